This design comes from an exercise in tuning for small area on the open sky130 flow, not from production work. Function was checked by simulation only, so behaviour that the tests miss may differ from the original. Runs are listed by start time; runs that overlapped did not see each other's results, and the first one shown may already differ from the original design. The series may have gaps, and a smaller design here may also do less where the tests do not look. No activity file was given, so power comes from the tool's default toggle rates.

--- flow/design.v ---
`timescale 1ns / 1ps
module register_component(
   input [15:0] in,
   input clock,
   input write,
   output wire [15:0] out,
	input reset
    );
	reg [15:0] internal;
	always @(posedge clock)
	begin
		if (reset)
		begin
			internal <= 16'b0000000000000000;
		end
		else if (write)
		begin
			internal <= in;
		end
	end
	assign out = internal;
endmodule
`timescale 1ns / 1ps
module left_shift_2(
    input [15:0] in,
    output reg [15:0] out
    );
	always@* begin
		out <= {in[13:0], 2'b00};
	end
endmodule
`timescale 1ns / 1ps
module sign_extender(
    input [7:0] in,
    output reg [15:0] out
    );
	always@* begin
		if (in[7] == 0) 
			out <= {8'b00000000, in}; 
		else
			out <= {8'b11111111, in};
	end 
endmodule
`timescale 1ns / 1ps
module zeroextender(
    input [7:0] in,
    output reg [15:0] out
    );
	always@* begin
		out <= {8'b00000000, in}; 
	end 
endmodule
`timescale 1ns / 1ps
module alu(
	input [15:0] mary,
	input [15:0] sp,
	input [15:0] shelley,
	input [15:0] zext_imm,
	input [15:0] sext_imm,
	input [15:0] sext_ls_imm,
	input [0:0] SrcA,
	input [1:0] SrcB,
	input [3:0] AluOp,
	input clock,
	output [15:0] out,
	output Overflow,
	input reset
	);
	reg [15:0] A;  
	reg [15:0] B;  
	reg [15:0] AluOut;  
	register_component AluOutReg(
	.in(AluOut),
	.clock(clock),
	.write(1'b1),
	.out(out),
	.reset(reset)
	);
	always @ *
	begin
		case(SrcA)
			1'b0: A = mary;
			1'b1: A = sp;
		endcase
		case(SrcB)
			2'b00: B = shelley;
			2'b01: B = zext_imm;
			2'b10: B = sext_imm;
			2'b11: B = sext_ls_imm;
		endcase
	end
	wire [16:0] add;  
	assign add = A + B;
	assign CarryOut = add[16];
	wire [15:0] sub;  
	assign sub = A - B;
	wire slt;  
	assign slt = (sub[15] == 1'b1) ? 1 : 0;
	wire seq;  
	assign seq = (sub == 0) ? 1 : 0;
	wire sgt;  
	assign sgt = (~slt & ~seq);
	always @*
	begin
		case(AluOp)
		4'b0000:  
			AluOut = A & B;
		4'b0001:  
			AluOut = A | B;
		4'b0010:  
			AluOut = add[15:0];
		4'b0011:  
			AluOut = sub;
		4'b0100:  
			AluOut = slt;
		4'b0101:  
			AluOut = sgt;
		4'b0110:  
			AluOut = seq;
		4'b0111:  
			AluOut = B;
		4'b1000:  
			AluOut = A << B;
		4'b1001:  
			AluOut = A >> B;
		default:
			AluOut = 16'b0000000000000000;
		endcase
	end
endmodule
`timescale 1ns / 1ps
module RegBlock(
	input [15:0] memval,
	input [15:0] aluout,
	input [15:0] immediate,
	input [15:0] pc,
	input mary_write,
	input shelley_write,
	input comp_write,
	input ra_write,
	input [2:0] mary_src,
	input [1:0] shelley_src,
	input ra_src,  
	input clock,
	output [15:0] mary_out,
	output [15:0] shelley_out,
	output [15:0] comp_out,
	output [15:0] ra_out,
	input reset,
	input [15:0] comary,
	input [15:0] coshelley,
	input [15:0] cocomp,
	input [15:0] cora
	);
	reg [15:0] mary_in;
	reg [15:0] shelley_in;
	reg [15:0] ra_in;
	always @*
	begin
		case(mary_src)
			3'b000: mary_in = memval;
			3'b001: mary_in = aluout;
			3'b010: mary_in = shelley_out;
			3'b011: mary_in = immediate;
			3'b100: mary_in = comary;  
			default: mary_in = memval;
		endcase
		case(shelley_src)
			2'b00: shelley_in = memval;
			2'b01: shelley_in = immediate;
			2'b10: shelley_in = mary_out;
			default: shelley_in = memval;
		endcase
		case(ra_src)
			1'b0: ra_in = memval;
			1'b1: ra_in = pc;
		endcase
	end
register_component mary(
	.in(mary_in),
	.clock(clock),
	.write(mary_write),
	.out(mary_out),
	.reset(reset)
	);
register_component shelley(
	.in(shelley_in),
	.clock(clock),
	.write(shelley_write),
	.out(shelley_out),
	.reset(reset)
	);
register_component comp(
	.in(aluout),
	.clock(clock),
	.write(comp_write),
	.out(comp_out),
	.reset(reset)
	);
register_component ra(
	.in(ra_in),
	.clock(clock),
	.write(ra_write),
	.out(ra_out),
	.reset(reset)
	);
endmodule
`timescale 1ns / 1ps
module RegBlock_backup(
	input [15:0] mary,
	input [15:0] shelley,
	input [15:0] comp,
	input [15:0] ra,
	input clock, 
	input in_kernel,
	output [15:0] comary_out,
	output [15:0] coshelley_out,
	output [15:0] cocomp_out,
	output [15:0] cora_out,
	input reset
	);
register_component comary(
	.in(mary),
	.clock(clock),
	.write(~in_kernel),
	.out(comary_out),
	.reset(reset)
	);
register_component coshelley(
	.in(shelley),
	.clock(clock),
	.write(~in_kernel),
	.out(coshelley_out),
	.reset(reset)
	);
endmodule
`timescale 1ns / 1ps
module RegBlockAndAlu(
	input [15:0] memval,
	input [7:0] immediate,
	input [15:0] sp,
	input [15:0] pc,
	input mary_write,
	input shelley_write,
	input comp_write,
	input ra_write,
	input [2:0] mary_src,
	input [1:0] shelley_src,
	input ra_src,  
	input clock,
	input [0:0] SrcA,
	input [1:0] SrcB,
	input [3:0] AluOp,
	output overflow,
	output [15:0] mary_output,
	output [15:0] shelley_output,
	output [15:0] comp_output,
	output [15:0] ra_output,
	output [15:0] zext_imm_output,
	output [15:0] sext_imm_output,
	output [15:0] sext_ls_imm_output,
	input reset,
	input in_kernel
	);
	wire [15:0] mary_reg_out;
	wire [15:0] shelley_reg_out;
	wire [15:0] comp_reg_out;
	wire [15:0] ra_reg_out;
	reg [15:0] mary_out;
	reg [15:0] shelley_out;
	reg [15:0] comp_out;
	reg [15:0] ra_out;
	wire [15:0] zeroextender_out;
	wire [15:0] signextender_out;
	wire [15:0] leftshifter_out;
	reg [15:0] zext_imm;
	reg [15:0] sext_imm;
	reg [15:0] sext_ls_imm;
	wire [15:0] aluout_wire;
	reg [15:0] aluout_reg;
	wire Overflow;
	always @ *
	begin
		zext_imm = zeroextender_out;
		sext_imm = signextender_out;
		sext_ls_imm = leftshifter_out;
		mary_out = mary_reg_out;
		shelley_out = shelley_reg_out;
		ra_out = ra_reg_out;
		comp_out = comp_reg_out;
	end
	assign ra_output = ra_reg_out;
	assign comp_output = comp_reg_out;
	assign shelley_output = shelley_reg_out;
	assign mary_output = mary_reg_out;
	assign zext_imm_output = zeroextender_out;
	assign sext_imm_output = signextender_out;
	assign sext_ls_imm_output = leftshifter_out;
zeroextender zeroextender(
	.in(immediate),
	.out(zeroextender_out)
	);
sign_extender signextender(
	.in(immediate),
	.out(signextender_out)
	);
left_shift_2 leftshifter(
	.in(sext_imm),
	.out(leftshifter_out)
	);
wire [15:0] comary_out;
wire [15:0] coshelley_out;
wire [15:0] cocomp_out;
wire [15:0] cora_out;
RegBlock RegBlock(
	.memval(memval),
	.aluout(aluout_wire),
	.immediate(sext_imm),
	.pc(pc),
	.mary_write(mary_write),
	.shelley_write(shelley_write),
	.comp_write(comp_write),
	.ra_write(ra_write),
	.mary_src(mary_src),
	.shelley_src(shelley_src),
	.ra_src(ra_src),
	.clock(clock),
	.mary_out(mary_reg_out),
	.shelley_out(shelley_reg_out),
	.comp_out(comp_reg_out),
	.ra_out(ra_reg_out),
	.reset(reset),
	.comary(comary_out),
	.coshelley(coshelley_out),
	.cocomp(cocomp_out),
	.cora(cora_out)
);
RegBlock_backup cop(
	.mary(mary_reg_out),
	.shelley(shelley_reg_out),
	.comp(comp_reg_out),
	.ra(ra_reg_out),
	.clock(clock),
	.in_kernel(in_kernel),
	.comary_out(comary_out),
	.coshelley_out(coshelley_out),
	.cocomp_out(cocomp_out),
	.cora_out(cora_out),
	.reset(reset)
	);
alu alu(
	.mary(mary_out),
	.sp(sp),
	.shelley(shelley_out),
	.zext_imm(zext_imm),
	.sext_imm(sext_imm),
	.sext_ls_imm(sext_ls_imm),
	.SrcA(SrcA),
	.SrcB(SrcB),
	.AluOp(AluOp),
	.clock(clock),
	.out(aluout_wire),
	.Overflow(Overflow),
	.reset(reset)
);
endmodule
`timescale 1ns / 1ps
module pc_block(
	input clock,
	input [3:0] pcSrc,
	input[15:0] immAddr,
	input[15:0] se_immAddr,
	input[15:0] ra,
	input[15:0] mary,
	input [15:0] comp,
	input pcWrite,
	input reset,
	output wire [15:0] pcOut,
	input in_kernel
	);
	reg pcWrite2;
	reg[15:0] muxOut;  
	register_component pc (
		.in(muxOut),
		.clock(clock),
		.write(pcWrite && pcWrite2),
		.out(pcOut),
		.reset(reset)
	);
	wire [15:0] copc_out;
	register_component copc(
		.in(pcOut),
		.clock(clock),
		.write(~in_kernel),
		.out(copc_out),
		.reset(reset)		
	);
	always @*
	begin
		pcWrite2 = (~comp & pcSrc[2] & pcSrc[1]) ? 0 : 1;
		case( pcSrc )
			 4'b0000 : muxOut = pcOut + 1;
			 4'b0001 : muxOut = se_immAddr + pcOut;
			 4'b0010 : muxOut = immAddr;
			 4'b0011 : muxOut = ra;
			 4'b0100 : muxOut = mary;
			 4'b0101 : muxOut = (mary << 4) + pcOut;
			 4'b0110 : muxOut = immAddr;
			 4'b0111 : muxOut = (se_immAddr + pcOut);
			 4'b1000 : muxOut = 254;  
			 4'b1001 : muxOut = copc_out;
			 default : muxOut = pcOut;
		endcase
	end
endmodule
`timescale 1ns / 1ps
module sp_block(
	input clock,
	input [1:0] spSrc,
	input spWrite,
	input reset,
	output wire [15:0] spCur
	);
	reg[15:0] muxOut;  
	register_component sp (
		.in(muxOut),
		.clock(clock),
		.write(spWrite),
		.out(spCur),
		.reset(reset)
	);
	always @*
	begin
				case( spSrc )
				 2'b00 : muxOut = spCur;
				 2'b01 : muxOut = spCur + 1;
				 2'b10 : muxOut = spCur - 1;
				 default : muxOut = spCur;
				endcase
	end
endmodule
`timescale 1ns / 1ps
module memory_datapath(
    input clock,
    input MemWrite,
    input [1:0] MemSrc,
    input [2:0] MemDst,
    input [15:0] pc,
    input [15:0] sp_in,
    input [15:0] ze_imm,
    input [15:0] ls_imm,
    input [15:0] MaryData,
    input [15:0] ShelleyData,
    input [15:0] RAData,
    output [15:0] mem_out,
	 input reset,
	 output [15:0] mem_addr,
	 output [15:0] mem_wdata,
	 output mem_we,
	 input [15:0] mem_rdata
    );
     reg [15:0] mux_to_mem_addr;
     reg [15:0] mux_to_mem_data;
     wire [15:0] mem_val = 0;
     always @* begin
			case (MemDst)
				3'b000: begin  
					mux_to_mem_addr = pc;
				end
            3'b001: begin  
                mux_to_mem_addr = ze_imm;
            end
            3'b010: begin  
                mux_to_mem_addr = MaryData;
            end
            3'b011: begin  
                mux_to_mem_addr = ShelleyData;
            end
            3'b100: begin  
                mux_to_mem_addr = sp_in + 1;
            end
            3'b101: begin  
                mux_to_mem_addr = sp_in + ls_imm;
            end
				3'b110: begin  
					mux_to_mem_addr = sp_in;
				end
            default: begin
                mux_to_mem_addr = pc;
            end
        endcase        
        case (MemSrc)
            2'b00: begin  
                mux_to_mem_data = MaryData;
            end
            2'b01: begin  
                mux_to_mem_data = ShelleyData;
            end
            2'b10: begin  
                mux_to_mem_data = RAData;
            end
				2'b11: begin  
					mux_to_mem_data = ze_imm;
				end
            default: begin
            end
        endcase
     end
	  assign mem_addr = mux_to_mem_addr;
	  assign mem_wdata = mux_to_mem_data;
	  assign mem_we = MemWrite;
	  assign mem_out = mem_rdata;
endmodule
`timescale 1ns / 1ps
module PCSPandMemoryBlock(
    input clock,
	 input MemWrite,
	 input [1:0] MemSrc,
	 input [2:0] MemDst,
	 input [15:0] ze_imm,
	 input [15:0] ls_imm,
	 input [15:0] se_imm,
	 input [15:0] MaryData,
	 input [15:0] ShelleyData,
	 input [15:0] RAData,
	 input [15:0] CompData,
	 input [3:0] PCSrc,
	 input [1:0] SPSrc,
	 input PCWrite,
	 input SPWrite,
	 input InstWrite,
	 input reset,
	 input [15:0] io_in,
	 output [15:0] io_out,
	 output [15:0] mem_data_out,
	 output [15:0] Inst_out,
	 output [15:0] pc_out,
	 output [15:0] sp_out,
	 input in_kernel,
	 output [15:0] mem_addr,
	 output [15:0] mem_wdata,
	 output mem_we,
	 input [15:0] mem_rdata
	 );
	 wire [15:0] mem_out;
	 reg new_MemWrite;
	 reg [15:0] io_in_reg;
	 reg [15:0] io_out_reg;
	 always @* begin
		if (ze_imm == 255) begin
			io_in_reg = io_in;
			new_MemWrite = 1'b0;
		end else begin
			io_in_reg = mem_out;
			new_MemWrite = MemWrite;
		end
	 end
	 always @ (posedge clock) begin
		if (reset)
			io_out_reg <= 16'b0000000000000000;
		else if (ze_imm == 255 && MemWrite == 1'b1 && Inst_out[14:10] == 5'b10100)
			io_out_reg <= MaryData;
	 end
	 assign mem_data_out = io_in_reg;
	 assign io_out = io_out_reg;
pc_block pc_block(
		.clock(clock),
		.pcSrc(PCSrc),
		.immAddr(ze_imm),
		.se_immAddr(se_imm),
		.ra(RAData),
		.mary(MaryData),
		.comp(CompData),
		.pcWrite(PCWrite),
		.reset(reset),
		.pcOut(pc_out),
		.in_kernel(in_kernel)
	);
sp_block sp_block(
		.clock(clock),
		.spSrc(SPSrc),
		.spWrite(SPWrite),
		.reset(reset),
		.spCur(sp_out)
	);
memory_datapath memory_datapath(
		.clock(clock),
		.MemWrite(new_MemWrite),
		.MemSrc(MemSrc),
		.MemDst(MemDst),
		.pc(pc_out),
		.sp_in(sp_out),
		.ze_imm(ze_imm),
		.ls_imm(ls_imm),
		.MaryData(MaryData),
		.ShelleyData(ShelleyData),
		.RAData(RAData),
		.mem_out(mem_out),
		.reset(reset),
		.mem_addr(mem_addr),
		.mem_wdata(mem_wdata),
		.mem_we(mem_we),
		.mem_rdata(mem_rdata)
	);
register_component Inst(
	.in(mem_out),
	.clock(clock),
	.write(InstWrite),
	.out(Inst_out),
	.reset(reset)
	);
endmodule
`timescale 1ns / 1ps
module ProcessorSansControl(
	input clock,
	input MemWrite,
	input [1:0] MemSrc,
	input [2:0] MemDst,
	input [3:0] PCSrc,
	input [1:0] SPSrc,
	input PCWrite,
	input SPWrite,
	input InstWrite,
	input reset,
	input mary_write,
	input shelley_write,
	input comp_write,
	input ra_write,
	input [2:0] mary_src,
	input [1:0] shelley_src,
	input ra_src,
	input SrcA,
	input [1:0] SrcB,
	input [3:0] AluOp,
	input [15:0] io_in,
	output [15:0] io_out,
	output overflow_output,
	output [15:0] instruction,
	input in_kernel,
	output [15:0] pc_out,
	output [15:0] mem_addr,
	output [15:0] mem_wdata,
	output mem_we,
	input [15:0] mem_rdata
   );
	wire [15:0] mem_out;
	wire [15:0] pc;
	assign pc_out = pc;
	wire [15:0] sp;
	wire [15:0] comp;
	wire [15:0] ra;
	wire [15:0] shelley;
	wire [15:0] mary;
	wire [15:0] sext_imm;
	wire [15:0] sext_ls_imm;
	wire [15:0] zext_imm;
PCSPandMemoryBlock PCSPandMemoryBlock(
	.clock(clock),
	.MemWrite(MemWrite),
	.MemSrc(MemSrc),
	.MemDst(MemDst),
	.ze_imm(zext_imm),
	.ls_imm(sext_ls_imm),
	.se_imm(sext_imm),
	.MaryData(mary),
	.ShelleyData(shelley),
	.RAData(ra),
	.CompData(comp),
	.PCSrc(PCSrc),
	.SPSrc(SPSrc),
	.PCWrite(PCWrite),
	.SPWrite(SPWrite),
	.InstWrite(InstWrite),
	.reset(reset),
	.io_in(io_in),
	.io_out(io_out),
	.mem_data_out(mem_out),
	.Inst_out(instruction),
	.pc_out(pc),
	.sp_out(sp),
	.in_kernel(in_kernel),
	.mem_addr(mem_addr),
	.mem_wdata(mem_wdata),
	.mem_we(mem_we),
	.mem_rdata(mem_rdata)
	);
	reg [15:0] inst_reg;
	always @*
	begin
		inst_reg = instruction;
	end
RegBlockAndAlu RegBlockAndAlu(
	.memval(mem_out),
	.immediate(inst_reg[9:2]),
	.sp(sp),
	.pc(pc),
	.mary_write(mary_write),
	.shelley_write(shelley_write),
	.comp_write(comp_write),
	.ra_write(ra_write),
	.mary_src(mary_src),
	.shelley_src(shelley_src),
	.ra_src(ra_src),
	.clock(clock),
	.SrcA(SrcA),
	.SrcB(SrcB),
	.AluOp(AluOp),
	.overflow(overflow),
	.mary_output(mary),
	.shelley_output(shelley),
	.comp_output(comp),
	.ra_output(ra),
	.zext_imm_output(zext_imm),
	.sext_imm_output(sext_imm),
	.sext_ls_imm_output(sext_ls_imm),
	.reset(reset),
	.in_kernel(in_kernel)
	);
	assign overflow_output = overflow;
endmodule
`timescale 1ns / 1ps
module control_unit(
    input [4:0] OPCODE,
    input flagbit,
	 input [15:0] io_in,
	 input [15:0] pc,
    output reg MemRead,
    output reg MemWrite,
    output reg [1:0] MemSrc,
    output reg RegWrite,
    output reg MaryWrite,
    output reg ShelleyWrite,
    output reg CompWrite,
    output reg RAWrite,
    output reg PCWrite,
    output reg SPWrite,
	 output reg InstWrite, 
    output reg [2:0] MarySrc,
    output reg [1:0] ShelleySrc,
    output reg RASrc,
    output reg [3:0] PCSrc,
    output reg [1:0] SPSrc,
    output reg RegDst,
	 output reg [2:0] MemDst,
    output reg RegData,
    output reg SrcA,
    output reg [1:0] SrcB,
    output reg [3:0] ALUOP,
	 output reg in_kernel,
	 input wire CLK,
	 input wire Reset 
	 );
	 reg [3:0] current_state;
	 reg [3:0] next_state;
	 reg max_state; 
	 reg in_kernel_q;
	parameter Fetch = 0; 
	parameter Decode = 1; 
	parameter Third = 2;  
	parameter Fourth = 3; 
	parameter Fifth = 4;
	always@ (posedge CLK) begin
		if(Reset)
		begin
			current_state <= Fetch; 
			in_kernel_q <= 1'b0;
		end
		else
		begin
			if (io_in != 16'b0000000000000000 && in_kernel == 0)  
				current_state <= Fifth;
			else
				current_state <= next_state;
			if (current_state == Fifth)
				in_kernel_q <= 1'b1;
		end
	end 
	always @* begin
		MemRead = 0;
		MemWrite = 0; 
		MemSrc = 0; 
		RegWrite = 0; 
		MaryWrite = 0; 
		ShelleyWrite = 0; 
		CompWrite = 0; 
		RAWrite = 0; 
		PCWrite = 0; 
		SPWrite = 0; 
		InstWrite = 0; 
		MarySrc = 0; 
		ShelleySrc = 0;
		RASrc = 0; 
		PCSrc = 0; 
		SPSrc = 0; 
		RegDst = 0; 
		MemDst = 0;
		RegData = 0; 
		SrcA = 0; 
		SrcB = 0; 
		ALUOP = 0; 
		max_state = 0; 
		in_kernel = in_kernel_q;
	case(current_state) 
		Fetch:
			if (pc == 255)  
			begin
				PCWrite = 1'b1; 
				PCSrc = 4'b1001;
				MaryWrite = 1'b1;
				MarySrc = 3'b100;
			end
			else
			begin
				PCWrite = 1'b1; 
				PCSrc = 4'b0000;
				MemWrite = 1'b0; 
				MemDst = 3'b000;
				InstWrite = 1'b0; 
			end 
		Decode:
			begin 
				MemRead = 0;
				MemWrite = 0; 
				MemSrc = 0; 
				RegWrite = 0; 
				MaryWrite = 0; 
				ShelleyWrite = 0; 
				CompWrite = 0; 
				RAWrite = 0; 
				PCWrite = 0; 
				SPWrite = 0; 
				InstWrite = 1; 
				MarySrc = 0; 
				ShelleySrc = 0;
				RASrc = 0; 
				PCSrc = 0; 
				SPSrc = 0; 
				RegDst = 0; 
				MemDst = 0;
				RegData = 0; 
				SrcA = 0; 
				SrcB = 0; 
				ALUOP = 0; 
			end 
	endcase 
	if (current_state == Fifth)
	begin
		PCSrc = 4'b1000;
		PCWrite = 1;
		in_kernel = 1;
	end
	if (current_state == 2 || current_state == 3)
	begin
	case (OPCODE)
		5'b00000: begin
		case (flagbit)
			0:  
			begin
				MaryWrite = 1'b1; 
				MarySrc = 3'b011;
			end
			1:  
			begin
				ShelleyWrite = 1'b1; 
				ShelleySrc = 2'b01; 
			end
			endcase
		end
		5'b00001:  
		begin
			MemDst = 3'b100; 
			SPWrite = 1'b1;
			SPSrc = 2'b01;
			MemWrite = 1'b1; 
			MemSrc = 2'b11;
		end
		5'b00010: begin
		case (flagbit)
			0:  
				begin
				case (current_state)
					2: begin
						SrcA = 1'b0;
						SrcB = 2'b01;
						ALUOP = 4'b0010;
						max_state = 1;
					end
					3: begin
						MaryWrite = 1'b1;  
						MarySrc = 3'b001; 
					end
				endcase
				end
			1:  
				begin
				case (current_state)
					2: begin
						SrcA = 1'b0;
						SrcB = 2'b00;
						ALUOP = 4'b0010;
						max_state = 1;
					end
					3: begin
						MaryWrite = 1'b1;  
						MarySrc = 3'b001; 
					end
				endcase
				end
			endcase
		end
		5'b00011: begin
		case (flagbit)
			0:  
			begin
				case (current_state)
					2: begin
						SrcA = 1'b0;
						SrcB = 2'b01;
						ALUOP = 4'b0011;
						max_state = 1; 
						end
					3: begin
						MaryWrite = 1'b1;  
						MarySrc = 3'b001; 
						end
				endcase
			end
			1:  
			begin
				case (current_state)
					2: begin
						SrcA = 1'b0;
						SrcB = 2'b00;
						ALUOP = 4'b0011;
						max_state = 1; 
					end
					3: begin
						MaryWrite = 1'b1;  
						MarySrc = 3'b001; 
					end
				endcase
			end
			endcase
			end
		5'b00100: begin
		case (flagbit)
			0:  
				begin
				case (current_state)
					2: begin
						MemWrite = 1'b0; 
						MemDst = 3'b101; 
						max_state = 1; 
						end
					3: begin
						MaryWrite = 1'b1;
						MarySrc = 3'b000;
						end
				endcase
				end
			1:  
				begin
				case (current_state)
					2: begin
						MemWrite = 1'b0; 
						MemDst = 3'b101; 
						max_state = 1; 
						end
					3: begin
						ShelleyWrite = 1'b1;
						ShelleySrc = 2'b00;
						end
				endcase
				end
			endcase
			end
		5'b00101: begin
		case (flagbit)
			0:  
				begin
				case (current_state)
					2: begin
						MemWrite = 1'b0; 
						MemDst = 3'b110; 
						max_state = 1; 
						end
					3: begin
						SPWrite = 1'b1; 
						SPSrc = 2'b10; 
						MaryWrite = 1'b1; 
						MarySrc = 3'b000; 
						end
				endcase
				end
			1:  
				begin
				case (current_state)
					2: begin
						MemWrite = 1'b0; 
						MemDst = 3'b110; 
						max_state = 1; 
						end
					3: begin
						SPWrite = 1'b1; 
						SPSrc = 2'b10; 
						ShelleyWrite = 1'b1; 
						ShelleySrc = 2'b00; 
						end
				endcase
				end
			endcase
			end
		5'b00110: begin
		case (current_state)  
			2: begin
				MemWrite = 1'b0; 
				MemDst = 3'b110; 
				max_state = 1;
				end
			3: begin
				SPWrite = 1'b1; 
				SPSrc = 2'b10; 
				RAWrite = 1'b1; 
				RASrc = 2'b00; 
				end
			endcase
		end
		5'b00111: begin
		case (flagbit)
			0:  
				begin
				PCWrite = 1'b1;
				PCSrc = 4'b0010; 
				end
			1:  
				begin
				PCWrite = 1'b1;
				PCSrc = 4'b0001; 
				end
			endcase
			end
		5'b01000: begin
		case (flagbit)
			0:  
				begin
				PCWrite = 1'b1;
				PCSrc = 4'b0100;
				end
			1:  
				begin
				PCWrite = 1'b1;
				PCSrc = 4'b0101;
				end
			endcase
		end
		5'b01001: begin
		case (flagbit)
			0:  
				begin
				PCWrite = 1'b1;
				PCSrc = 4'b0110; 
				end
			1:  
				begin
				PCWrite = 1'b1;
				PCSrc = 4'b0111; 
				end
			endcase
		end
		5'b01010:  
			begin
			PCWrite = 1'b1;
			PCSrc = 4'b0011; 
			end
		5'b01011: begin
		case (flagbit)
			0:  
				begin
				RAWrite = 1'b1; 
				RASrc = 1'b1; 
				PCWrite = 1'b1;
				PCSrc = 4'b0010;
				end
			1:  
				begin
				RAWrite = 1'b1; 
				RASrc = 1'b1; 
				PCWrite = 1'b1;
				PCSrc = 4'b0001; 
				end
			endcase
		end
		5'b01100: begin
		case (flagbit)
			0: begin
			case (current_state)  
				2: begin
					SrcA = 1'b0; 
					SrcB = 2'b01; 
					ALUOP = 4'b0110;
					max_state = 1; 
					end
				3: begin
					CompWrite = 1'b1; 
					end
				endcase
			end
			1: begin
			case (current_state)  
				2: begin
					SrcA = 1'b0; 
					SrcB = 2'b00; 
					ALUOP = 4'b0110; 
					max_state = 1;
					end
				3: begin
					CompWrite = 1'b1; 
					end
				endcase
			end
			endcase
		end
		5'b01101: begin
		case (flagbit)
			0: begin
			case (current_state)  
				2: begin
					SrcA = 1'b0;
					SrcB = 2'b01; 
					ALUOP = 4'b0100;
					max_state = 1; 
					end
				3: begin
					CompWrite = 1'b1;
					end
				endcase
			end
			1: begin
			case (current_state)  
				2: begin
					SrcA = 1'b0;
					SrcB = 2'b00; 
					ALUOP = 4'b0100;
					max_state = 1; 
					end
				3: begin
					CompWrite = 1'b1; 
					end
				endcase
			end
			endcase
		end
		5'b01110: begin
		case (flagbit)
			0: begin
			case (current_state)  
				2: begin
					SrcA = 1'b0;
					SrcB = 2'b01; 
					ALUOP = 4'b0101;
					max_state = 1; 
					end
				3: begin
					CompWrite = 1'b1; 
					end
				endcase
			end
			1: begin
			case (current_state)  
				2: begin
					SrcA = 1'b0;
					SrcB = 2'b00; 
					ALUOP = 4'b0101;
					max_state = 1; 
					end
				3: begin
					CompWrite = 1'b1; 
					end
				endcase
			end
			endcase
		end
		5'b01111: begin
		case (flagbit)
			0: begin
			case (current_state)  
				2: begin
					SrcA = 1'b0; 
					SrcB = 2'b01; 
					ALUOP = 4'b0001;
					max_state = 1; 
					end
				3: begin
					MaryWrite = 1'b1; 
					MarySrc = 3'b001; 
					end
				endcase
			end
			1: begin
			case (current_state)  
				2: begin
					SrcA = 1'b0; 
					SrcB = 2'b00; 
					ALUOP = 4'b0001;
					max_state = 1; 
					end
				3: begin
					MaryWrite = 1'b1; 
					MarySrc = 3'b001; 
					end
				endcase
			end
			endcase
		end
		5'b10000: begin
		case (flagbit)
			0: begin
			case (current_state)  
				2: begin
					SrcA = 1'b0; 
					SrcB = 2'b01; 
					ALUOP = 4'b0000;
					max_state = 1; 
					end
				3: begin
					MaryWrite = 1'b1; 
					MarySrc = 3'b001; 
					end
				endcase
			end
			1: begin
			case (current_state)  
				2: begin
					SrcA = 1'b0; 
					SrcB = 2'b00; 
					ALUOP = 4'b0000;
					max_state = 1; 
					end
				3: begin
					MaryWrite = 1'b1; 
					MarySrc = 3'b001; 
					end
				endcase
			end
			endcase
		end
		5'b10001: begin
		case (flagbit)
			0: begin
			case (current_state)  
				2: begin
					SrcA = 1'b0; 
					SrcB = 2'b01;
					ALUOP = 4'b1000;
					max_state = 1; 
					end
				3: begin
					MaryWrite = 1'b1; 
					MarySrc = 3'b001;
					end
				endcase
			end
			1: begin
			case (current_state)  
				2: begin
					SrcA = 1'b0; 
					SrcB = 2'b00;
					ALUOP = 4'b1000;
					max_state = 1; 
					end
				3: begin
					MaryWrite = 1'b1; 
					MarySrc = 3'b001;
					end
				endcase
			end
			endcase
		end
		5'b10010: begin
		case (flagbit)
			0: begin
			case (current_state)  
				2: begin
					SrcA = 1'b0; 
					SrcB = 2'b01; 
					ALUOP = 4'b1001;
					max_state = 1; 
					end
				3: begin
					MaryWrite = 1'b1; 
					MarySrc = 3'b001; 
					end
				endcase
			end
			1: begin
			case (current_state)  
				2: begin
					SrcA = 1'b0; 
					SrcB = 2'b00; 
					ALUOP = 4'b1001;
					max_state = 1; 
					end
				3: begin
					MaryWrite = 1'b1; 
					MarySrc = 3'b001; 
					end
				endcase
			end
			endcase
		end
		5'b10011: begin
		case (flagbit)
			0: begin
			case (current_state)  
				2: begin
					MemWrite = 1'b0;
					MemDst = 3'b001;
					max_state = 1;
					end
				3: begin
					MaryWrite = 1'b1; 
					MarySrc = 3'b000; 
					end
				endcase
			end
			1: begin
			case (current_state)  
				2: begin
					MemWrite = 1'b0;
					MemDst = 3'b011;
					max_state = 1;
					end
				3: begin
					MaryWrite = 1'b1; 
					MarySrc = 3'b000; 
					end
				endcase
			end
			endcase
		end
		5'b10100: begin
		case (flagbit)
			0:  
				begin
				MemWrite = 1'b1;
				MemDst = 3'b001;
				MarySrc = 3'b000;
				end
			1:  
				begin
				MemWrite = 1'b1;
				MemDst = 3'b011;
				MarySrc = 3'b000;
				end
			endcase
		end
		5'b10101: begin
		case (flagbit)
			0:  
				begin
				SPWrite = 1'b1;
				SPSrc = 2'b01; 
				MemWrite = 1'b1; 
				MemDst = 3'b100; 
				MemSrc = 2'b00; 
				end
			1:  
				begin
				SPWrite = 1'b1;
				SPSrc = 2'b01; 
				MemWrite = 1'b1; 
				MemDst = 3'b100; 
				MemSrc = 2'b01; 
				end
			endcase
		end
		5'b10110:  
		begin
			SPWrite = 1'b1;
			SPSrc = 2'b01; 
			MemWrite = 1'b1; 
			MemDst = 3'b100; 
			MemSrc = 2'b10; 
		end
		5'b10111:  
		begin
		MaryWrite = 1'b1;
		MarySrc = 3'b010;
		ShelleyWrite = 1'b1;
		ShelleySrc = 2'b10;
		end
	endcase
	end
	end
	always @* begin
		next_state = Fetch;
		if(current_state == Fetch) begin
			next_state = Decode; 
		end
		if(current_state == Decode) begin
			next_state = Third; 
		end 
		if(current_state == Third && max_state == 0) begin
			next_state = Fetch; 
		end
		if(current_state == Third && max_state == 1) begin
			next_state = Fourth; 
		end
		if(current_state == Fourth) begin
			next_state = Fetch; 
		end 
		if(current_state == Fifth) begin
			next_state = Fetch;
		end
	end
endmodule
`timescale 1ns / 1ps
module Frankie(
	input clock,
	input reset,
	input [15:0] io_in,
	output [15:0] io_out,
	output [15:0] mem_addr,
	output [15:0] mem_wdata,
	output mem_we,
	input [15:0] mem_rdata
    );
	wire [15:0] inst_out;
	wire MemWrite;
	wire [1:0] MemSrc;
	wire [2:0] MemDst;
	wire [3:0] PCSrc;
	wire [1:0] SPSrc;
	wire PCWrite;
	wire SPWrite;
	wire InstWrite;
	wire mary_write;
	wire shelley_write;
	wire comp_write;
	wire ra_write;
	wire [2:0] mary_src;
	wire [1:0] shelley_src;
	wire ra_src;
	wire SrcA;
	wire [1:0] SrcB;
	wire [3:0] AluOp;
	wire in_kernel;
	wire [15:0] pc_out;
ProcessorSansControl processor(
		.clock(clock),
		.MemWrite(MemWrite),
		.MemSrc(MemSrc),
		.MemDst(MemDst),
		.PCSrc(PCSrc),
		.SPSrc(SPSrc),
		.PCWrite(PCWrite),
		.SPWrite(SPWrite),
		.InstWrite(InstWrite),
		.reset(reset),
		.mary_write(mary_write),
		.shelley_write(shelley_write),
		.comp_write(comp_write),
		.ra_write(ra_write),
		.mary_src(mary_src),
		.shelley_src(shelley_src),
		.ra_src(ra_src),
		.SrcA(SrcA),
		.SrcB(SrcB),
		.AluOp(AluOp),
		.io_in(io_in),
		.io_out(io_out),
		.overflow_output(overflow),
		.instruction(inst_out),
		.in_kernel(in_kernel),
		.pc_out(pc_out),
		.mem_addr(mem_addr),
		.mem_wdata(mem_wdata),
		.mem_we(mem_we),
		.mem_rdata(mem_rdata)
	);
	reg [15:0] inst;
	always @ *
	begin
		inst = inst_out;
	end
control_unit control(
		.OPCODE(inst[14:10]),
		.flagbit(inst[15]),
		.io_in(io_in),
		.pc(pc_out),
		.MemRead(MemRead),
		.MemWrite(MemWrite),
		.MemSrc(MemSrc),
		.RegWrite(RegWrite),
		.MaryWrite(mary_write),
		.ShelleyWrite(shelley_write),
		.CompWrite(comp_write),
		.RAWrite(ra_write),
		.PCWrite(PCWrite),
		.SPWrite(SPWrite),
		.InstWrite(InstWrite),
		.MarySrc(mary_src),
		.ShelleySrc(shelley_src),
		.RASrc(ra_src),
		.PCSrc(PCSrc),
		.SPSrc(SPSrc),
		.RegDst(RegDst),
		.MemDst(MemDst),
		.RegData(RegData),
		.SrcA(SrcA),
		.SrcB(SrcB),
		.ALUOP(AluOp),
		.in_kernel(in_kernel),
		.CLK(clock),
		.Reset(reset)
	);
endmodule
--- flow/constraint.sdc ---
create_clock -name core_clock -period 8.0 [get_ports {clock}]
set_input_delay 1.6000 -clock core_clock [delete_from_list [all_inputs] [get_ports {clock}]]
set_output_delay 1.6000 -clock core_clock [all_outputs]
set_load 0.01 [all_outputs]
--- flow/run.sh ---
#!/bin/bash
# synth_recipe.tcl (not shown) runs the flow's synth.tcl, then flattens the netlist and writes it again
# the make line also repeats each setting of config.mk as NAME=value (left out here)
make -C /OpenROAD-flow-scripts/flow DESIGN_CONFIG=/design/flow/config.mk WORK_HOME=/design/flow/orfs CLKGATE_MAP_FILE= SYNTH_SCRIPT=/design/flow/synth_recipe.tcl finish
--- flow/config.mk ---
export PLATFORM = sky130hd
export DESIGN_NAME = Frankie
export DESIGN_NICKNAME = Frankie
export VERILOG_FILES = /design/flow/design.v
export SDC_FILE = /design/flow/constraint.sdc
export NUM_CORES = 4
export LEC_CHECK = 0
export CAP_MARGIN = 20
export CORE_MARGIN = 2
export CORE_UTILIZATION = 40
export PLACE_DENSITY = 0.6
export SLEW_MARGIN = 20
==> reports/summary.txt, run 1 <==
status: complete, no violations
most frequent cells in the layout: nand2_1 (276), a21oi_1 (240), nor2_1 (215)
crit-path max FO: 19
top cell type by total area after synthesis: dfxtp_1
Pint: 1490 uW
placement row count: 69
Routed WL: 63.3 mm
switching part of the total: 33.8%
post-cts sizing count: 0
total core area: 35,600 um^2
Filler cells: 3,712
top_reg_cell synth: dfxtp_1
Least-Margin Pin Slew: 1080 ps
largest net degree at the start of global routing: 94
max_slew headroom: 27.8%
global-route wire length before repair: 94.6 mm
HPWL after DPL: 46.6 mm
setup violators final: 0
Final Cycle Share: 79.2%
Critical Path Start Type: flop
sequential power share: 41.0%
LEAKAGE: 0.00593 uW
WP data arrival: 4730 ps
area grow syn2layout: 11.8%
worst-path cell chain: nor2b_1, nand3_1, nor3_1, a31oi_1, nand4_1, buf_4, o21ai_0, a21oi_1, o21ai_0, nor2_1, mux2_2, nor2_1, clkdlybuf4s50_1
area share of the largest cell type after synthesis: 22.6%
Area contributors post-synth: dfxtp_1 (23%), a21oi_1 (8.3%), ha_1 (7.5%)
syn_area_per_cell: 6.98 um^2
DR WL/cell: 25.1 um
IO buf count: 82
grt ovf: 0
first-pass detailed-route iteration total: 9
max frequency: 158 MHz
Syn Nets: 2,190
Synth cell types: 83
PwrDens: 139 nW/um^2
cts hold-fix bufs: 0
Power Total: 2250 uW
Worst-Skew Late Latency: 460 ps
total CTS buffers: 17
non-filler cells, final: 2,516
Sum Neg Setup Slack: 0 ps
combinational share of power: 21.3%
Max H-tree Level: 4
required time worst endpoint: 6400 ps
Ports: 83
Num Clock Sinks: 163
sequential cell area fraction in the yosys report: 22.6%
Placed Cells: 2,483
Die Y: 194 um
antenna viol nets, final: 0
DRC errors left: 0
Critical Path Sink Type: output pin
Final #Nets: 2,165
Final Hold Vio Count: 0
asr flop ratio synth: 0%
vias post-DR: 16,193
clk root buf: clkbuf_16
Final Max Tran Viols: 0
max_cap viols: 0
peak supply drop: 158 uV
Clock Skews: 17.5 ps
post-layout min period: 6330 ps
die area: 37,600 um^2
Setup Fix Bufs, Post-CTS: 0
EDFF count, synth: 0
gp weighted congestion: 0.983
Clock Pin Slew Worst Setup and Hold Paths: 70 ps
crit path max-delay cell type: a31oi_1
vias per cell: 6.44
Yosys warning count: 21
initial antenna violation count: 1
#FFs+latches synth: 163
number of global-route vias before repair: 14,861
DIE WIDTH: 194 um
DR iter-0 viols: 2,356
power share of the clock group: 37.8%
most common cell after layout, fill and taps aside: nand2_1
synthesized area: 14,400 um^2
CTS tree: done
Clock Path Buffers: 2
Psw: 761 uW
Final Hold Slack: 454 ps
unrepaired setup endpoints after global routing: false
Starting Density: 40.6%
CP peak stage delay: 790 ps
Total GRT Usage: 32.7%
Syn Inst Count: 2,066
kind of critical path: reg2out
hold crit path type: reg2reg
layout cells sized above 1: 5.84%
worst max-delay path, delay by kind of cell, from the launching register on:
kind	cells	cell delay, ps
mux	1	270
simple gates	6	1250
compound gates	4	1100
flops	1	720
buf+inv	2	940
power groups by stage:
stage | sequential (uW) | combinational (uW) | clock [uW]
global placement | 935 | 462 | 0
finish | 922 | 478 | 849
CTS | 917 | 470 | 858
global route | 924 | 518 | 885
detailed placement | 936 | 466 | 0
floorplan | 888 | 317 | 0
logic make-up after synthesis:
kind of cell	Yosys count	share of synthesized area [%]
AO/OA/AOI/OAI	682	31.1
AND/OR/NAND/NOR	747	23.3
adder cells (fa/ha/maj)	90	8.02
XOR/XNOR	72	4.37
buffers and inverters	260	6.87
multiplexers	52	3.70
flip-flops	163	22.6
final cells by class:
cell class                      instances  area, um^2  share of cell area, %
Multi-Input combinational cell       1643       10200                   63.3
Sequential cell                       163        3260                   20.2
Timing Repair Buffer                  126        1150                   7.12
Tap cell                              461         577                   3.58
Clock buffer                           20         467                   2.89
Inverter                               90         338                   2.09
Clock inverter                         12         123                  0.760
Antenna cell                            1        2.50                 0.0155
worst paths after layout:
kind / cells after the start / start / slack, ps / end
worst max-delay path: 13 / processor.PCSPandMemoryBlock.Inst.internal[13]$_SDFFE_PP0P_ / 1670 / mem_addr[14]
worst min-delay path: 2 / processor.PCSPandMemoryBlock.io_out_reg[7]$_SDFFE_PP0P_ / 450 / processor.PCSPandMemoryBlock.io_out_reg[7]$_SDFFE_PP0P_
worst max register to register: 16 / processor.PCSPandMemoryBlock.Inst.internal[14]$_SDFFE_PP0P_ / 2110 / flop
worst min register to register: 2 / processor.PCSPandMemoryBlock.io_out_reg[7]$_SDFFE_PP0P_ / 450 / processor.PCSPandMemoryBlock.io_out_reg[7]$_SDFFE_PP0P_
stage by stage:
step	utilization [%]	cell area [um^2]	setup slack, ps
2_1_floorplan	-	14400	3550
3_3_place_gp	43.7	15500	2350
3_5_place_dp	43.7	15500	2250
4_1_cts	45.3	16100	1770
5_1_grt	45.3	16100	1330
6_report	45.3	16100	1670
synth_stat cells, types with 9 or more instances:
cell      count
a211oi_1     55
a21o_1       19
a21oi_1     240
a221o_1      12
a221oi_1     41
a222oi_1     11
a22o_1       14
a22oi_1      23
a31oi_1      35
and2_1       11
and3_1       24
buf_1        10
buf_2        12
clkbuf_1    148
dfxtp_1     163
ha_1         86
inv_1        89
mux2_2        9
mux2i_1      42
nand2_1     276
nand2b_1     15
nand3_1      59
nor2_1      218
nor2b_1      12
nor3_1       53
nor4_1       20
o211ai_1     23
o21ai_0      95
o21bai_1     14
o221ai_1     12
o22ai_1      12
or3_1        13
xnor2_1      52
xor2_1       20
layer usage:
metal,vias up,routed length (um),global-route usage (%),share of wire [%]
met3,175,7670,10.3,12
met1,7638,26500,43.7,42
met5,-,0,0,0
met2,928,26600,49.2,42
met4,0,2510,12.0,4.0
li1,7452,-,-,-
==> run 2, diff against run 1 <==
==> flow/design.v (replaced) <==
`timescale 1ns / 1ps
module Frankie(
	input clock,
	input reset,
	input [15:0] io_in,
	output [15:0] io_out,
	output [15:0] mem_addr,
	output [15:0] mem_wdata,
	output mem_we,
	input [15:0] mem_rdata
	);
	reg [2:0] st;
	reg kern;             
	reg [15:0] pc, sp, mary, shel, ra, copc, comary, io_q;
	reg [15:2] ir;
	reg comp;
	wire sF = (st == 3'd0);
	wire sD = (st == 3'd1);
	wire sE1 = (st == 3'd2);
	wire sE2 = (st == 3'd3);
	wire sK = (st == 3'd4);
	wire [4:0] op = ir[14:10];
	wire f = ir[15];
	wire [7:0] imm = ir[9:2];
	wire io = &imm;
	wire [15:0] zimm = {8'b0, imm};
	wire [15:0] simm = {{8{imm[7]}}, imm};
	wire [15:0] memval = io ? io_in : mem_rdata;
	wire o_aput = (op == 5'd0);
	wire o_sput = (op == 5'd1);
	wire o_aadd = (op == 5'd2);
	wire o_asub = (op == 5'd3);
	wire o_spek = (op == 5'd4);
	wire o_spop = (op == 5'd5);
	wire o_rpop = (op == 5'd6);
	wire o_jimm = (op == 5'd7);
	wire o_jacc = (op == 5'd8);
	wire o_jcmp = (op == 5'd9);
	wire o_jret = (op == 5'd10);
	wire o_jfnc = (op == 5'd11);
	wire o_cequ = (op == 5'd12);
	wire o_cles = (op == 5'd13);
	wire o_cgre = (op == 5'd14);
	wire o_lorr = (op == 5'd15);
	wire o_land = (op == 5'd16);
	wire o_shfl = (op == 5'd17);
	wire o_shfr = (op == 5'd18);
	wire o_load = (op == 5'd19);
	wire o_stor = (op == 5'd20);
	wire o_bkac = (op == 5'd21);
	wire o_bkra = (op == 5'd22);
	wire o_swap = (op == 5'd23);
	wire o_cmp = o_cequ | o_cles | o_cgre;
	wire o_push = o_sput | o_bkac | o_bkra;
	wire two = o_aadd | o_asub | o_spek | o_spop | o_rpop | o_cmp | o_lorr |
	           o_land | o_shfl | o_shfr | o_load;
	wire [15:0] B = f ? shel : zimm;
	wire [15:0] sum = mary + (o_aadd ? B : ~B) + {15'b0, ~o_aadd};
	wire zero = (sum == 16'd0);
	wire big = |B[15:4];
	wire [15:0] shin = o_shfl ? mary : {mary[0], mary[1], mary[2], mary[3], mary[4], mary[5], mary[6], mary[7],
	                                    mary[8], mary[9], mary[10], mary[11], mary[12], mary[13], mary[14], mary[15]};
	wire [15:0] shv = big ? 16'd0 : (shin << B[3:0]);
	wire [15:0] shout = o_shfl ? shv : {shv[0], shv[1], shv[2], shv[3], shv[4], shv[5], shv[6], shv[7],
	                                    shv[8], shv[9], shv[10], shv[11], shv[12], shv[13], shv[14], shv[15]};
	reg [15:0] alu;
	always @* begin
		if (o_lorr) alu = mary | B;
		else if (o_land) alu = mary & B;
		else if (o_shfl | o_shfr) alu = shout;
		else alu = sum;
	end
	wire [15:0] padd = pc + (sF ? 16'd1 : (o_jacc ? {mary[11:0], 4'b0} : simm));
	wire [15:0] sadd = sp + (sE2 ? 16'hffff : (o_spek ? {simm[13:0], 2'b00} : 16'd1));
	reg [15:0] addr;
	always @* begin
		addr = pc;
		if (sE1) begin
			if (o_push | o_spek) addr = sadd;
			else if (o_spop | o_rpop) addr = sp;
			else if (o_load | o_stor) addr = f ? shel : zimm;
		end
	end
	assign mem_addr = addr;
	assign mem_we = sE1 & (o_stor | o_push) & ~io;
	assign mem_wdata = o_bkra ? ra : o_sput ? zimm : (o_bkac & f) ? shel : mary;
	assign io_out = io_q;
	wire ret = (pc == 16'd255);
	wire intr = (io_in != 16'd0) & ~kern & ~sK;
	wire nokern = ~kern & ~sK;
	always @(posedge clock) begin
		if (reset) begin
			st <= 3'd0;
			kern <= 1'b0;
		end else begin
			if (intr) st <= 3'd4;
			else if (sF) st <= 3'd1;
			else if (sD) st <= 3'd2;
			else if (sE1 & two) st <= 3'd3;
			else st <= 3'd0;
			if (sK) kern <= 1'b1;
		end
	end
	always @(posedge clock) begin
		if (nokern) begin
			copc <= pc;
			comary <= mary;
		end
	end
	always @(posedge clock) begin
		if (sD) ir <= mem_rdata[15:2];
	end
	always @(posedge clock) begin
		if (reset) io_q <= 16'd0;
		else if (sE1 & o_stor & io) io_q <= mary;
	end
	always @(posedge clock) begin
		if (reset) pc <= 16'd0;
		else if (sF) pc <= ret ? copc : padd;
		else if (sK) pc <= 16'd254;
		else if (sE1) begin
			if (o_jret) pc <= ra;
			else if (o_jacc) pc <= f ? padd : mary;
			else if (o_jimm | o_jfnc | (o_jcmp & comp)) pc <= f ? padd : zimm;
		end
	end
	always @(posedge clock) begin
		if (reset) sp <= 16'd0;
		else if ((sE1 & o_push) | (sE2 & (o_spop | o_rpop))) sp <= sadd;
	end
	always @(posedge clock) begin
		if (reset) mary <= 16'd0;
		else if (sF & ret) mary <= comary;
		else if (sE1 & o_aput & ~f) mary <= simm;
		else if (sE1 & o_swap) mary <= shel;
		else if (sE2 & (((o_spek | o_spop) & ~f) | o_load)) mary <= memval;
		else if (sE2 & (o_aadd | o_asub | o_lorr | o_land | o_shfl | o_shfr)) mary <= alu;
	end
	always @(posedge clock) begin
		if (reset) shel <= 16'd0;
		else if (sE1 & o_aput & f) shel <= simm;
		else if (sE1 & o_swap) shel <= mary;
		else if (sE2 & (o_spek | o_spop) & f) shel <= memval;
	end
	always @(posedge clock) begin
		if (reset) ra <= 16'd0;
		else if (sE1 & o_jfnc) ra <= pc;
		else if (sE2 & o_rpop) ra <= memval;
	end
	always @(posedge clock) begin
		if (reset) comp <= 1'b0;
		else if (sE2 & o_cmp)
			comp <= o_cequ ? zero : o_cles ? sum[15] : (~sum[15] & ~zero);
	end
endmodule
==> run 2 against run 1 <==
Against the previous run:
- sequential power grew 7.7%
- synthesized area shrank 14%
- largest cell class unchanged
- die area shrank 14%
- worst setup slack lost 580 ps
- cell area shrank 13%
- via count shrank 19%
- maximum frequency shrank 8.4%
- combinational power grew 44%
- clock power shrank 8.6%
- clock-buffer cell count shrank 3
- synthesized cell count shrank 23%
- critical path depth grew 3
==> reports/summary.txt, run 2 <==
Num Clock Sinks: 147
total CTS buffers: 17
CP peak stage delay: 650 ps
asr flop ratio synth: 0%
Filler cells: 3,085
grt ovf: 0
crit-path max FO: 14
largest net degree at the start of global routing: 76
Synth Area in Simple Gates: 22.4%
Syn Inst Count: 1,583
Final Hold Vio Count: 0
antenna viol nets, final: 0
DIE WIDTH: 180 um
Routed WL: 52.2 mm
vias post-DR: 13,175
peak supply drop: 163 uV
#FFs+latches synth: 147
Final #Nets: 1,675
cts hold-fix bufs: 0
status: complete, no violations
PwrDens: 176 nW/um^2
Die Y: 180 um
Ports: 83
first-pass detailed-route iteration total: 7
Top Layer Used: met5
Area contributors post-synth: dfxtp_1 (16%), edfxtp_1 (11%), nor2_1 (6.0%)
clk root buf: clkbuf_16
max_slew headroom: 18.7%
LEAKAGE: 0.00506 uW
global-route wire length before repair: 77.8 mm
most frequent cells after synthesis: nor2_1 (197), nand2_1 (192), a21oi_1 (138), o21ai_0 (107), dfxtp_1 (101)
Crit path max-delay family: compound AO/OA/AOI/OAI gates
Sum Neg Setup Slack: 0 ps
Synth Area in Compound Gates: 27.0%
vias per cell: 6.59
Final Max Tran Viols: 0
max_cap viols: 0
xor-xnor portion of the synthesized cell area: 3.67%
Metal-1 WL: 21.1 mm
Final Cycle Share: 86.4%
Clock Skews: 12.9 ps
post-layout min period: 6910 ps
sequential cell area fraction in the yosys report: 27.4%
Least-Margin Pin Slew: 1220 ps
worst-path cell chain: or3b_2, nor3_2, nand2_1, ha_1, inv_1, fa_1, nor2b_1, o21ai_0, a21boi_0, o21ai_0, a211oi_1, o31ai_1, o21ai_0, mux2i_1, a211o_1, clkdlybuf4s50_1
DR WL/cell: 26.1 um
Synth cell types: 95
area grow syn2layout: 12.9%
met2 wire length: 22.2 mm
CP bufs+invs: 2
Multi-input gate area: 8430 um^2
HPWL after DPL: 37.5 mm
placement row count: 64
most common cell in the netlist: nor2_1
crit path max-delay cell type: edfxtp_1
unrepaired setup endpoints after global routing: false
synthesized area: 12,400 um^2
Worst-Skew Late Latency: 450 ps
top cell type by total area after synthesis: dfxtp_1
layout cells sized above 1: 8.92%
main combinational cell family by area after synthesis: compound AO/OA/AOI/OAI gates
post-cts sizing count: 0
DR iter-0 viols: 2,138
setup violators final: 0
area share of the largest cell type after synthesis: 16.3%
Setup Fix Bufs, Post-CTS: 0
top_reg_cell synth: dfxtp_1
Clock Path Buffers: 2
Yosys warning count: 1
Syn Nets: 1,668
Most common cell on crit path: o21ai_0
Starting Density: 40.5%
number of global-route vias before repair: 12,159
Placed Area: 13,400 um^2
DRC errors left: 0
Critical Path Sink Type: output pin
Critical Path Start Type: flop
hold crit path type: reg2reg
gp weighted congestion: 0.998
met3 wire len: 5.90 mm
mux share of post-synthesis cell area: 9.18%
EDFF count, synth: 46
Adder-Cell Fraction of Synth Area: 5.33%
die area: 32,400 um^2
total core area: 30,600 um^2
max frequency: 145 MHz
WP data arrival: 5310 ps
most frequent cells in the layout: nor2_1 (193), nand2_1 (192), a21oi_1 (137)
most common cell after layout, fill and taps aside: nor2_1
fin util: 45.8%
Max H-tree Level: 4
Sequential Area: 3400 um^2
syn_area_per_cell: 7.83 um^2
kind of critical path: reg2out
Total GRT Usage: 31.4%
IO buf count: 82
Clock Pin Slew Worst Setup and Hold Paths: 70 ps
initial antenna violation count: 2
required time worst endpoint: 6400 ps
CTS tree: done
Non-Filler Cell Area, Final: 14,000 um^2
run 2: cell types whose count changed in the layout (fill, tap and decap cells not counted), moves of 14 or more:
cell	before	now
dfxtp_1	163	101
mux2i_1	42	64
xnor2_1	52	38
nor2_1	215	193
nand2_1	276	192
a21oi_1	240	137
a31oi_1	35	12
ha_1	86	48
nand3_1	59	27
inv_1	89	15
edfxtp_1	0	46
and3_1	24	10
run 2: final cells by class:
type | instances | share of cell area, %
multi-input cells | 1295 | 60.3
inverters | 16 | 0.429
flip-flops and latches | 147 | 24.3
diodes | 1 | 0.0179
well taps | 396 | 3.54
clock inverters | 15 | 0.894
repair buffers | 113 | 7.51
clock buffers | 17 | 3.04
run 2: power by group:
part           switching (uW)  internal [uW]  leakage (uW)
combinational             410            281       0.00351
sequential                134            859       0.00128
clock                     371            405      0.000270
run 2: metrics by stage:
stage | power, uW | hold WS, ps | instances | setup slack (ps)
after global routing | 2560 | 469 | 1999 | 624
after CTS | 2440 | 457 | 1999 | 1110
final | 2460 | 453 | 2000 | 1090
after floorplan | 1390 | 406 | 1583 | 2710
after detailed placement | 1670 | 445 | 1967 | 1620
after global placement | 1670 | 437 | 1967 | 1710
run 2: logic make-up (layout without fill, tap and decap cells):
family	Yosys count	after routing
AND/OR/NAND/NOR	593	593
multiplexers	93	93
buffers and inverters	141	161
AO/OA/AOI/OAI	506	506
adder cells (fa/ha/maj)	51	51
XOR/XNOR	52	52
other	0	1
flip-flops	147	147
run 2: final timing paths:
check	from	slack, ps	to	cells after the start
max	ir[13]$_DFFE_PP_	1090	mem_addr[14]	16
min	io_q[4]$_SDFFE_PP0P_	450	io_q[4]$_SDFFE_PP0P_	2
max reg2reg	ir[11]$_DFFE_PP_	2880	comp$_SDFFE_PP0P_	14
min reg2reg	io_q[4]$_SDFFE_PP0P_	450	io_q[4]$_SDFFE_PP0P_	2
run 2: worst register-to-register path, cell delays in order (launching register included):
cell and delay [ps]:
edfxtp_1 840, or3b_1 550, or2_2 540, nand2_1 120, o21ai_0 190, fa_1 530
a211oi_2 250, o211ai_1 200, a41oi_1 430, xnor2_1 160, a2111oi_1 420, o2111ai_1 270
o31a_1 290, o21bai_1 130, a21oi_1 70
run 2: layer usage:
layer	up-vias	global-route usage (%)
met1	6219	41.7
met4	2	16.8
li1	5916	-
met5	-	0
met2	860	47.4
met3	178	7.32
==> run 3, diff against run 2 <==
--- a/flow/design.v
+++ b/flow/design.v
@@ -53,8 +53,48 @@
 	wire o_cmp = o_cequ | o_cles | o_cgre;
 	wire o_push = o_sput | o_bkac | o_bkra;
-	wire two = o_aadd | o_asub | o_spek | o_spop | o_rpop | o_cmp | o_lorr |
+	wire o_pop = o_spop | o_rpop;
+	wire o_jimmlike = o_jimm | o_jfnc | o_jcmp;
+	wire two = o_aadd | o_asub | o_spek | o_pop | o_cmp | o_lorr |
 	           o_land | o_shfl | o_shfr | o_load;
 	wire [15:0] B = f ? shel : zimm;
-	wire [15:0] sum = mary + (o_aadd ? B : ~B) + {15'b0, ~o_aadd};
+	reg [15:0] aop, xop;
+	reg cin;
+	always @* begin
+		aop = 16'd0;
+		xop = 16'd0;
+		cin = 1'b0;
+		if (sE2) begin
+			if (o_pop) begin
+				aop = sp;
+				xop = 16'hffff;
+			end else begin
+				aop = mary;
+				xop = o_aadd ? B : ~B;
+				cin = ~o_aadd;
+			end
+		end else if (sE1) begin
+			if (o_push) begin
+				aop = sp;
+				cin = 1'b1;
+			end else if (o_spek) begin
+				aop = sp;
+				xop = {simm[13:0], 2'b00};
+			end else if (o_pop) begin
+				aop = sp;
+			end else if (o_jacc) begin
+				aop = f ? pc : 16'd0;
+				xop = f ? {mary[11:0], 4'b0} : mary;
+			end else if (o_jret) begin
+				xop = ra;
+			end else begin
+				aop = f ? pc : 16'd0;
+				xop = f ? simm : zimm;
+			end
+		end else begin
+			aop = pc;
+			cin = 1'b1;
+		end
+	end
+	wire [15:0] sum = aop + xop + {15'b0, cin};
 	wire zero = (sum == 16'd0);
 	wire big = |B[15:4];
@@ -71,16 +111,6 @@
 		else alu = sum;
 	end
-	wire [15:0] padd = pc + (sF ? 16'd1 : (o_jacc ? {mary[11:0], 4'b0} : simm));
-	wire [15:0] sadd = sp + (sE2 ? 16'hffff : (o_spek ? {simm[13:0], 2'b00} : 16'd1));
-	reg [15:0] addr;
-	always @* begin
-		addr = pc;
-		if (sE1) begin
-			if (o_push | o_spek) addr = sadd;
-			else if (o_spop | o_rpop) addr = sp;
-			else if (o_load | o_stor) addr = f ? shel : zimm;
-		end
-	end
-	assign mem_addr = addr;
+	wire memop = o_push | o_spek | o_pop | o_load | o_stor;
+	assign mem_addr = (sE1 & memop) ? ((o_load | o_stor) ? B : sum) : pc;
 	assign mem_we = sE1 & (o_stor | o_push) & ~io;
 	assign mem_wdata = o_bkra ? ra : o_sput ? zimm : (o_bkac & f) ? shel : mary;
@@ -117,15 +147,11 @@
 	always @(posedge clock) begin
 		if (reset) pc <= 16'd0;
-		else if (sF) pc <= ret ? copc : padd;
+		else if (sF) pc <= ret ? copc : sum;
 		else if (sK) pc <= 16'd254;
-		else if (sE1) begin
-			if (o_jret) pc <= ra;
-			else if (o_jacc) pc <= f ? padd : mary;
-			else if (o_jimm | o_jfnc | (o_jcmp & comp)) pc <= f ? padd : zimm;
-		end
+		else if (sE1 & (o_jret | o_jacc | o_jimm | o_jfnc | (o_jcmp & comp))) pc <= sum;
 	end
 	always @(posedge clock) begin
 		if (reset) sp <= 16'd0;
-		else if ((sE1 & o_push) | (sE2 & (o_spop | o_rpop))) sp <= sadd;
+		else if ((sE1 & o_push) | (sE2 & o_pop)) sp <= sum;
 	end
 	always @(posedge clock) begin
==> flow/flow/run.sh (new file) <==
#!/bin/bash
# Own flow: the standard layout, except that synthesis maps the logic with an
# area-oriented ABC script (flow/synth.tcl, flow/area.abc).
set -euo pipefail
W=$(pwd)
bash standard.sh SYNTH_SCRIPT=$W/flow/synth.tcl synth > $W/synth.log 2>&1
grep -q "abc with script" orfs/logs/*/Frankie/base/1_2_yosys.log
# the rest of the standard layout
bash standard.sh finish > $W/layout.log 2>&1
==> flow/flow/area.abc (new file) <==
strash; &get -n; &deepsyn -T 40; &put; dch -f; amap; topo; stime -c
==> flow/flow/synth.tcl (new file) <==
# The standard synthesis (synth_recipe.tcl), with ABC's technology mapping run on an
# area-oriented script (area.abc beside this file) instead of ORFS's speed script.
# Registers are mapped before ABC runs, so their names and cells are unchanged.
proc synth {args} { yosys synth -nofsm -noshare {*}$args }
set ::area_abc [file join [file dirname [file normalize [info script]]] area.abc]
proc abc {args} {
  set i [lsearch -exact $args -script]
  if {$i >= 0} {
    set args [lreplace $args [expr {$i + 1}] [expr {$i + 1}] $::area_abc]
  }
  puts "abc with script $::area_abc"
  yosys abc {*}$args
}
source $::env(SCRIPTS_DIR)/synth.tcl
# left out here: clear keep_hierarchy, flatten, clean up, hide names made inside functions, write 1_2_yosys.v
==> flow/standard.sh (new file) <==
#!/bin/bash
# synth_recipe.tcl (not shown) runs the flow's synth.tcl, then flattens the netlist and writes it again
# the make line also repeats each setting of config.mk as NAME=value (left out here)
make -C /OpenROAD-flow-scripts/flow DESIGN_CONFIG=/design/flow/config.mk WORK_HOME=/design/flow/orfs CLKGATE_MAP_FILE= SYNTH_SCRIPT=/design/flow/synth_recipe.tcl "${@:-finish}"
removed: flow/run.sh
==> run 3 against run 2 <==
Against the previous run:
- sequential share of layout area grew 5.5 points
- synthesized cell count shrank 28%
- via count shrank 16%
- clock power grew 15%
- worst setup slack lost 700 ps
- global-route usage grew 8.6 points
- critical path depth grew 19
- die area shrank 28%
- highest routed layer is now met4
- register-to-register slack lost 1200 ps
- hold slack lost 6.3 ps
- synthesized area shrank 28%
- power shrank 5.8%
==> reports/summary.txt, run 3 <==
Least-Margin Pin Slew: 1200 ps
layout cells sized above 1: 10.5%
Critical Path Sink Type: output pin
number of diodes: 0
area grow syn2layout: 28.4%
met2 wire length: 20.9 mm
status: complete, no violations
most common cell after layout, fill and taps aside: nor2_1
sequential cell area fraction in the yosys report: 38.3%
met3 wire len: 5.59 mm
PwrDens: 203 nW/um^2
Synth cell types: 42
Area contributors post-synth: dfxtp_1 (23%), edfxtp_1 (16%), o22ai_1 (8.3%)
Sum Neg Setup Slack: 0 ps
#FFs+latches synth: 147
total core area: 21,800 um^2
max_slew headroom: 18.9%
die area: 23,400 um^2
Total GRT Usage: 40.0%
Hold Crit Depth: 2
IO buf count: 82
DRC errors left: 0
Routed WL: 47.9 mm
vias per cell: 6.81
EDFF count, synth: 46
grt ovf: 0
kind of critical path: reg2out
total CTS buffers: 17
Syn Nets: 1,197
fin util: 52.4%
CP peak stage delay: 600 ps
antenna viol nets, final: 0
Pint: 1540 uW
placement row count: 54
Psw: 773 uW
LEAKAGE: 0.00393 uW
max_cap viols: 0
DR iter-0 viols: 1,460
Most common cell on crit path: buf_4
Clock Path Buffers: 2
syn_area_per_cell: 7.76 um^2
Final Max Tran Viols: 0
Yosys warning count: 1
first-pass detailed-route iteration total: 8
post-layout min period: 7610 ps
asr flop ratio synth: 0%
HPWL after DPL: 37.0 mm
most common cell in the netlist: nor2_1
switching part of the total: 33.4%
DR WL/cell: 29.5 um
Starting Density: 40.8%
Num Clock Sinks: 147
Critical Path Start Type: flop
initial antenna violation count: 0
clk root buf: clkbuf_16
Die Y: 153 um
largest net degree at the start of global routing: 27
CTS tree: done
crit-path max FO: 9
Clock Pin Slew Worst Setup and Hold Paths: 70 ps
Syn Inst Count: 1,147
synthesized area: 8900 um^2
peak supply drop: 145 uV
max frequency: 131 MHz
Reg2Reg Depth: 42
WP data arrival: 6010 ps
top cell type by total area after synthesis: dfxtp_1
required time worst endpoint: 6400 ps
Non-Filler Cell Area, Final: 11,400 um^2
Clock Skews: 13.6 ps
global-route wire length before repair: 69.5 mm
Max H-tree Level: 4
power share of the clock group: 38.4%
sequential power share: 38.2%
Power Total: 2320 uW
top_reg_cell synth: dfxtp_1
combinational share of power: 23.4%
most frequent cells in the layout: nor2_1 (178), clkinv_1 (168), o22ai_1 (118)
crit path max-delay cell type: clkdlybuf4s50_1
Final #Nets: 1,383
Final Hold Vio Count: 0
Worst-Skew Late Latency: 440 ps
Final Cycle Share: 95.2%
area share of the largest cell type after synthesis: 22.7%
cts hold-fix bufs: 0
setup violators final: 0
DIE WIDTH: 153 um
Top Layer Used: met4
gp weighted congestion: 1.06
most frequent cells after synthesis: nor2_1 (188), clkinv_1 (175), o22ai_1 (118), dfxtp_1 (101), nand2_1 (80)
hold crit path type: reg2reg
number of global-route vias before repair: 10,480
Placed Area: 10,600 um^2
vias post-DR: 11,065
Ports: 83
Metal-1 WL: 18.6 mm
==> run 3: cell types whose count changed after synthesis, sizes merged, moves of 45 or more <==
cell / change
clkinv: +175
nand2: -115
o22ai: +105
clkbuf: -87
a21oi: -83
mux2i: -67
o221ai: +63
a211oi: -45
==> run 3: cells by family (layout without fill, tap and decap cells) <==
family,after synthesis,after routing,share of synthesized area [%]
flip-flops,147,147,38.3
AO/OA/AOI/OAI,458,458,35.4
adder cells (fa/ha/maj),16,16,2.42
AND/OR/NAND/NOR,351,351,16.6
buffers and inverters,175,373,7.38
==> run 3: layer usage <==
layer  global-route usage [%]  vias up
li1                         -     4794
met1                     52.5     5287
met2                     61.5      821
met3                     9.10      163
met4                     20.9        0
met5                        0        -
==> run 3: path summary, 6_finish.rpt <==
kind / start / endpoint / slack [ps]
worst min-delay path: copc[11]$_DFFE_PP_ / pc[11]$_SDFFE_PP0P_ / 450
worst min register to register: copc[11]$_DFFE_PP_ / pc[11]$_SDFFE_PP0P_ / 450
worst max-delay path: ir[11]$_DFFE_PP_ / mem_addr[12] / 390
worst max register to register: ir[11]$_DFFE_PP_ / mary[15]$_SDFFE_PP0P_ / 1710
==> run 3: worst max-delay path: cells and delay by family (launching register included) <==
kind / cells / cell delay (ps)
AOI/OAI and AO/OA: 10 / 2060
buffers and inverters: 11 / 1680
and+or+nand+nor: 13 / 1240
DFF: 1 / 460
adders and majority gates: 1 / 170
==> run 3: stage by stage <==
stage               hold slack (ps)  setup slack [ps]  std cells
floorplan                       425              29.6       1147
global placement                432               190       1579
detailed placement              440              26.5       1579
CTS                             455              25.8       1618
global route                    465             -10.9       1625
finish                          447               387       1625
==> run 3: what timing repair did <==
action	CTS	global route
gates cloned	0	0
resized for setup	13	24
setup endpoints to repair	3	6
setup buffers	8	6
pin swaps	1	5
==> run 3: final cells by class <==
| class | count | area, um^2 |
|---|---|---|
| Clock buffer | 20 | 489 |
| Multi-Input combinational cell | 825 | 4910 |
| Tap cell | 280 | 350 |
| Inverter | 175 | 676 |
| Clock inverter | 11 | 138 |
| Fill cell | 2164 | 10400 |
| Timing Repair Buffer | 167 | 1460 |
| Sequential cell | 147 | 3400 |
==> run 3: power by group through the flow <==
| stage | Clock, uW | Combinational [uW] | Sequential, uW |
|---|---|---|---|
| 2_1_floorplan | 0 | 261 | 887 |
| 3_5_place_dp | 0 | 497 | 901 |
| 4_1_cts | 889 | 517 | 885 |
| 6_report | 889 | 542 | 886 |
| 5_1_grt | 917 | 570 | 892 |
| 3_3_place_gp | 0 | 498 | 900 |
==> run 4, diff against run 3 <==
==> flow/design.v (replaced) <==
`timescale 1ns / 1ps
module Frankie(
	input clock,
	input reset,
	input [15:0] io_in,
	output [15:0] io_out,
	output [15:0] mem_addr,
	output [15:0] mem_wdata,
	output mem_we,
	input [15:0] mem_rdata
	);
	reg [2:0] st;
	reg kern;             
	reg [15:0] pc, sp, mary, shel, ra, copc, comary, io_q;
	reg [15:2] ir;
	reg comp;
	wire sF = (st == 3'd0);
	wire sD = (st == 3'd1);
	wire sE1 = (st == 3'd2);
	wire sE2 = (st == 3'd3);
	wire sK = (st == 3'd4);
	wire rF = sF & ~reset;
	wire rD = sD & ~reset;
	wire rE1 = sE1 & ~reset;
	wire rE2 = sE2 & ~reset;
	wire rK = sK & ~reset;
	wire [4:0] op = ir[14:10];
	wire f = ir[15];
	wire [7:0] imm = ir[9:2];
	wire io = &imm;
	wire [15:0] memval = io ? io_in : mem_rdata;
	wire o_aput = (op == 5'd0);
	wire o_sput = (op == 5'd1);
	wire o_aadd = (op == 5'd2);
	wire o_asub = (op == 5'd3);
	wire o_spek = (op == 5'd4);
	wire o_spop = (op == 5'd5);
	wire o_rpop = (op == 5'd6);
	wire o_jimm = (op == 5'd7);
	wire o_jacc = (op == 5'd8);
	wire o_jcmp = (op == 5'd9);
	wire o_jret = (op == 5'd10);
	wire o_jfnc = (op == 5'd11);
	wire o_cequ = (op == 5'd12);
	wire o_cles = (op == 5'd13);
	wire o_cgre = (op == 5'd14);
	wire o_lorr = (op == 5'd15);
	wire o_land = (op == 5'd16);
	wire o_shfl = (op == 5'd17);
	wire o_shfr = (op == 5'd18);
	wire o_load = (op == 5'd19);
	wire o_stor = (op == 5'd20);
	wire o_bkac = (op == 5'd21);
	wire o_bkra = (op == 5'd22);
	wire o_swap = (op == 5'd23);
	wire o_cmp = o_cequ | o_cles | o_cgre;
	wire o_push = o_sput | o_bkac | o_bkra;
	wire o_pop = o_spop | o_rpop;
	wire o_shift = o_shfl | o_shfr;
	wire o_jump = o_jimm | o_jfnc | o_jcmp;
	wire two = o_aadd | o_asub | o_spek | o_pop | o_cmp | o_lorr |
	           o_land | o_shift | o_load;
	wire [15:0] B = (((f & ~o_sput) | o_swap)) ? shel : {8'b0, imm};
	wire [4:0] nop = mem_rdata[14:10];
	wire n_push = (nop == 5'd1) | (nop == 5'd21) | (nop == 5'd22);
	wire n_spek = (nop == 5'd4);
	wire [7:0] limm = sD ? mem_rdata[9:2] : imm;
	wire [15:0] lsimm = {{6{limm[7]}}, limm, 2'b00};
	wire intr = (io_in != 16'd0) & ~kern & ~sK;
	reg [15:0] aop, xop;
	reg inv, cin;
	always @* begin
		aop = 16'd0;
		xop = 16'd0;
		inv = 1'b0;
		cin = 1'b0;
		if (rF) begin
			aop = pc;
			cin = 1'b1;
		end
		if (rD) begin
			aop = sp;
			if (n_spek) xop = lsimm;
			else cin = 1'b1;
		end
		if (rE1) begin
			if (o_spek) aop = sp;
			else if (f & (o_jacc | o_jump)) aop = pc;
			if (o_spek) begin
				xop = lsimm;
				inv = 1'b1;
				cin = 1'b1;
			end else if (o_jacc & f) xop = {mary[11:0], 4'b0};
			else if (o_jacc | o_stor | (o_bkac & ~f)) xop = mary;
			else if (o_jret | o_bkra) xop = ra;
			else if (o_swap | o_sput | o_bkac) xop = B;
			else xop = {{8{imm[7] & (f | o_aput)}}, imm};    
		end
		if (rE2) begin
			if (o_pop) begin
				aop = sp;
				inv = 1'b1;
				cin = 1'b0;
			end else begin
				aop = mary;
				xop = B;
				inv = o_asub | o_cmp;
				cin = o_asub | o_cmp;
			end
		end
		if (rK) xop = 16'd254;
	end
	wire [15:0] sum = aop + (xop ^ {16{inv}}) + {15'b0, cin};
	wire zero = (sum == 16'd0);
	wire big = rE1 & (|B[15:4]);
	wire [3:0] sha = rE1 ? B[3:0] : 4'd0;
	wire [15:0] rmary = {mary[0], mary[1], mary[2], mary[3], mary[4], mary[5], mary[6], mary[7],
	                     mary[8], mary[9], mary[10], mary[11], mary[12], mary[13], mary[14], mary[15]};
	wire [15:0] shin = o_shfr ? rmary : mary;
	wire [15:0] shv = big ? 16'd0 : (shin << sha);
	wire sel_mem = rE2 & (o_spek | o_pop | o_load);
	wire sel_or = rE2 & o_lorr;
	wire sel_and = rE2 & o_land;
	wire sel_sh = (rE1 | rE2) & o_shift;
	reg [15:0] res;
	always @* begin
		if (sel_mem) res = memval;
		else if (sel_or) res = mary | B;
		else if (sel_and) res = mary & B;
		else if (sel_sh) res = shv;
		else res = sum;
	end
	assign mem_addr = (sE1 & (o_push | o_spek | o_pop)) ? sp : (sE1 & (o_load | o_stor)) ? B : pc;
	assign mem_we = sE1 & (o_stor | o_push) & ~io;
	assign mem_wdata = xop;
	assign io_out = io_q;
	wire ret = (pc == 16'd255);
	always @(posedge clock) begin
		if (reset) begin
			st <= 3'd0;
			kern <= 1'b0;
		end else begin
			if (intr) st <= 3'd4;
			else if (sF) st <= 3'd1;
			else if (sD) st <= 3'd2;
			else if (sE1 & two) st <= 3'd3;
			else st <= 3'd0;
			if (sK) kern <= 1'b1;
		end
	end
	always @(posedge clock) begin
		if (~kern & ~sK) copc <= pc;
		if (~kern & ~sK & ~(sE2 & o_shift)) comary <= mary;
	end
	always @(posedge clock) begin
		if (sD) ir <= mem_rdata[15:2];
	end
	always @(posedge clock) begin
		if (reset | (rE1 & o_stor & io)) io_q <= res;
	end
	always @(posedge clock) begin
		if (reset | rF | rK | (rE1 & (o_jret | o_jacc | o_jimm | o_jfnc | (o_jcmp & comp))))
			pc <= (rF & ret) ? copc : res;
	end
	always @(posedge clock) begin
		if (reset | (rD & (n_push | n_spek) & ~intr) | (rE1 & o_spek) | (rE2 & o_pop))
			sp <= sum;
	end
	always @(posedge clock) begin
		if (reset | (rF & ret) | (rE1 & ((o_aput & ~f) | o_swap | (o_shift & ~intr))) |
		    (rE2 & (((o_spek | o_spop) & ~f) | o_load | o_aadd | o_asub | o_lorr | o_land | o_shift)))
			mary <= (rF & ret) ? comary : res;
	end
	always @(posedge clock) begin
		if (reset | (rE1 & ((o_aput & f) | o_swap)) | (rE2 & (o_spek | o_spop) & f))
			shel <= (rE1 & o_swap) ? mary : res;
	end
	always @(posedge clock) begin
		if (reset | (rE1 & o_jfnc) | (rE2 & o_rpop))
			ra <= (rE1 & o_jfnc) ? pc : res;
	end
	always @(posedge clock) begin
		if (reset) comp <= 1'b0;
		else if (sE2 & o_cmp)
			comp <= o_cequ ? zero : o_cles ? sum[15] : (~sum[15] & ~zero);
	end
endmodule
==> flow/flow/run.sh (replaced) <==
#!/bin/bash
# Own flow: the standard layout, with
#  - synthesis mapping the logic with an area-oriented ABC script (flow/synth.tcl, flow/area.abc),
#  - the smallest buffer on each port,
#  - a clock tree built from small clock buffers, without dummy loads.
# Each step's full output goes to a log file in this folder.
set -euo pipefail
W=$(pwd)
bash standard.sh SYNTH_SCRIPT=$W/flow/synth.tcl synth > $W/synth.log 2>&1
grep -q "abc with script" orfs/logs/*/Frankie/base/1_2_yosys.log
# the rest of the standard layout
bash standard.sh \
  "BUFFER_PORTS_ARGS=-buffer_cell sky130_fd_sc_hd__buf_1" \
  "CTS_ARGS=-sink_clustering_enable -repair_clock_nets -dont_use_dummy_load -buf_list sky130_fd_sc_hd__clkbuf_8 -root_buf sky130_fd_sc_hd__clkbuf_8" \
  finish > $W/layout.log 2>&1
==> flow/flow/area.abc (replaced) <==
strash; dc2; &get -n; &deepsyn -T 40; &put; dch -f; amap; topo; stime -c; upsize -D 5000; dnsize -D 5000
--- a/flow/config.mk
+++ b/flow/config.mk
@@ -9,4 +9,5 @@
 export CORE_MARGIN = 2
 export CORE_UTILIZATION = 40
+export GPL_TIMING_DRIVEN = 0
 export PLACE_DENSITY = 0.6
 export SLEW_MARGIN = 20
==> run 4 against run 3 <==
Against the previous run:
- still clean on timing, DRC and antenna
- worst setup slack better by 43 ps
- global-route usage is 5.4 points lower
- register-to-register slack worse by 1300 ps
- hold slack improved by 32 ps
- sequential power rose by 38%
- die area is 0.63% lower
- largest power group is now sequential cells
- highest routed layer unchanged
==> reports/summary.txt, run 4 <==
Synth Area in Compound Gates: 28.0%
CTS tree: done
Clock Skews: 34.0 ps
top_reg_cell synth: edfxtp_1
Power Total: 2430 uW
gp weighted congestion: 1.03
setup violators final: 0
WP data arrival: 7940 ps
Final Cycle Share: 94.6%
non-filler cells, final: 1,392
Clock Path Buffers: 2
peak supply drop: 89.8 uV
crit path max-delay cell type: dfxtp_1
EDFF count, synth: 142
Synth Area in Simple Gates: 13.0%
CP bufs+invs: 5
Multi-input gate area: 4120 um^2
DR iter-0 viols: 1,507
Syn Inst Count: 979
Final Hold Vio Count: 0
clk root buf: clkbuf_8
most common cell after layout, fill and taps aside: clkinv_1
sequential cell area fraction in the yosys report: 49.4%
#FFs+latches synth: 147
syn_area_per_cell: 9.03 um^2
DR WL/cell: 29.4 um
status: complete, no violations
placement row count: 54
DIE WIDTH: 153 um
DRC errors left: 0
Starting Density: 40.6%
mux share of post-synthesis cell area: 0%
main combinational cell family by area after synthesis: compound AO/OA/AOI/OAI gates
post-layout min period: 7570 ps
xor-xnor portion of the synthesized cell area: 0%
Critical Path Start Type: flop
most frequent cells after synthesis: clkinv_1 (168), edfxtp_1 (142), nor2_1 (130), o21ai_0 (89), o22ai_1 (74)
hold crit path type: reg2reg
layout cells sized above 1: 8.54%
vias per cell: 6.56
Max H-tree Level: 4
PwrDens: 234 nW/um^2
Most common cell on crit path: nand2_1
synthesized area: 8840 um^2
Final Max Tran Viols: 0
Filler cells: 2,123
number of diodes: 0
grt ovf: 0
Syn Nets: 1,029
total CTS buffers: 17
Sequential Area: 4360 um^2
max_cap viols: 0
most common cell in the netlist: clkinv_1
IO buf count: 82
area grow syn2layout: 17.3%
antenna viol nets, final: 0
top cell type by total area after synthesis: edfxtp_1
Clock Pin Slew Worst Setup and Hold Paths: 80 ps
vias post-DR: 9,131
first-pass detailed-route iteration total: 6
initial antenna violation count: 0
Routed WL: 40.9 mm
Critical Path Sink Type: flop
Non-Filler Cell Area, Final: 10,400 um^2
kind of critical path: reg2reg
Placed Cells: 1,352
Least-Margin Pin Slew: 1150 ps
asr flop ratio synth: 0%
global-route wire length before repair: 58.7 mm
LEAKAGE: 0.00342 uW
Area contributors post-synth: edfxtp_1 (48%), clkinv_1 (7.1%), nor2_1 (5.5%)
Num Clock Sinks: 147
required time worst endpoint: 8370 ps
crit-path max FO: 26
most frequent cells in the layout: clkinv_1 (163), edfxtp_1 (142), nor2_1 (120)
CP peak stage delay: 630 ps
Synth cell types: 44
Total GRT Usage: 34.6%
reg2reg setup slack: 430 ps
total core area: 21,800 um^2
Worst-Skew Late Latency: 460 ps
largest net degree at the start of global routing: 27
cts hold-fix bufs: 0
Ports: 83
Die Y: 153 um
die area: 23,300 um^2
area share of the largest cell type after synthesis: 48.2%
max frequency: 132 MHz
number of global-route vias before repair: 8,431
Final #Nets: 1,164
Yosys warning count: 1
Placed Area: 9690 um^2
HPWL after DPL: 31.8 mm
max_slew headroom: 22.5%
Adder-Cell Fraction of Synth Area: 2.43%
Crit path max-delay family: simple AND/OR/NAND/NOR gates
[run 4: cell types whose count changed after synthesis, sizes merged, moves of 11 or more]
cell     before  now
o21ai        78   90
o22ai       118   74
o221ai       64   26
a211oi        4   22
dfxtp       101    5
nor2        188  130
a221oi       21    2
nand2        80   66
edfxtp       46  142
a2111oi      14    3
[run 4: through the flow]
step | TNS [ps] | util (%) | setup WS [ps] | hold slack (ps)
floorplan | 0 | - | 124 | 433
global placement | -123390 | 43.7 | -2990 | 450
detailed placement | -118310 | 44.6 | -2910 | 452
CTS | 0 | 46.3 | 3.34 | 478
global route | -57.4 | 47.6 | -23.9 | 490
finish | 0 | 47.6 | 430 | 479
[run 4: worst min-delay path: cells and delay by family, from the launching register on]
kind	cells	cell delay [ps]
AO/OA/AOI/OAI	1	70
buffers and inverters	1	50
flip-flops	1	310
[run 4: worst paths after layout]
kind,from,end,depth (start not counted)
min,comp$_SDFFE_PP0P_,comp$_SDFFE_PP0P_,2
max,st[0]$_SDFF_PP0_,comp$_SDFFE_PP0P_,37
min reg2reg,comp$_SDFFE_PP0P_,comp$_SDFFE_PP0P_,2
max reg2reg,st[0]$_SDFF_PP0_,comp$_SDFFE_PP0P_,37
[run 4: cells by family after synthesis]
logic type,after synthesis
adder cells (fa/ha/maj),16
AND/OR/NAND/NOR,268
AO/OA/AOI/OAI,379
buffers and inverters,169
flip-flops,147
[run 4: timing repair]
action	CTS	global route
setup endpoints to repair	88	24
pin swaps	3	6
setup buffers	5	17
resized for setup	23	30
[run 4: layout make-up]
type / instances / area share (%)
Sequential cell: 147 / 42.1
Multi-Input combinational cell: 663 / 39.7
Inverter: 169 / 6.28
Timing Repair Buffer: 116 / 6.27
Tap cell: 280 / 3.38
Clock buffer: 17 / 2.26
[run 4: power by group]
part	total, uW	leakage, uW	switching, uW	internal, uW
Combinational	749	0.00179	524	225
Sequential	1220	0.00151	147	1070
Clock	462	0.000122	274	188
Total	2430	0.00342	945	1480
[run 4: per-layer routing]
layer / GRT usage, % / wire (um)
met1: 49.9 / 16800
met2: 49.2 / 16900
met3: 9.47 / 5000
met4: 14.1 / 2210
met5: 0 / 0
==> run 5, diff against run 4 <==
--- a/flow/design.v
+++ b/flow/design.v
@@ -15,9 +15,10 @@
 	reg [15:2] ir;
 	reg comp;
-	wire sF = (st == 3'd0);
-	wire sD = (st == 3'd1);
-	wire sE1 = (st == 3'd2);
-	wire sE2 = (st == 3'd3);
-	wire sK = (st == 3'd4);
+	localparam [2:0] S_F = 3'd0, S_D = 3'd1, S_E1 = 3'd2, S_E2 = 3'd3, S_K = 3'd4;
+	wire sF = (st == S_F);
+	wire sD = (st == S_D);
+	wire sE1 = (st == S_E1);
+	wire sE2 = (st == S_E2);
+	wire sK = (st == S_K);
 	wire rF = sF & ~reset;
 	wire rD = sD & ~reset;
@@ -65,4 +66,5 @@
 	wire n_push = (nop == 5'd1) | (nop == 5'd21) | (nop == 5'd22);
 	wire n_spek = (nop == 5'd4);
+	wire n_jfnc = (nop == 5'd11);
 	wire [7:0] limm = sD ? mem_rdata[9:2] : imm;
 	wire [15:0] lsimm = {{6{limm[7]}}, limm, 2'b00};
@@ -80,7 +82,7 @@
 		end
 		if (rD) begin
-			aop = sp;
+			aop = n_jfnc ? pc : sp;
 			if (n_spek) xop = lsimm;
-			else cin = 1'b1;
+			cin = n_push;
 		end
 		if (rE1) begin
@@ -138,12 +140,12 @@
 	always @(posedge clock) begin
 		if (reset) begin
-			st <= 3'd0;
+			st <= S_F;
 			kern <= 1'b0;
 		end else begin
-			if (intr) st <= 3'd4;
-			else if (sF) st <= 3'd1;
-			else if (sD) st <= 3'd2;
-			else if (sE1 & two) st <= 3'd3;
-			else st <= 3'd0;
+			if (intr) st <= S_K;
+			else if (sF) st <= S_D;
+			else if (sD) st <= S_E1;
+			else if (sE1 & two) st <= S_E2;
+			else st <= S_F;
 			if (sK) kern <= 1'b1;
 		end
@@ -177,6 +179,6 @@
 	end
 	always @(posedge clock) begin
-		if (reset | (rE1 & o_jfnc) | (rE2 & o_rpop))
-			ra <= (rE1 & o_jfnc) ? pc : res;
+		if (reset | (rD & n_jfnc & ~intr) | (rE2 & o_rpop))
+			ra <= res;
 	end
 	always @(posedge clock) begin
--- a/flow/config.mk
+++ b/flow/config.mk
@@ -6,8 +6,8 @@
 export NUM_CORES = 4
 export LEC_CHECK = 0
-export CAP_MARGIN = 20
+export CAP_MARGIN = 0
 export CORE_MARGIN = 2
 export CORE_UTILIZATION = 40
 export GPL_TIMING_DRIVEN = 0
 export PLACE_DENSITY = 0.6
-export SLEW_MARGIN = 20
+export SLEW_MARGIN = 0
==> run 5 against run 4 <==
Against the previous run:
- critical path type is now in2reg
- core utilization down 0.52 points
- clock power about the same
- non-clock buffer count down 10
- sequential power down 3%
- power down 5.8%
- critical path depth unchanged
- synthesized area down 2.9%
- combinational power down 14%
- clock skew down 1.7 ps
- cell area down 4.4%
- wire length down 6.8%
==> reports/summary.txt, run 5 <==
die area: 22,700 um^2
synthesized area: 8590 um^2
most frequent cells after synthesis: clkinv_1 (145), edfxtp_1 (142), nor2_1 (116), o21ai_0 (111), nand2_1 (77)
HPWL after DPL: 28.3 mm
total CTS buffers: 17
area grow syn2layout: 15.4%
CP peak stage delay: 350 ps
vias per cell: 6.59
Clock Path Buffers: 2
Synth cell types: 44
LEAKAGE: 0.00331 uW
number of diodes: 0
Worst-Skew Late Latency: 480 ps
cts hold-fix bufs: 0
EDFF count, synth: 142
total core area: 21,000 um^2
#FFs+latches synth: 147
CTS tree: done
post-layout min period: 7710 ps
Total GRT Usage: 34.0%
Num Clock Sinks: 147
Setup WS pre-CTS: -2140 ps
max_slew headroom: 7.61%
IO buf count: 82
most common cell after layout, fill and taps aside: edfxtp_1
DR WL/cell: 28.7 um
kind of critical path: in2reg
Least-Margin Pin Slew: 1370 ps
DR iter-0 viols: 967
peak supply drop: 159 uV
max frequency: 130 MHz
hold crit path type: reg2reg
setup ws final: 292 ps
fin util: 47.1%
top_reg_cell synth: edfxtp_1
largest net degree at the start of global routing: 49
grt ovf: 0
Max H-tree Level: 4
Final Cycle Share: 96.3%
area share of the largest cell type after synthesis: 49.7%
Ports: 83
clk root buf: clkbuf_8
DRC errors left: 0
Routed WL: 38.2 mm
unrepaired setup endpoints after global routing: false
max_cap viols: 0
sequential cell area fraction in the yosys report: 50.8%
syn_area_per_cell: 9.24 um^2
Final Hold Vio Count: 0
most frequent cells in the layout: edfxtp_1 (142), clkinv_1 (137), nor2_1 (109)
setup violators final: 0
DIE WIDTH: 151 um
number of global-route vias before repair: 7,987
gp weighted congestion: 1.03
Starting Density: 40.8%
asr flop ratio synth: 0%
Critical Path Sink Type: flop
Sum Neg Setup Slack: 0 ps
Final #Nets: 1,104
Clock Pin Slew Worst Setup and Hold Paths: 90 ps
status: complete, no violations
layout cells sized above 1: 7.13%
PwrDens: 231 nW/um^2
crit path max-delay cell type: a21oi_1
Final Max Tran Viols: 0
Clock Skews: 32.4 ps
initial antenna violation count: 0
Syn Inst Count: 929
Critical Path Start Type: input port
global-route wire length before repair: 54.5 mm
WP data arrival: 7990 ps
Most common cell on crit path: nor2_1
vias post-DR: 8,750
Syn Nets: 979
Area contributors post-synth: edfxtp_1 (50%), o21ai_0 (6.5%), clkinv_1 (6.3%)
placement row count: 53
Die Y: 151 um
most common cell in the netlist: clkinv_1
Yosys warning count: 1
crit-path max FO: 9
Power Total: 2290 uW
required time worst endpoint: 8280 ps
first-pass detailed-route iteration total: 8
top cell type by total area after synthesis: edfxtp_1
antenna viol nets, final: 0
-- run 5: cell count changes after synthesis, moves of 6 or more --
cell and delta:
a2111oi_0 +14, a211oi_1 -19, a21oi_1 -18, a31oi_1 -12, clkinv_1 -23, nand2_1 +11, nor2_1 -14, o21a_1 +6
o21ai_0 +22, o221ai_1 -10, o22a_1 -6, o22ai_1 -9
-- run 5: metal layers --
| metal | wire length, um | GRT usage, % |
|---|---|---|
| met1 | 14900 | 47.3 |
| met2 | 16000 | 49.3 |
| met3 | 5400 | 10.2 |
| met4 | 1810 | 14.3 |
| met5 | 0 | 0 |
-- run 5: final cells by class --
| class | instances | area, um^2 |
|---|---|---|
| fillers | 2032 | 11100 |
| inverters | 145 | 573 |
| well taps | 275 | 344 |
| multi-input cells | 637 | 3820 |
| clock buffers | 17 | 234 |
| repair buffers | 106 | 567 |
| flip-flops and latches | 147 | 4360 |
-- run 5: kinds of logic (layout without fill, tap and decap cells) --
family,count (synthesis),count (layout),synth area share (%)
AO/OA/AOI/OAI,353,353,26.7
XOR/XNOR,1,1,0.102
adder cells (fa/ha/maj),16,16,2.51
buffers and inverters,145,268,6.34
flip-flops,147,147,50.8
AND/OR/NAND/NOR,267,267,13.5
-- run 5: through the flow --
stage / hold WS, ps / area [um^2] / std cells
finish: 485 / 9900 / 1327
global route: 515 / 9900 / 1327
detailed placement: 459 / 9410 / 1298
floorplan: 435 / 8590 / 929
global placement: 468 / 9240 / 1286
CTS: 494 / 9760 / 1320
-- run 5: path summary, 6_finish.rpt --
path / from / end / slack [ps] / cells after the start
worst max register to register: ir[10]$_DFFE_PN_ / shel[15]$_DFFE_PP_ / 500 / 37
worst min register to register: mary[14]$_DFFE_PP_ / comary[14]$_DFFE_PP_ / 480 / 0
worst min-delay path: mary[14]$_DFFE_PP_ / comary[14]$_DFFE_PP_ / 480 / 0
worst max-delay path: reset / shel[15]$_DFFE_PP_ / 290 / 37
-- run 5: critical path, delay by kind of cell --
family / cells / cell delay (ps)
adders and majority gates: 1 / 220
AOI/OAI and AO/OA: 12 / 2420
and+or+nand+nor: 21 / 3180
buffers and inverters: 3 / 560
-- run 5: power breakdown --
part	switching (uW)	total, uW	internal (uW)
registers	115	1180	1070
logic	465	645	180
clock network	274	462	188
-- run 5: timing repair --
item	in CTS	in global routing
pin swaps	1	2
resized for setup	18	13
endpoints found under the hold margin	0	0
cloned	0	0
endpoints found under the setup margin	85	18
buffers inserted	5	5
==> run 6, diff against run 5 <==
--- a/flow/flow/run.sh
+++ b/flow/flow/run.sh
@@ -13,3 +13,3 @@
   "BUFFER_PORTS_ARGS=-buffer_cell sky130_fd_sc_hd__buf_1" \
   "CTS_ARGS=-sink_clustering_enable -repair_clock_nets -dont_use_dummy_load -buf_list sky130_fd_sc_hd__clkbuf_8 -root_buf sky130_fd_sc_hd__clkbuf_8" \
-  finish > $W/layout.log 2>&1
+  RECOVER_POWER=100 finish > $W/layout.log 2>&1
==> run 6 against run 5 <==
Against the previous run:
- the layout now fails its checks (capacitance limit, slew limit)
- non-clock buffer count rose by 6
- synthesized area rose by 0.63%
- first-iteration DRC count rose by 37%
- combinational power rose by 8.8%
- core utilization rose by 0.69 points
- worst setup slack got worse by 49 ps
- clock skew fell by 1.2 ps
- power rose by 2.9%
- hold slack got worse by 20 ps
- synthesized cell count rose by 1.3%
- sequential share of layout area fell by 0.77 points
- clock power fell by 3%
- largest power group unchanged
- highest routed layer unchanged
==> reports/summary.txt, run 6 <==
post-layout min period: 7760 ps
placement row count: 53
number of global-route vias before repair: 8,366
Crit path max-delay family: compound AO/OA/AOI/OAI gates
setup ws final: 243 ps
max frequency: 129 MHz
WP data arrival: 7930 ps
top cell type by total area after synthesis: edfxtp_1
syn_area_per_cell: 9.18 um^2
cts hold-fix bufs: 0
HPWL after DPL: 27.3 mm
most common cell in the netlist: nor2_1
vias post-DR: 8,846
grt ovf: 0
Starting Density: 41.0%
Yosys warning count: 1
Final Cycle Share: 97.0%
die area: 22,800 um^2
initial antenna violation count: 1
vias per cell: 6.57
setup violators final: 0
LEAKAGE: 0.00338 uW
clk root buf: clkbuf_8
top_reg_cell synth: edfxtp_1
DR WL/cell: 27.4 um
area grow syn2layout: 16.7%
gp weighted congestion: 0.989
required time worst endpoint: 8170 ps
Most common cell on crit path: nor2_1
largest net degree at the start of global routing: 49
#FFs+latches synth: 147
Setup WS pre-CTS: -2510 ps
crit path max-delay cell type: o22ai_2
PwrDens: 234 nW/um^2
Clock Skews: 31.1 ps
Clock Pin Slew Worst Setup and Hold Paths: 80 ps
global-route wire length before repair: 53.6 mm
Area contributors post-synth: edfxtp_1 (49%), nor2_1 (6.5%), clkinv_1 (6.3%)
Reg2Reg Depth: 43
layout cells sized above 1: 8.79%
hold crit path type: reg2reg
DR iter-0 viols: 1,324
most frequent cells in the layout: edfxtp_1 (142), nor2_1 (141), clkinv_1 (133)
Critical Path Stages: 43
antenna viol nets, final: 0
Critical Path Start Type: flop
Num Clock Sinks: 147
Least-Margin Pin Slew: 2680 ps
most common cell after layout, fill and taps aside: edfxtp_1
Routed WL: 36.9 mm
sequential cell area fraction in the yosys report: 50.5%
DIE WIDTH: 151 um
total CTS buffers: 17
Die Y: 151 um
CP peak stage delay: 460 ps
Clock Path Buffers: 2
asr flop ratio synth: 0%
max_cap viols: 1
peak supply drop: 104 uV
status: failed layout checks
Placed Cells: 1,309
Final #Nets: 1,122
EDFF count, synth: 142
first-pass detailed-route iteration total: 6
Final Hold Vio Count: 0
Syn Inst Count: 941
kind of critical path: reg2reg
Layout Check Fails: capacitance limit, slew limit
CTS tree: done
crit-path max FO: 21
Final Max Tran Viols: 19
Synth cell types: 49
most frequent cells after synthesis: nor2_1 (150), clkinv_1 (144), edfxtp_1 (142), o21ai_0 (77), nand2_1 (73)
IO buf count: 82
max_slew headroom: -78.8%
Total GRT Usage: 32.9%
Hold Crit Depth: 0
Ports: 83
CP bufs+invs: 6
Worst-Skew Late Latency: 460 ps
Max H-tree Level: 4
synthesized area: 8640 um^2
non-filler cells, final: 1,346
total core area: 21,100 um^2
DRC errors left: 0
Sum Neg Setup Slack: 0 ps
Syn Nets: 991
Power Total: 2360 uW
area share of the largest cell type after synthesis: 49.4%
Critical Path Sink Type: flop
run 6: cell types whose count changed after synthesis, sizes merged, moves of 5 or more:
cell	before	now
a221o	3	8
o22ai	65	71
a22oi	20	10
o21ai	111	77
a2111oi	17	26
o21a	19	9
nor2	116	151
run 6: cells by family (layout without fill, tap and decap cells):
| logic type | count (synthesis) | in the layout | synth area share (%) |
|---|---|---|---|
| compound gates | 326 | 326 | 25.2 |
| simple gates | 307 | 307 | 15.5 |
| flops | 147 | 147 | 50.5 |
| buf+inv | 145 | 274 | 6.30 |
| fa+ha+maj | 16 | 16 | 2.49 |
| other cells | 0 | 1 | 0 |
run 6: metrics by stage:
stage | util (%) | area [um^2] | hold WS [ps]
4_1_cts | 47.4 | 10000 | 472
3_3_place_gp | 44.1 | 9290 | 445
6_report | 47.8 | 10100 | 465
3_5_place_dp | 45.0 | 9490 | 452
5_1_grt | 47.8 | 10100 | 475
2_1_floorplan | - | 8640 | 435
run 6: routing by layer:
layer	vias up	part of all wire, %	global-route usage, %
li1	3831	-	-
met1	4188	40	43.9
met2	695	44	51.0
met3	132	11	7.71
met4	0	4.9	14.7
met5	-	0	0
run 6: worst paths after layout:
kind,from,endpoint,slack [ps]
min,mary[2]$_DFFE_PP_,comary[2]$_DFFE_PP_,460
max reg2reg,ir[11]$_DFFE_PN_,shel[15]$_DFFE_PP_,240
min reg2reg,mary[2]$_DFFE_PP_,comary[2]$_DFFE_PP_,460
max,ir[11]$_DFFE_PN_,shel[15]$_DFFE_PP_,240
run 6: where the power goes:
part           switching (uW)  internal, uW  total (uW)
registers                 120          1080        1200
logic                     495           208         702
clock network             263           187         450
total                     877          1480        2360
run 6: area by class of cell:
cell class | count | area [um^2]
Antenna cell | 1 | 2.50
Multi-Input combinational cell | 649 | 4020
Inverter | 145 | 569
Timing Repair Buffer | 112 | 547
Fill cell | 2090 | 11000
Tap cell | 275 | 344
Clock buffer | 17 | 234
Sequential cell | 147 | 4360
run 6: what timing repair did:
item | 4_1_cts | 5_1_grt
endpoints found under the setup margin | 50 | 14
endpoints found under the hold margin | 0 | 0
buffers inserted | 14 | 5
pin swaps | 4 | 7
resized for setup | 45 | 31
==> run 7, diff against run 6 <==
--- a/flow/design.v
+++ b/flow/design.v
@@ -161,21 +161,21 @@
 		if (reset | (rE1 & o_stor & io)) io_q <= res;
 	end
-	always @(posedge clock) begin
-		if (reset | rF | rK | (rE1 & (o_jret | o_jacc | o_jimm | o_jfnc | (o_jcmp & comp))))
-			pc <= (rF & ret) ? copc : res;
-	end
+	wire pc_we = reset | rF | rK | (rE1 & (o_jret | o_jacc | o_jimm | o_jfnc | (o_jcmp & comp)));
+	wire pc_co = rF & ret;
+	always @(posedge clock)
+		pc <= ({16{~pc_we}} & pc) | ({16{pc_co}} & copc) | ({16{pc_we & ~pc_co}} & res);
 	always @(posedge clock) begin
 		if (reset | (rD & (n_push | n_spek) & ~intr) | (rE1 & o_spek) | (rE2 & o_pop))
 			sp <= sum;
 	end
-	always @(posedge clock) begin
-		if (reset | (rF & ret) | (rE1 & ((o_aput & ~f) | o_swap | (o_shift & ~intr))) |
-		    (rE2 & (((o_spek | o_spop) & ~f) | o_load | o_aadd | o_asub | o_lorr | o_land | o_shift)))
-			mary <= (rF & ret) ? comary : res;
-	end
-	always @(posedge clock) begin
-		if (reset | (rE1 & ((o_aput & f) | o_swap)) | (rE2 & (o_spek | o_spop) & f))
-			shel <= (rE1 & o_swap) ? mary : res;
-	end
+	wire mary_we = reset | (rF & ret) | (rE1 & ((o_aput & ~f) | o_swap | (o_shift & ~intr))) |
+	    (rE2 & (((o_spek | o_spop) & ~f) | o_load | o_aadd | o_asub | o_lorr | o_land | o_shift));
+	wire mary_co = rF & ret;
+	always @(posedge clock)
+		mary <= ({16{~mary_we}} & mary) | ({16{mary_co}} & comary) | ({16{mary_we & ~mary_co}} & res);
+	wire shel_we = reset | (rE1 & ((o_aput & f) | o_swap)) | (rE2 & (o_spek | o_spop) & f);
+	wire shel_sw = rE1 & o_swap;
+	always @(posedge clock)
+		shel <= ({16{~shel_we}} & shel) | ({16{shel_sw}} & mary) | ({16{shel_we & ~shel_sw}} & res);
 	always @(posedge clock) begin
 		if (reset | (rD & n_jfnc & ~intr) | (rE2 & o_rpop))
==> flow/flow/run.sh (replaced) <==
#!/bin/bash
# Own flow: the standard layout (standard.sh), with
#  - synthesis mapping the logic with an area-oriented ABC script (flow/synth.tcl, flow/area.abc);
#    the registers are mapped before ABC runs, and this flow checks that they match the standard
#    synthesis's (names and cells), falling back to the standard synthesis if they do not,
#  - the smallest buffer (buf_1) on each port,
#  - a clock tree of clkbuf_8 buffers, without dummy loads.
# Each step's full output goes to a log file in this folder.
set -euo pipefail
W=$(pwd)
RES=orfs/results/sky130hd/Frankie/base

# the standard synthesis, as a reference for the registers
sed "s|WORK_HOME=[^ ]*|WORK_HOME=$W/orfs_ref|" standard.sh > ref_synth.sh
bash ref_synth.sh synth > $W/ref_synth.log 2>&1

bash standard.sh SYNTH_SCRIPT=$W/flow/synth.tcl synth > $W/synth.log 2>&1
if ! grep -q "abc with script" orfs/logs/*/Frankie/base/1_2_yosys.log ||
   ! python3 flow/regs.py orfs_ref/results/sky130hd/Frankie/base/1_2_yosys.v $RES/1_2_yosys.v > $W/regs.log 2>&1; then
  echo "falling back to the standard synthesis" >> $W/regs.log
  rm -rf orfs
  bash standard.sh synth > $W/synth.log 2>&1
fi

# the rest of the standard layout
bash standard.sh \
  "BUFFER_PORTS_ARGS=-buffer_cell sky130_fd_sc_hd__buf_1" \
  "CTS_ARGS=-sink_clustering_enable -repair_clock_nets -dont_use_dummy_load -buf_list sky130_fd_sc_hd__clkbuf_8 -root_buf sky130_fd_sc_hd__clkbuf_8" \
  finish > $W/layout.log 2>&1
==> flow/flow/regs.py (new file) <==
#!/usr/bin/env python3
"""regs.py REF MINE: exit 0 if both netlists have the same registers (instance name and cell
family), else print the difference and exit 1."""
import re
import sys

CELL = re.compile(r"^\s*(sky130_fd_sc_hd__\w+)\s+(\\\S+|\w+)\s*\(", re.M)


def regs(path):
    text = open(path).read()
    return {
        name.lstrip("\\"): re.sub(r"_\d+$", "", cell)
        for cell, name in CELL.findall(text)
        if re.search(r"__(e|s|se)?df", cell)
    }


ref, mine = regs(sys.argv[1]), regs(sys.argv[2])
if ref == mine and ref:
    print(f"registers match: {len(ref)}")
    sys.exit(0)
print(f"registers differ: reference {len(ref)}, this synthesis {len(mine)}")
for n in sorted(set(ref) ^ set(mine))[:20]:
    print("  ", n, ref.get(n), mine.get(n))
sys.exit(1)
--- a/flow/config.mk
+++ b/flow/config.mk
@@ -6,8 +6,8 @@
 export NUM_CORES = 4
 export LEC_CHECK = 0
-export CAP_MARGIN = 0
+export CAP_MARGIN = 10
 export CORE_MARGIN = 2
 export CORE_UTILIZATION = 40
 export GPL_TIMING_DRIVEN = 0
 export PLACE_DENSITY = 0.6
-export SLEW_MARGIN = 0
+export SLEW_MARGIN = 10
==> run 7 against run 6 <==
Against the previous run:
- now clean on timing, DRC and antenna
- synthesized area is 1.1% lower
- clock skew is 3.1 ps lower
- sequential cell count stayed put
- die area is 1.1% lower
- worst setup slack better by 280 ps
- global-route usage is 0.23 points higher
- synthesized cell count is 3.3% higher
- clock power hardly changed
- maximum frequency is 3.7% higher
- non-clock buffer count stayed put
- critical path type is now in2reg
- critical endpoint is now pc[15]$_DFF_P_
- largest cell class is now multi-input combinational cells
==> reports/summary.txt, run 7 <==
Num Clock Sinks: 147
Synth cell types: 48
#FFs+latches synth: 147
DIE WIDTH: 150 um
PwrDens: 224 nW/um^2
sequential cell area fraction in the yosys report: 45.4%
crit path max-delay cell type: a221o_2
top cell type by total area after synthesis: edfxtp_1
WP data arrival: 7840 ps
setup ws final: 518 ps
DR iter-0 viols: 1,077
die area: 22,500 um^2
asr flop ratio synth: 0%
Clock Pin Slew Worst Setup and Hold Paths: 90 ps
peak supply drop: 96.6 uV
Multi-input gate area: 4260 um^2
CTS tree: done
Routed WL: 37.1 mm
Area contributors post-synth: edfxtp_1 (33%), dfxtp_1 (12%), clkinv_1 (7.4%)
crit-path max FO: 13
most frequent cells in the layout: clkinv_1 (159), nor2_1 (98), edfxtp_1 (94)
Starting Density: 40.7%
syn_area_per_cell: 8.79 um^2
grt ovf: 0
Least-Margin Pin Slew: 1270 ps
status: complete, no violations
Max H-tree Level: 4
Final Hold Slack: 452 ps
max_cap viols: 0
Final #Nets: 1,153
layout cells sized above 1: 9.08%
CP peak stage delay: 430 ps
Clock Skews: 28.1 ps
max_slew headroom: 14.5%
area share of the largest cell type after synthesis: 33.0%
gp weighted congestion: 1.04
setup violators final: 0
Most common cell on crit path: nor2_1
top_reg_cell synth: edfxtp_1
Critical Path Start Type: input port
cts hold-fix bufs: 0
largest net degree at the start of global routing: 31
Worst-Skew Late Latency: 480 ps
synthesized area: 8550 um^2
placement row count: 53
Syn Nets: 1,022
clk root buf: clkbuf_8
most frequent cells after synthesis: clkinv_1 (169), nor2_1 (108), edfxtp_1 (94), o21ai_0 (75), nand2_1 (72)
number of global-route vias before repair: 8,311
total CTS buffers: 17
HPWL after DPL: 28.4 mm
Ports: 83
DRC errors left: 0
DR WL/cell: 26.9 um
Final Hold Vio Count: 0
most common cell in the netlist: clkinv_1
Clock Path Buffers: 2
Power Total: 2230 uW
first-pass detailed-route iteration total: 6
Syn Inst Count: 972
Sequential Area: 3880 um^2
LEAKAGE: 0.00323 uW
kind of critical path: in2reg
number of diodes: 0
Total GRT Usage: 33.1%
fin util: 47.4%
antenna viol nets, final: 0
initial antenna violation count: 0
total core area: 21,000 um^2
vias post-DR: 8,957
hold crit path type: reg2reg
global-route wire length before repair: 54.0 mm
area grow syn2layout: 16.7%
Setup WS pre-CTS: -2490 ps
most common cell after layout, fill and taps aside: clkinv_1
max frequency: 134 MHz
Final Cycle Share: 93.5%
post-layout min period: 7480 ps
EDFF count, synth: 94
required time worst endpoint: 8360 ps
Filler cells: 2,075
vias per cell: 6.51
Critical Path Sink Type: flop
Die Y: 150 um
Final Max Tran Viols: 0
IO buf count: 82
Yosys warning count: 1
==> run 7: cell types whose count changed in the layout (fill, tap and decap cells not counted), moves of 7 or more <==
cell       previous run  this run
dfxtp_1               5        53
edfxtp_1            142        94
nor2_1              141        98
o221ai_1             17        48
clkinv_1            133       159
a2111oi_0            25         3
nand3_1               8        26
o22ai_1              68        54
a222oi_1              8        20
a21oi_1              44        34
clkbuf_1              7         0
==> run 7: logic make-up (layout without fill, tap and decap cells) <==
logic type | after synthesis | count (layout) | synth area share, %
compound gates | 360 | 360 | 30.0
fa+ha+maj | 16 | 16 | 2.52
simple gates | 279 | 279 | 14.5
buf+inv | 170 | 299 | 7.47
flops | 147 | 147 | 45.4
==> run 7: timing repair <==
action | CTS | global route
buffers inserted | 3 | 16
pin swaps | 1 | 6
cloned | 0 | 0
setup endpoints to repair | 84 | 26
resized for setup | 26 | 33
==> run 7: critical path: cells and delay by family <==
family | cells | cell delay [ps]
fa+ha+maj | 1 | 290
simple gates | 20 | 2510
compound gates | 13 | 2700
buf+inv | 5 | 700
==> run 7: through the flow <==
stage,TNS (ps),cells,area (um^2)
after global placement,-86770,1329,9200
after global routing,-1.95,1376,9970
after floorplan,0,972,8550
final,0,1376,9970
after CTS,-46.3,1360,9740
after detailed placement,-85290,1340,9410
==> run 7: area by class of cell <==
class	instances	area share (%)
multi-input cells	655	42.7
flip-flops and latches	147	38.9
inverters	170	6.80
repair buffers	112	5.75
well taps	275	3.45
clock buffers	17	2.35
==> run 7: worst paths after layout <==
check,cells after the start,slack (ps),endpoint,from
hold / removal,2,450,pc[3]$_DFF_P_,copc[3]$_DFFE_PP_
hold reg to reg,2,450,pc[3]$_DFF_P_,copc[3]$_DFFE_PP_
setup / recovery,39,520,pc[15]$_DFF_P_,reset
setup reg to reg,45,600,pc[15]$_DFF_P_,ir[12]$_DFFE_PN_
==> run 7: power by group <==
group	internal (uW)	leakage, uW	switching, uW
Clock	187	0.000122	260
Combinational	201	0.00171	465
Sequential	996	0.00139	123
==> run 7: layer usage <==
layer | share of wire (%) | GRT usage (%)
met1 | 41 | 44.1
met2 | 45 | 52.3
met3 | 9.0 | 6.27
met4 | 4.3 | 14.9
met5 | 0 | 0
==> run 8, diff against run 7 <==
--- a/flow/design.v
+++ b/flow/design.v
@@ -56,11 +56,13 @@
 	wire o_swap = (op == 5'd23);
 	wire o_cmp = o_cequ | o_cles | o_cgre;
+	wire o_jump = o_jimm | o_jfnc | o_jcmp;
 	wire o_push = o_sput | o_bkac | o_bkra;
 	wire o_pop = o_spop | o_rpop;
 	wire o_shift = o_shfl | o_shfr;
-	wire o_jump = o_jimm | o_jfnc | o_jcmp;
 	wire two = o_aadd | o_asub | o_spek | o_pop | o_cmp | o_lorr |
 	           o_land | o_shift | o_load;
-	wire [15:0] B = (((f & ~o_sput) | o_swap)) ? shel : {8'b0, imm};
+	wire selshel = (f & ~(o_sput | o_aput | o_jump)) | o_swap;
+	wire sx = o_aput | (f & o_jump);
+	wire [15:0] B = selshel ? shel : {{8{imm[7] & sx}}, imm};
 	wire [4:0] nop = mem_rdata[14:10];
 	wire n_push = (nop == 5'd1) | (nop == 5'd21) | (nop == 5'd22);
@@ -96,6 +98,5 @@
 			else if (o_jacc | o_stor | (o_bkac & ~f)) xop = mary;
 			else if (o_jret | o_bkra) xop = ra;
-			else if (o_swap | o_sput | o_bkac) xop = B;
-			else xop = {{8{imm[7] & (f | o_aput)}}, imm};    
+			else xop = B;    
 		end
 		if (rE2) begin
==> run 8 against run 7 <==
Against the previous run:
- maximum frequency decreased by 2.4%
- first-iteration DRC count up 10%
- highest routed layer unchanged
- largest power group unchanged
- final cell count fell by 0.36%
- global-route usage down 0.059 points
- critical path depth is 8 higher
- largest cell class unchanged
- clock-buffer cell count is the same
- critical endpoint unchanged
- hold slack got worse by 5.0 ps
- synthesized cell count is 2.4% lower
==> reports/summary.txt, run 8 <==
status: complete, no violations
vias post-DR: 8,956
EDFF count, synth: 94
WP data arrival: 8000 ps
most common cell in the netlist: clkinv_1
Yosys warning count: 1
number of diodes: 0
Syn Nets: 999
layout cells sized above 1: 12.0%
peak supply drop: 113 uV
total core area: 20,900 um^2
Final Cycle Share: 95.8%
vias per cell: 6.53
Critical Path Start Type: input port
CP peak stage delay: 320 ps
top_reg_cell synth: edfxtp_1
Starting Density: 40.5%
Non-Filler Cell Area, Final: 10,100 um^2
Clock Pin Slew Worst Setup and Hold Paths: 90 ps
Final Hold Slack: 447 ps
Least-Margin Pin Slew: 1430 ps
top cell type by total area after synthesis: edfxtp_1
total CTS buffers: 17
met3 wire len: 3.91 mm
Crit path max-delay family: simple AND/OR/NAND/NOR gates
Max H-tree Level: 4
number of global-route vias before repair: 8,242
DIE WIDTH: 149 um
Filler cells: 2,053
largest net degree at the start of global routing: 33
grt ovf: 0
Top Layer Used: met4
synthesized area: 8450 um^2
Hold Crit Depth: 0
Most common cell on crit path: nor2_1
Area contributors post-synth: edfxtp_1 (33%), dfxtp_1 (13%), clkinv_1 (6.4%)
Ports: 83
max_cap viols: 0
Routed WL: 36.8 mm
global-route wire length before repair: 53.0 mm
cts hold-fix bufs: 0
DRC errors left: 0
DR WL/cell: 26.9 um
area grow syn2layout: 19.7%
LEAKAGE: 0.00338 uW
Synth cell types: 49
setup violators final: 0
most frequent cells after synthesis: clkinv_1 (145), nor2_1 (125), edfxtp_1 (94), nand2_1 (74), o21ai_0 (58)
crit path max-delay cell type: o221ai_2
most frequent cells in the layout: clkinv_1 (137), nor2_1 (112), edfxtp_1 (94)
DR iter-0 viols: 1,189
clk root buf: clkbuf_8
Final Max Tran Viols: 0
asr flop ratio synth: 0%
initial antenna violation count: 1
max frequency: 130 MHz
Placed Cells: 1,325
met2 wire length: 15.9 mm
kind of critical path: in2reg
post-layout min period: 7660 ps
Syn Inst Count: 949
Metal-1 WL: 15.0 mm
IO buf count: 82
Critical Path Sink Type: flop
Clock Skews: 51.9 ps
non-filler cells, final: 1,371
CP bufs+invs: 7
antenna viol nets, final: 0
PwrDens: 230 nW/um^2
Total GRT Usage: 33.0%
CTS tree: done
Reg2Reg Depth: 45
area share of the largest cell type after synthesis: 33.4%
gp weighted congestion: 1.08
HPWL after DPL: 27.9 mm
syn_area_per_cell: 8.91 um^2
Critical Path Stages: 47
Die Y: 149 um
#FFs+latches synth: 147
Final #Nets: 1,148
Placed Area: 9330 um^2
Multi-input gate area: 4380 um^2
Num Clock Sinks: 147
crit-path max FO: 9
placement row count: 53
die area: 22,300 um^2
most common cell after layout, fill and taps aside: clkinv_1
Worst-Skew Late Latency: 480 ps
hold crit path type: reg2reg
Final Hold Vio Count: 0
first-pass detailed-route iteration total: 8
sequential cell area fraction in the yosys report: 46.0%
Clock Path Buffers: 2
max_slew headroom: 3.92%
Sequential Area: 3880 um^2
required time worst endpoint: 8330 ps
==> run 8: cell types whose count changed after synthesis, moves of 8 or more <==
cell       change
a2111oi_0     +13
a221o_1       -15
a221oi_1       -8
a22oi_1        +9
clkinv_1      -24
nor2_1        +17
o21ai_0       -17
o221ai_1       +8
o22a_1         +8
==> run 8: path summary, 6_finish.rpt <==
check             slack, ps                  to              from
setup / recovery        340      pc[15]$_DFF_P_             reset
hold / removal          450  copc[10]$_DFFE_PP_    pc[10]$_DFF_P_
setup reg to reg        420      pc[15]$_DFF_P_  ir[11]$_DFFE_PP_
hold reg to reg         450  copc[10]$_DFFE_PP_    pc[10]$_DFF_P_
==> run 8: cell type report <==
cell class,count,area share [%]
clock buffers,17,2.31
inverters,147,5.70
multi-input cells,655,43.2
flip-flops and latches,147,38.4
well taps,275,3.40
repair buffers,130,6.97
==> run 8: where the power goes <==
part / switching (uW) / leakage [uW] / internal (uW)
Clock: 265 / 0.000122 / 187
Sequential: 121 / 0.00139 / 1010
Combinational: 507 / 0.00187 / 243
Total: 893 / 0.00338 / 1440
==> run 8: timing repair <==
action                     CTS  global route
resized for setup           55            32
setup endpoints to repair   29            16
pin swaps                    7             5
buffers inserted            26             3
==> run 8: logic make-up after synthesis <==
logic type | after synthesis | synth area share, %
AOI/OAI and AO/OA | 351 | 30.1
xor gates and xnor gates | 1 | 0.104
DFF | 147 | 46.0
adders and majority gates | 16 | 2.55
buffers and inverters | 147 | 6.53
and+or+nand+nor | 287 | 14.8
==> run 8: worst register-to-register path, delay by kind of cell, from the launching register on <==
family,cells,cell delay (ps)
adders and majority gates,1,280
buffers and inverters,7,1220
xor gates and xnor gates,1,170
DFF,1,460
AOI/OAI and AO/OA,16,3080
and+or+nand+nor,20,2230
==> run 8: metrics by stage <==
stage	worst slack (ps)	TNS, ps	util, %	total power [uW]
after global placement	-3340	-116040	43.6	1790
final	336	0	48.4	2330
after floorplan	60.6	0	-	1500
after global routing	-31.8	-38.0	48.4	2420
after detailed placement	-2510	-35610	44.6	1810
after CTS	22.8	0	47.8	2310
==> run 8: routing by layer <==
metal	vias to the layer above	GRT usage [%]
li1	3992	-
met1	4304	44.2
met2	557	50.1
met3	103	7.61
met4	0	16.7
met5	-	0
==> run 9, diff against run 8 <==
--- a/flow/design.v
+++ b/flow/design.v
@@ -72,46 +72,19 @@
 	wire [15:0] lsimm = {{6{limm[7]}}, limm, 2'b00};
 	wire intr = (io_in != 16'd0) & ~kern & ~sK;
-	reg [15:0] aop, xop;
-	reg inv, cin;
-	always @* begin
-		aop = 16'd0;
-		xop = 16'd0;
-		inv = 1'b0;
-		cin = 1'b0;
-		if (rF) begin
-			aop = pc;
-			cin = 1'b1;
-		end
-		if (rD) begin
-			aop = n_jfnc ? pc : sp;
-			if (n_spek) xop = lsimm;
-			cin = n_push;
-		end
-		if (rE1) begin
-			if (o_spek) aop = sp;
-			else if (f & (o_jacc | o_jump)) aop = pc;
-			if (o_spek) begin
-				xop = lsimm;
-				inv = 1'b1;
-				cin = 1'b1;
-			end else if (o_jacc & f) xop = {mary[11:0], 4'b0};
-			else if (o_jacc | o_stor | (o_bkac & ~f)) xop = mary;
-			else if (o_jret | o_bkra) xop = ra;
-			else xop = B;    
-		end
-		if (rE2) begin
-			if (o_pop) begin
-				aop = sp;
-				inv = 1'b1;
-				cin = 1'b0;
-			end else begin
-				aop = mary;
-				xop = B;
-				inv = o_asub | o_cmp;
-				cin = o_asub | o_cmp;
-			end
-		end
-		if (rK) xop = 16'd254;
-	end
+	wire a_pc = rF | (rD & n_jfnc) | (rE1 & f & (o_jacc | o_jump));
+	wire a_sp = (rD & ~n_jfnc) | (rE1 & o_spek) | (rE2 & o_pop);
+	wire a_mary = rE2 & ~o_pop;
+	wire x_lsimm = (rD & n_spek) | (rE1 & o_spek);
+	wire x_mary4 = rE1 & o_jacc & f;
+	wire x_mary = rE1 & ((o_jacc & ~f) | o_stor | (o_bkac & ~f));
+	wire x_ra = rE1 & (o_jret | o_bkra);
+	wire x_B = (rE1 & ~(o_spek | o_jacc | o_stor | (o_bkac & ~f) | o_jret | o_bkra)) |
+	           (rE2 & ~o_pop);
+	wire [15:0] aop = ({16{a_pc}} & pc) | ({16{a_sp}} & sp) | ({16{a_mary}} & mary);
+	wire [15:0] xop = ({16{x_lsimm}} & lsimm) | ({16{x_mary4}} & {mary[11:0], 4'b0}) |
+	                  ({16{x_mary}} & mary) | ({16{x_ra}} & ra) | ({16{x_B}} & B) |
+	                  ({16{rK}} & 16'd254);
+	wire inv = (rE1 & o_spek) | (rE2 & (o_pop | o_asub | o_cmp));
+	wire cin = rF | (rD & n_push) | (rE1 & o_spek) | (rE2 & (o_asub | o_cmp));
 	wire [15:0] sum = aop + (xop ^ {16{inv}}) + {15'b0, cin};
 	wire zero = (sum == 16'd0);
@@ -126,13 +99,11 @@
 	wire sel_and = rE2 & o_land;
 	wire sel_sh = (rE1 | rE2) & o_shift;
-	reg [15:0] res;
-	always @* begin
-		if (sel_mem) res = memval;
-		else if (sel_or) res = mary | B;
-		else if (sel_and) res = mary & B;
-		else if (sel_sh) res = shv;
-		else res = sum;
-	end
-	assign mem_addr = (sE1 & (o_push | o_spek | o_pop)) ? sp : (sE1 & (o_load | o_stor)) ? B : pc;
+	wire sel_sum = ~(sel_mem | sel_or | sel_and | sel_sh);
+	wire [15:0] res = ({16{sel_mem & io}} & io_in) | ({16{sel_mem & ~io}} & mem_rdata) |
+	                  ({16{sel_or}} & (mary | B)) | ({16{sel_and}} & (mary & B)) |
+	                  ({16{sel_sh}} & shv) | ({16{sel_sum}} & sum);
+	wire ad_sp = sE1 & (o_push | o_spek | o_pop);
+	wire ad_B = sE1 & (o_load | o_stor);
+	assign mem_addr = ({16{ad_sp}} & sp) | ({16{ad_B}} & B) | ({16{~(ad_sp | ad_B)}} & pc);
 	assign mem_we = sE1 & (o_stor | o_push) & ~io;
 	assign mem_wdata = xop;
==> run 9 against run 8 <==
Against the previous run:
- sequential cell count unchanged
- sequential power up 9.7%
- final cell count down 4.5%
- combinational power up 25%
- die area down 2.4%
- synthesized cell count down 5.0%
- clock power down 2%
- via count down 3.0%
- power up 12%
- critical endpoint is now comp$_SDFFE_PP0P_
- highest routed layer unchanged
==> reports/summary.txt, run 9 <==
status: complete, no violations
CTS tree: done
Area contributors post-synth: edfxtp_1 (34%), dfxtp_1 (13%), o221ai_1 (5.6%)
power share of the clock group: 17.0%
Least-Margin Pin Slew: 1330 ps
Die Y: 148 um
kind of critical path: reg2reg
Clock Path Buffers: 2
max_slew headroom: 10.4%
peak supply drop: 150 uV
cts hold-fix bufs: 0
most common cell in the netlist: clkinv_1
max frequency: 129 MHz
Routed WL: 37.5 mm
Clock Skews: 40.3 ps
Num Clock Sinks: 147
most frequent cells after synthesis: clkinv_1 (119), nor2_1 (100), edfxtp_1 (94), nand2_1 (68), o21ai_0 (66)
Total GRT Usage: 34.4%
WP data arrival: 8140 ps
DRC errors left: 0
Synth Area in Simple Gates: 14.3%
crit-path max FO: 16
gp weighted congestion: 1.02
R2R Path End: comp$_SDFFE_PP0P_
Final Max Tran Viols: 0
Final #Nets: 1,091
largest net degree at the start of global routing: 25
layout cells sized above 1: 9.72%
Syn Nets: 952
placement row count: 52
hold crit path type: reg2reg
sequential cell area fraction in the yosys report: 47.1%
Hold Crit Depth: 2
DIE WIDTH: 148 um
sequential power share: 47.3%
Synth cell types: 48
antenna viol nets, final: 0
synthesized area: 8240 um^2
Filler cells: 2,015
max_cap viols: 0
Max H-tree Level: 4
HPWL after DPL: 29.0 mm
Reg2Reg Depth: 27
initial antenna violation count: 0
Critical Path Sink Type: flop
Yosys warning count: 1
Adder-Cell Fraction of Synth Area: 2.61%
mux share of post-synthesis cell area: 0%
LEAKAGE: 0.00320 uW
Synth Area in Compound Gates: 30.5%
Ports: 83
vias per cell: 6.64
most common cell after layout, fill and taps aside: clkinv_1
IO buf count: 82
vias post-DR: 8,689
first-pass detailed-route iteration total: 7
reg2reg setup slack: 240 ps
Pint: 1530 uW
#FFs+latches synth: 147
total CTS buffers: 17
area share of the largest cell type after synthesis: 34.2%
Starting Density: 40.7%
xor-xnor portion of the synthesized cell area: 0%
grt ovf: 0
number of diodes: 0
top cell type by total area after synthesis: edfxtp_1
combinational share of power: 35.7%
Final Cycle Share: 97.1%
asr flop ratio synth: 0%
non-filler cells, final: 1,309
clk root buf: clkbuf_8
setup violators final: 0
syn_area_per_cell: 9.14 um^2
Placed Cells: 1,270
global-route wire length before repair: 54.0 mm
DR iter-0 viols: 1,318
Min-Delay Endpoint: mary[0]$_DFF_P_
total core area: 20,200 um^2
Clock Pin Slew Worst Setup and Hold Paths: 80 ps
Power Total: 2620 uW
Psw: 1090 uW
DR WL/cell: 28.6 um
Syn Inst Count: 902
area grow syn2layout: 17.7%
required time worst endpoint: 8380 ps
switching part of the total: 41.6%
R2R Path Start: ir[10]$_DFFE_PP_
EDFF count, synth: 94
Worst-Skew Late Latency: 500 ps
number of global-route vias before repair: 8,018
Final Hold Vio Count: 0
main combinational cell family by area after synthesis: compound AO/OA/AOI/OAI gates
Critical Path Start Type: flop
Hold Crit Start: comary[0]$_DFFE_PP_
PwrDens: 270 nW/um^2
post-layout min period: 7760 ps
die area: 21,800 um^2
top_reg_cell synth: edfxtp_1
most frequent cells in the layout: clkinv_1 (113), nor2_1 (94), edfxtp_1 (94)
[run 9: changes by cell type in the layout (fill, tap and decap cells not counted), sizes merged, moves of 9 or more]
cell	delta
a2111oi	-11
a21oi	+24
buf	-12
clkinv	-24
nand3	-10
nor2	-24
o21ai	+9
o21bai	+11
o22a	-15
o22ai	-19
[run 9: repair_timing]
action	in CTS	in global routing
hold endpoints to repair	0	0
gates resized for setup	26	18
buffers inserted	15	5
endpoints found under the setup margin	72	20
pin swaps	8	3
gates cloned	1	0
[run 9: critical path, stage by stage (launching register included)]
cell and delay (ps):
edfxtp_1 510, clkinv_1 370, nor2_2 450, nand3_1 150, o21a_1 230, nor2_1 250
o21ai_4 190, clkinv_2 260, o22ai_2 200, o221ai_1 580, o21ai_1 170, fa_2 420
fa_1 460, clkinv_1 80, a21oi_1 60, o21bai_1 200, nand2_1 120, o21ai_2 120
clkinv_1 160, nor4_1 240, or4b_4 520, or4_1 520, or4_1 500, or3_4 410
nand3_1 90, o21ai_0 90, o221ai_1 190, a21oi_1 100
[run 9: area by class of cell]
| type | count | area, um^2 | share of cell area [%] |
|---|---|---|---|
| Inverter | 120 | 462 | 4.76 |
| Timing Repair Buffer | 119 | 596 | 6.14 |
| Multi-Input combinational cell | 636 | 4190 | 43.2 |
| Clock buffer | 17 | 234 | 2.41 |
| Sequential cell | 147 | 3880 | 40.0 |
| Tap cell | 270 | 338 | 3.48 |
[run 9: worst max-delay path by stage]
stage                     startpoint  cells past startpoint            endpoint  slack, ps
finish              ir[10]$_DFFE_PP_                     27   comp$_SDFFE_PP0P_        240
global route        ir[10]$_DFFE_PP_                     40    shel[15]$_DFF_P_         -5
CTS                            reset                     29   comp$_SDFFE_PP0P_         60
detailed placement             reset                     41    shel[15]$_DFF_P_      -3020
global placement               reset                     38  io_q[14]$_DFFE_PP_      -3850
floorplan                      reset                     31   comp$_SDFFE_PP0P_         80
[run 9: power groups by stage]
| stage | combinational (uW) | clock, uW | sequential (uW) |
|---|---|---|---|
| after global routing | 987 | 469 | 1260 |
| final | 934 | 445 | 1240 |
| after CTS | 886 | 447 | 1230 |
| after global placement | 843 | 0 | 1250 |
| after floorplan | 498 | 0 | 1190 |
| after detailed placement | 858 | 0 | 1250 |
[run 9: per-layer routing]
layer | up-vias | GRT usage (%) | wire length (um)
li1 | 3822 | - | -
met1 | 4150 | 50.6 | 15800
met2 | 649 | 49.3 | 15800
met3 | 68 | 9.38 | 4830
met4 | 0 | 10.6 | 1020
met5 | - | 0 | 0
[run 9: kinds of logic after synthesis]
group | Yosys count
buf+inv | 120
simple gates | 261
fa+ha+maj | 16
compound gates | 358
flops | 147
[run 9: stage by stage]
step | setup TNS (ps) | area (um^2) | utilization, % | hold slack (ps) | setup WS, ps
2_1_floorplan | 0 | 8270 | - | 424 | 79.2
3_3_place_gp | -177540 | 8910 | 44.0 | 428 | -3850
3_5_place_dp | -112790 | 9130 | 45.1 | 434 | -3020
4_1_cts | 0 | 9600 | 47.4 | 413 | 63.1
5_1_grt | -10.3 | 9710 | 48.0 | 432 | -5.23
6_report | 0 | 9710 | 48.0 | 413 | 236
==> run 10, diff against run 9 <==
--- a/flow/design.v
+++ b/flow/design.v
@@ -56,13 +56,11 @@
 	wire o_swap = (op == 5'd23);
 	wire o_cmp = o_cequ | o_cles | o_cgre;
-	wire o_jump = o_jimm | o_jfnc | o_jcmp;
 	wire o_push = o_sput | o_bkac | o_bkra;
 	wire o_pop = o_spop | o_rpop;
 	wire o_shift = o_shfl | o_shfr;
+	wire o_jump = o_jimm | o_jfnc | o_jcmp;
 	wire two = o_aadd | o_asub | o_spek | o_pop | o_cmp | o_lorr |
 	           o_land | o_shift | o_load;
-	wire selshel = (f & ~(o_sput | o_aput | o_jump)) | o_swap;
-	wire sx = o_aput | (f & o_jump);
-	wire [15:0] B = selshel ? shel : {{8{imm[7] & sx}}, imm};
+	wire [15:0] B = (((f & ~o_sput) | o_swap)) ? shel : {8'b0, imm};
 	wire [4:0] nop = mem_rdata[14:10];
 	wire n_push = (nop == 5'd1) | (nop == 5'd21) | (nop == 5'd22);
@@ -79,9 +77,10 @@
 	wire x_mary = rE1 & ((o_jacc & ~f) | o_stor | (o_bkac & ~f));
 	wire x_ra = rE1 & (o_jret | o_bkra);
-	wire x_B = (rE1 & ~(o_spek | o_jacc | o_stor | (o_bkac & ~f) | o_jret | o_bkra)) |
-	           (rE2 & ~o_pop);
+	wire x_B = (rE1 & (o_swap | o_sput | (o_bkac & f))) | (rE2 & ~o_pop);
+	wire x_imm = rE1 & ~(o_spek | o_jacc | o_stor | o_bkac | o_jret | o_bkra | o_swap | o_sput);
 	wire [15:0] aop = ({16{a_pc}} & pc) | ({16{a_sp}} & sp) | ({16{a_mary}} & mary);
 	wire [15:0] xop = ({16{x_lsimm}} & lsimm) | ({16{x_mary4}} & {mary[11:0], 4'b0}) |
 	                  ({16{x_mary}} & mary) | ({16{x_ra}} & ra) | ({16{x_B}} & B) |
+	                  ({16{x_imm}} & {{8{imm[7] & (f | o_aput)}}, imm}) |    
 	                  ({16{rK}} & 16'd254);
 	wire inv = (rE1 & o_spek) | (rE2 & (o_pop | o_asub | o_cmp));
==> run 10 against run 9 <==
Against the previous run:
- still clean on timing, DRC and antenna
- clock-buffer cell count unchanged
- combinational power down 31%
- hold slack improved by 39 ps
- first-iteration DRC count fell by 9.1%
- sequential share of layout area decreased by 0.44 points
- die area is 2.3% higher
- clock power is essentially flat
- non-clock buffer count decreased by 11
- critical path type is now in2reg
==> reports/summary.txt, run 10 <==
status: complete, no violations
Least-Margin Pin Slew: 1320 ps
Worst-Skew Late Latency: 490 ps
peak supply drop: 142 uV
grt ovf: 0
largest net degree at the start of global routing: 26
sequential cell area fraction in the yosys report: 46.0%
most frequent cells in the layout: clkinv_1 (151), nor2_1 (142), edfxtp_1 (94)
Placed Cells: 1,357
Clock Skews: 42.3 ps
DR iter-0 viols: 1,198
LEAKAGE: 0.00314 uW
initial antenna violation count: 0
Synth cell types: 47
top cell type by total area after synthesis: edfxtp_1
syn_area_per_cell: 8.56 um^2
IO buf count: 82
global-route wire length before repair: 55.1 mm
Routed WL: 38.4 mm
setup violators final: 0
fin util: 47.0%
total CTS buffers: 17
synthesized area: 8440 um^2
number of global-route vias before repair: 8,347
WP data arrival: 7830 ps
vias post-DR: 9,122
Critical Path Start Type: input port
Clock Pin Slew Worst Setup and Hold Paths: 70 ps
Max H-tree Level: 4
hold crit path type: reg2reg
Yosys warning count: 1
most common cell in the netlist: clkinv_1
PwrDens: 225 nW/um^2
antenna viol nets, final: 0
setup ws final: 507 ps
Clock Path Buffers: 2
Critical Path Sink Type: flop
Power Total: 2210 uW
Sum Neg Setup Slack: 0 ps
Starting Density: 40.4%
max_cap viols: 0
max frequency: 133 MHz
Multi-input gate area: 4200 um^2
Most common cell on crit path: nor2_1
crit-path max FO: 16
Filler cells: 2,128
Syn Nets: 1,036
Final Max Tran Viols: 0
most frequent cells after synthesis: clkinv_1 (156), nor2_1 (150), edfxtp_1 (94), nand2_1 (92), a21oi_1 (76)
most common cell after layout, fill and taps aside: clkinv_1
first-pass detailed-route iteration total: 6
HPWL after DPL: 29.4 mm
Syn Inst Count: 986
die area: 22,300 um^2
Die Y: 149 um
vias per cell: 6.58
Num Clock Sinks: 147
Final Hold Vio Count: 0
Final Cycle Share: 93.7%
#FFs+latches synth: 147
CTS tree: done
Setup WS pre-CTS: -2090 ps
EDFF count, synth: 94
placement row count: 53
Area contributors post-synth: edfxtp_1 (33%), dfxtp_1 (13%), o221ai_1 (7.2%)
max_slew headroom: 10.9%
area share of the largest cell type after synthesis: 33.4%
Total GRT Usage: 34.5%
clk root buf: clkbuf_8
area grow syn2layout: 16.3%
gp weighted congestion: 1.01
asr flop ratio synth: 0%
top_reg_cell synth: edfxtp_1
layout cells sized above 1: 7.55%
Ports: 83
DIE WIDTH: 149 um
non-filler cells, final: 1,387
crit path max-delay cell type: nor4_1
post-layout min period: 7490 ps
Final #Nets: 1,164
DR WL/cell: 27.7 um
total core area: 20,900 um^2
kind of critical path: in2reg
number of diodes: 0
DRC errors left: 0
required time worst endpoint: 8330 ps
CP peak stage delay: 920 ps
Sequential Area: 3880 um^2
-- run 10: repair_timing --
action | CTS | global route
setup endpoints to repair | 82 | 19
cloned | 1 | 0
setup buffers | 1 | 11
hold buffers | 0 | 0
gates resized for setup | 23 | 24
pin swaps | 1 | 5
-- run 10: critical path, delay by kind of cell --
| kind | cells | cell delay, ps |
|---|---|---|
| AND/OR/NAND/NOR | 17 | 2980 |
| AO/OA/AOI/OAI | 13 | 2380 |
| buffers and inverters | 3 | 550 |
| adder cells (fa/ha/maj) | 1 | 290 |
-- run 10: final timing paths --
path | startpoint | to | slack (ps) | cells after the start
max | reset | shel[15]$_DFF_P_ | 510 | 34
min | comary[3]$_DFFE_PP_ | mary[3]$_DFF_P_ | 450 | 2
max reg2reg | ir[12]$_DFFE_PP_ | shel[15]$_DFF_P_ | 690 | 38
min reg2reg | comary[3]$_DFFE_PP_ | mary[3]$_DFF_P_ | 450 | 2
-- run 10: layer usage --
metal | share of wire [%] | vias up | track usage [%]
li1 | - | 3994 | -
met1 | 41 | 4372 | 48.1
met2 | 42 | 656 | 50.6
met3 | 12 | 100 | 9.97
met4 | 4.3 | 0 | 13.3
met5 | 0 | - | 0
-- run 10: per-stage QoR --
step	instance area, um^2	hold WS, ps
6_report	9820	452
5_1_grt	9820	464
4_1_cts	9640	453
3_5_place_dp	9310	436
3_3_place_gp	9090	427
2_1_floorplan	8440	425
-- run 10: layout make-up --
cell class                      instances  area share [%]
Clock buffer                           17            2.38
Inverter                              156            6.13
Multi-Input combinational cell        684            42.8
Sequential cell                       147            39.6
Tap cell                              275            3.51
Timing Repair Buffer                  108            5.63
-- run 10: power by group --
part	internal, uW	switching (uW)
logic	179	469
clock network	187	261
registers	992	123
total	1360	853
-- run 10: cell families (layout without fill, tap and decap cells) --
| family | after synthesis | after routing | share of synthesized area, % |
|---|---|---|---|
| buf+inv | 156 | 281 | 6.94 |
| xor+xnor | 1 | 1 | 0.104 |
| simple gates | 321 | 322 | 16.2 |
| flops | 147 | 147 | 46.0 |
| compound gates | 345 | 345 | 28.2 |
| fa+ha+maj | 16 | 16 | 2.55 |

==> separate check: timing with driven ports <==
The flow's constraints put no driver on any port. The routed layouts listed below were extracted and timed again, unchanged, in two steps.
Step 1 sets driving cells, clkbuf_16 on the clock port and buf_2 on the other inputs (assumed; they add their load-dependent delay and slew).
Step 2 also shifts input and output timing later by t, the mid clock arrival at the registers, as if the neighbouring blocks saw the same clock.
a / b / c = no drivers / after step 1 / after step 2; a / b = the first two.
| run | t, ns | setup WS [ns] | worst setup path after step 2 | worst register clock-pin slew, ns | worst slew at a driven data input, ns |
|---|---|---|---|---|---|
| run 1 | 0.508 | 1.667 / 1.612 / 2.113 | register to register | 0.08 / 0.08 | 0.04 |
| run 2 | 0.494 | 1.089 / 1.038 / 1.533 | register to output | 0.07 / 0.07 | 0.05 |
| run 3 | 0.478 | 0.387 / 0.337 / 0.816 | register to output | 0.07 / 0.07 | 0.06 |
| run 4 | 0.488 | 0.430 / 0.430 / -0.011 | input to register | 0.10 / 0.10 | 0.03 |
| run 5 | 0.506 | 0.292 / 0.313 / -0.193 | input to register | 0.09 / 0.09 | 0.04 |
| run 6 | 0.491 | 0.243 / 0.243 / -0.206 | input to register | 0.09 / 0.09 | 0.04 |
| run 7 | 0.506 | 0.518 / 0.534 / 0.028 | input to register | 0.09 / 0.09 | 0.03 |
| run 8 | 0.494 | 0.336 / 0.354 / -0.140 | input to register | 0.11 / 0.11 | 0.03 |
| run 9 | 0.516 | 0.236 / 0.236 / -0.150 | input to register | 0.10 / 0.10 | 0.04 |
| run 10 | 0.508 | 0.507 / 0.531 / 0.023 | input to register | 0.09 / 0.09 | 0.04 |
The setup slack of run 7, which loses most, moves by +0.016 ns with the drivers and by -0.490 ns with both steps.
